From an optimization exercise on the open Yosys and OpenROAD flow, aimed at small area and a short achievable clock period; shortcuts taken in it are not production practice. The RTL was checked by simulation tests, not by an equivalence proof against the original design. Runs are listed by start time; runs that overlapped did not see each other's results, and the first one shown may already differ from the original design. Not every run is shown, and edits may drop behaviour that the tests do not exercise. The clock port is modelled as an ideal driver; clocking choices that lean on that would not hold on a real chip. Power and IR drop assume default switching activity.

==> flow/design.v <==
module Timer_Cmp(DataA, DataB, AGB);
input  [21:0] DataA, DataB;
output AGB;
assign AGB = (DataA > DataB);
endmodule
module necount_cmp(DataA, DataB, ALEB);
input  [10:0] DataA, DataB;
output ALEB;
assign ALEB = (DataA <= DataB);
endmodule
module necount_inc(DataA, Sum);
input  [11:0] DataA;
output [11:0] Sum;
assign Sum = DataA + 12'd1;
endmodule
module timer( 
             rst_n,     
             clk_sys,   
             datain,    
             work_n,      
             state_start,
             state_over_n,
             time_up   
             );
input  rst_n;           
input  clk_sys;         
input  [21:0] datain;   
input  work_n;            
input  state_start;
input  state_over_n;
output time_up;          
reg    time_up;          
reg    [21:0] timedata; 
wire   cmp_result;
wire   [21:0] datain; 
wire   en;
wire   rst_n_w;
assign en      = state_start & state_over_n;
assign rst_n_w = rst_n       & !work_n;
always @ (posedge clk_sys)
    begin
         if (rst_n_w == 1'b0)
             begin
                  timedata <= 22'b1;
                  time_up <=  1'b0;
             end    
         else
             begin                
                  if (en == 1'b1)
                      begin
                           timedata <= timedata + 1'b1;
                           time_up <= cmp_result;
                      end
                  else
                      begin
                           timedata <= 22'b1;
                           time_up <=  1'b0;
                      end
             end              
    end
Timer_Cmp Timer_Cmp_0(timedata,datain,cmp_result);
endmodule  
module state_switch(
                   clk_sys,
                   rst_n,
                   time_up_in,
                   start,
                   state_over_in,
                   datain_scale,
                   datain_scan,
                   datain_noise,
                   datain_pluse,
                   datain_state_1ms,
                   dataout,
                   state_start,
                   state_over_n,
                   clk_en_scale,
                   clk_en_scan,
                   clk_en_noise,
                   clk_en_pluse,
                   clk_en_st1ms
                   );
input clk_sys;
input rst_n;
input time_up_in;
input[4:0] start;
input[3:0] state_over_in;
input[21:0] datain_scale;
input[19:0] datain_scan;
input[19:0] datain_noise;
input[19:0] datain_pluse;
input[19:0] datain_state_1ms;
output reg state_start;
output reg [21:0] dataout;
output reg state_over_n;
output reg clk_en_scale;
output reg clk_en_scan;
output reg clk_en_noise;
output reg clk_en_pluse;
output reg clk_en_st1ms;
always@(posedge clk_sys)
  begin
    if(!rst_n)
        begin
            state_over_n <= 1'b1;
            dataout <= 22'd0;
        end
    else
        begin
            case(start)
                5'b00001:
                    begin
                        state_over_n <= state_over_in[0];
                        dataout <= datain_scale;
                    end
                5'b00010:
                    begin
                        state_over_n <= state_over_in[1];
                        dataout <= datain_scan;
                    end
                5'b00100:
                    begin
                        state_over_n <= state_over_in[2];
                        dataout <= datain_noise;
                    end
                5'b01000:
                    begin
                        state_over_n <= state_over_in[3];
                        dataout <= datain_pluse;
                    end
                5'b10000:
                    begin
                        state_over_n <= 1'b1;
                        dataout <= datain_state_1ms;
                    end
                default:
                    begin
                        state_over_n <= 1'b1;
                        dataout <= 22'd0;               
                    end
             endcase       
        end
  end
always@(posedge clk_sys)
  begin
    if(!rst_n)
        state_start <= 1'b0;
    else
        if(start==5'd1|start==5'd2|start==5'd4|start==5'd8|start==5'd16)
            state_start <= 1'b1;
        else
            state_start <= 1'b0;
  end
always@(posedge clk_sys)
  begin
    if(!rst_n)
        begin
            clk_en_scale <= 1'b0;
            clk_en_scan  <= 1'b0;
            clk_en_noise <= 1'b0;
            clk_en_pluse <= 1'b0;
            clk_en_st1ms <= 1'b0;
        end
    else
        begin
            if(start[0])
                clk_en_scale <= time_up_in;
            else
                clk_en_scale <= 1'b0;
            if(start[1])
                clk_en_scan <= time_up_in;
            else
                clk_en_scan <= 1'b0;
            if(start[2])
                clk_en_noise <= time_up_in;
            else
                clk_en_noise <= 1'b0;
            if(start[3])
                clk_en_pluse <= time_up_in;
            else
                clk_en_pluse <= 1'b0;
            if(start[4])
                clk_en_st1ms <= time_up_in;
            else
                clk_en_st1ms <= 1'b0;
        end
  end
endmodule
module scalestate(
                  clk_sys,         
                  clken_p,
                  rst_n,         
                  soft_d,            
                  rt_sw,             
                  sw_acq1,           
                  sw_acq2,           
                  timecount,        
                  s_acq,            
                  dds_conf,           
                  datain,
                  load,
                  loadchoice,
                  pn_change,
                  inv_turn,
                  dump_start,
                  pluse_start,
                  pn_out,
                  bb_ch,
                  reset_out,
                  load_out,
                  s_acqnum,
                  intertodsp,
                  state_over_n,
                  strippluse,
                  dumpoff_ctr,
                  off_test,
                  tetw_pluse,
                  s_acq180,
                  long_opentime,
                  dump_sustain_ctrl,
                  ne_le             
                 );
parameter[20:0]   IDLE         = 21'b000000000000000000000,     
                  INI_RST1     = 21'b000000000000000000001,
                  INI_RST2     = 21'b000000000000000000010,
                  START        = 21'b000000000000000000100,
                  PLUSE90      = 21'b000000000000000001000,
                  DUMP90       = 21'b000000000000000010000,
                  SOFT_DUMP90  = 21'b000000000000000100000,
                  CUT_DEC90    = 21'b000000000000001000000,
                  RESET        = 21'b000000000000010000000,
                  DDSCONF      = 21'b000000000000100000000,
                  PLUSE180     = 21'b000000000001000000000,
                  DUMP180      = 21'b000000000010000000000,
                  SOFT_DUMP180 = 21'b000000000100000000000,
                  OPEN_DEC     = 21'b000000001000000000000,
                  OPEN_SWITCH  = 21'b000000010000000000000,
                  ECHO_ACQ     = 21'b000000100000000000000,
                  CUT_DEC180   = 21'b000001000000000000000,
                  JUMP         = 21'b000010000000000000000,
                  STOP         = 21'b000100000000000000000,         
                  START_TEST   = 21'b001000000000000000000,
                  DDSCONF_TEST = 21'b010000000000000000000, 
                  CUT_DECI90   = 21'b100000000000000000000;        
input  clk_sys;          
input  clken_p;
input  rst_n;            
input  [15:0] datain;
input  load;
input  [4:0] loadchoice;
input  pn_change;
input  inv_turn;
output soft_d;              
output rt_sw;               
output sw_acq1;             
output sw_acq2;             
output [21:0] timecount;   
output s_acq;              
output dds_conf;            
output dump_start;
output pluse_start;
output reset_out;
output load_out;
output [15:0] s_acqnum;
output intertodsp;
output state_over_n;
output pn_out;
output [11:0] strippluse;
output off_test;
output tetw_pluse;
output s_acq180;
output dumpoff_ctr;
output bb_ch;
output ne_le;
wire ne_le;
output reg long_opentime;
output reg dump_sustain_ctrl;
reg dumpoff_ctr;
reg    bb_ch;
reg    soft_d;              
reg    rt_sw;               
reg    sw_acq1;             
reg    sw_acq2;             
reg    [21:0] timecount;   
reg    s_acq;              
reg    dds_conf;            
reg    dump_start;
reg    pluse_start;
reg    reset_out;
reg    load_out;
reg    [15:0] s_acqnum;
reg    intertodsp;
reg    state_over_n;
reg    pn_out;
reg    [11:0] strippluse;
reg    off_test; 
reg    tetw_pluse;
reg    s_acq180;
reg    [15:0] PLUSETIME90;
reg    [15:0] PLUSETIME180;
reg    [15:0] DUMPTIME;
reg    [15:0] S_DUMPTIME;
reg    [21:0] CUTTIME90;
reg    [19:0] CUTTIME180;
reg    [19:0] OPENTIME;
reg    [15:0] ACQTIME;
reg    [10:0] NE_NUM;
reg    [11:0] ACQ90_NUM;
reg    [11:0] ACQ180_NUM;
reg    [11:0] ACQECHO_NUM;
reg    [11:0] STRIPNUM90_NUM;
reg    [11:0] STRIPNUM180_NUM;
reg    [10:0] M_NUM;
reg    [21:0] CUTTIME180_Tini;
reg    [21:0] CUTTIME180_TEL;
reg    [21:0] OPENTIME_TEL;
reg    [21:0] CUTTIMEI90;
reg    [20:0] CS;
reg    [20:0] NS;
reg    [10:0] necount;
wire   [10:0] necount1;
reg    necount_LE_M;
reg    necount_LE_NE;
wire   necount_LE_M_1;
wire   necount_LE_NE_1;
reg fst_lst_pulse;
reg M_pulse;
always @ (posedge clk_sys)
    begin
         if (load == 1'b1)
             begin
                  case(loadchoice)
                      0:
                          begin
                               PLUSETIME90 <= datain; 
                          end
                      1:
                          begin
                               PLUSETIME180 <= datain; 
                          end
                      2:
                          begin
                               DUMPTIME <= datain; 
                          end
                      3:
                          begin
                               S_DUMPTIME <= datain; 
                          end
                      4:
                          begin
                               CUTTIME90[15:0] <= datain; 
                          end
                      5:
                          begin
                               CUTTIME90[21:16] <= datain[5:0]; 
                          end
                      6:
                          begin
                               CUTTIME180[15:0] <= datain; 
                          end
                      7:
                          begin
                               CUTTIME180[19:16] <= datain[3:0]; 
                          end
                      8:
                          begin
                               OPENTIME[15:0] <= datain; 
                          end
                      9:
                          begin
                               OPENTIME[19:16] <= datain[3:0]; 
                          end
                      10:
                          begin
                               ACQTIME <= datain; 
                          end                  
                      11:
                          begin
                               NE_NUM <= datain[10:0]; 
                          end                  
                      12:
                          begin
                               ACQ90_NUM <= datain[11:0]; 
                          end                  
                      13:
                          begin
                               ACQ180_NUM <= datain[11:0]; 
                          end                  
                      14:
                          begin
                               ACQECHO_NUM <= datain[11:0]; 
                          end                  
                      15:
                          begin
                               STRIPNUM90_NUM <= datain[11:0]; 
                          end                  
                      16:
                          begin
                               STRIPNUM180_NUM <= datain[11:0]; 
                          end
                      17:
                          begin
                               M_NUM <= datain[10:0];
                          end
                      18:
                          begin
                               CUTTIME180_TEL[15:0] <= datain;
                          end
                      19:
                          begin
                               CUTTIME180_TEL[21:16] <= datain[5:0];
                          end
                      20:
                          begin
                               OPENTIME_TEL[15:0] <= datain;
                          end
                      21:
                          begin
                               OPENTIME_TEL[21:16] <= datain[5:0];
                          end 
                      22:
                          begin
                                CUTTIME180_Tini[15:0] <= datain;
                          end
                      23:
                          begin
                               CUTTIME180_Tini[21:16] <= datain[5:0];
                          end 
                      24:
                          begin
                               CUTTIMEI90[15:0] <= datain; 
                          end
                      25:
                          begin
                               CUTTIMEI90[21:16] <= datain[5:0]; 
                          end                     
                  endcase
             end
         else
             begin
                  PLUSETIME90       <= PLUSETIME90; 
                  PLUSETIME180      <= PLUSETIME180; 
                  DUMPTIME          <= DUMPTIME; 
                  S_DUMPTIME        <= S_DUMPTIME; 
                  CUTTIME90[15:0]   <= CUTTIME90[15:0]; 
                  CUTTIME90[21:16]  <= CUTTIME90[21:16]; 
                  CUTTIME180[15:0]  <= CUTTIME180[15:0]; 
                  CUTTIME180[19:16] <= CUTTIME180[19:16]; 
                  OPENTIME[15:0]    <= OPENTIME[15:0]; 
                  OPENTIME[19:16]   <=  OPENTIME[19:16]; 
                  ACQTIME           <= ACQTIME; 
                  NE_NUM            <= NE_NUM; 
                  ACQ90_NUM         <= ACQ90_NUM; 
                  ACQ180_NUM        <= ACQ180_NUM; 
                  ACQECHO_NUM       <= ACQECHO_NUM; 
                  STRIPNUM90_NUM    <= STRIPNUM90_NUM; 
                  STRIPNUM180_NUM   <= STRIPNUM180_NUM; 
                  M_NUM                 <= M_NUM;   
                  CUTTIME180_TEL[15:0]  <= CUTTIME180_TEL[15:0]; 
                  CUTTIME180_TEL[21:16] <= CUTTIME180_TEL[21:16]; 
                  OPENTIME_TEL[15:0]    <= OPENTIME_TEL[15:0];    
                  OPENTIME_TEL[21:16]   <= OPENTIME_TEL[21:16]; 
                  CUTTIME180_Tini[15:0] <= CUTTIME180_Tini[15:0];    
                  CUTTIME180_Tini[21:16]<= CUTTIME180_Tini[21:16];
                  CUTTIMEI90[15:0]   <= CUTTIMEI90[15:0]; 
                  CUTTIMEI90[21:16]  <= CUTTIMEI90[21:16];
             end
    end
always @ (posedge clk_sys)
   if(!rst_n) 
       CS <= IDLE;
   else 
       if(clken_p)      
           CS <= NS;
always @ (CS or necount_LE_NE or inv_turn)
    begin
        case(CS)
            IDLE:  
                NS = INI_RST1;
            CUT_DECI90:
                NS = INI_RST2;
            INI_RST1: 
                NS = INI_RST2;
            INI_RST2:
                NS = START;
            START:       
                NS = START_TEST;
            START_TEST:
                NS = PLUSE90;
            PLUSE90:
                NS = DUMP90;
            DUMP90:
                NS = SOFT_DUMP90;
            SOFT_DUMP90:
                NS = CUT_DEC90;
            CUT_DEC90:
                if(necount_LE_NE)
                    NS = RESET;
                else
                    NS = STOP;
            RESET:
                NS = DDSCONF;
            DDSCONF:
                NS = DDSCONF_TEST; 
            DDSCONF_TEST:
                NS = PLUSE180;
            PLUSE180:
                NS = DUMP180;
            DUMP180:
                NS = SOFT_DUMP180;
            SOFT_DUMP180:
                if (necount_LE_NE)
                    NS = OPEN_DEC;
                else
                    NS = CUT_DECI90;
            OPEN_DEC:
                NS = OPEN_SWITCH;
            OPEN_SWITCH:
                NS = ECHO_ACQ;
            ECHO_ACQ:
                NS = CUT_DEC180;   
            CUT_DEC180:
                NS = JUMP;
            JUMP:
                if(necount_LE_NE || inv_turn)
                    NS = RESET;
                else
                    NS = STOP;
            STOP:
                NS = STOP;
            default:
                NS = IDLE;
        endcase  
    end
always @ (posedge clk_sys)
    begin
        if(!rst_n)
            begin
                timecount     <= 50;    
                soft_d        <= 0;       
                rt_sw         <= 0;       
                sw_acq1       <= 1;      
                sw_acq2       <= 1;      
                s_acq         <= 0;     
                s_acq180      <= 0;
                bb_ch         <= 0;
                pluse_start   <= 0;
                reset_out     <= 0;
                load_out      <= 0;
                pn_out        <= 0;
                dds_conf      <= 0;      
                off_test      <= 0;
                dump_start    <= 0;
                dumpoff_ctr   <= 0;
                intertodsp    <= 0; 
                state_over_n  <= 1;   
                tetw_pluse    <= 1;
                long_opentime <= 0;
                dump_sustain_ctrl <= 0;
                necount <= 1;
                s_acqnum <= 0;
                strippluse <= 0;
                fst_lst_pulse <= 1;
                M_pulse <= 0;
            end        
        else 
            if(clken_p)
                case(NS)
                   IDLE:
                       ;
                   INI_RST1:
                       begin
                           reset_out <= 0;
                           timecount <= 90;
                       end
                   CUT_DECI90:
                       begin
                           soft_d  <= 0;      
                           rt_sw   <= 0;
                           sw_acq1 <= 1;      
                           sw_acq2 <= 1;
                           reset_out <= 0;              
                           timecount <= CUTTIMEI90;
                        end
                   INI_RST2:
                       begin
                           reset_out <= 1;
                           pn_out <= pn_change;
                           s_acqnum <= ACQ90_NUM;
                           strippluse <= STRIPNUM90_NUM;
                           timecount <= 200;
                       end
                   START:
                       begin
                           dump_start <= 1;          
                           soft_d  <= 1;      
                           rt_sw   <= 0;       
                           sw_acq1 <= 0;      
                           sw_acq2 <= 1;
                           dds_conf <= 1;      
                           load_out  <= 1;
                           bb_ch <= 0;
                           timecount <= 30; 
                       end
                   START_TEST:
                       begin
                           dump_start <= 1;          
                           soft_d  <= 1;      
                           rt_sw   <= 0;       
                           sw_acq1 <= 0;      
                           sw_acq2 <= 1;
                           pluse_start <= 1;
                           dds_conf <= 1;      
                           load_out  <= 1;
                           bb_ch <= 0;
                           s_acq <= 1;
                           timecount <= 570;
                       end
                   PLUSE90:
                       begin 
                           dds_conf <= 0;      
                           load_out  <= 0;
                           off_test <=1'b1;
                           timecount <= PLUSETIME90; 
                       end
                   DUMP90:
                       begin
                           pluse_start <= 1'b0;          
                           soft_d  <= 1;      
                           rt_sw   <= 0;       
                           sw_acq1 <= 1;      
                           sw_acq2 <= 1;
                           dump_start <= 1;
                           s_acq <= 0;            
                           intertodsp <= 1;
                           off_test <= 1'b0;
                           timecount <= DUMPTIME; 
                       end
                   SOFT_DUMP90:
                       begin
                           dump_start <= 0;
                           soft_d  <= 1;      
                           rt_sw   <= 1;       
                           sw_acq1 <= 1;      
                           sw_acq2 <= 1;
                           intertodsp <= 0;
                           timecount <= S_DUMPTIME;
                       end
                   CUT_DEC90:
                       begin
                           soft_d  <= 0;      
                           rt_sw   <= 0;       
                           sw_acq1 <= 1;      
                           sw_acq2 <= 1;
                           reset_out <= 0;              
                           timecount <= CUTTIME90;
                        end
                   RESET:
                       begin
                           reset_out <= 1;                
                           if(fst_lst_pulse)
                               begin
                                   s_acqnum <= ACQ180_NUM;
                                   strippluse <= STRIPNUM180_NUM; 
                               end
                           pn_out <= 1;
                           timecount <= 200;
                       end
                   DDSCONF:
                       begin 
                           dump_start <= 1;  
                           soft_d  <= 1;  
                           rt_sw   <= 0;       
                           if(fst_lst_pulse)
                               begin  
                                   sw_acq1 <= 0;      
                                   sw_acq2 <= 1;
                               end            
                           dds_conf <= 1;      
                           load_out  <= 1;
                           bb_ch <= 1;         
                           if(necount_LE_M)
                               long_opentime <= 1;
                           else  
                               long_opentime <= 0;
                           timecount <= 30;
                       end
                   DDSCONF_TEST:
                       begin 
                           dump_start <= 1;
                           soft_d  <= 1;      
                           rt_sw   <= 0;       
                           if(fst_lst_pulse)
                               begin  
                                   sw_acq1 <= 0;      
                                   sw_acq2 <= 1;
                                   s_acq180 <= 1;
                               end    
                           pluse_start <= 1;                        
                           dds_conf <= 1;      
                           load_out  <= 1;
                           bb_ch <= 1; 
                           s_acq <= 1;            
                           timecount <= 570;
                       end
                   PLUSE180:
                       begin
                           dds_conf <= 0;      
                           load_out  <= 0;
                           off_test<=1'b1;
                           timecount <= PLUSETIME180;
                       end
                   DUMP180:
                       begin
                           pluse_start <= 0;
                           soft_d  <= 1;      
                           rt_sw   <= 0;          
                           sw_acq1 <= 1;      
                           sw_acq2 <= 1;          
                           dump_start <= 1;
                           off_test<= 0;
                           s_acq180 <= 0;
                           if(fst_lst_pulse)
                               begin
                                   intertodsp <= 1;
                               end                 
                           timecount <= DUMPTIME;
                       end
                   SOFT_DUMP180:
                       begin 
                           dump_start <= 0;
                           soft_d  <= 1;      
                           rt_sw   <= 1;       
                           sw_acq1 <= 1;      
                           sw_acq2 <= 1;
                           intertodsp <= 0;
                           reset_out <= 0;
                           s_acqnum <= ACQECHO_NUM;
                           strippluse <= 0; 
                           dump_sustain_ctrl <= 1;
                            if (necount_LE_NE)
                                timecount <= S_DUMPTIME;
                            else
                                timecount <= 4000;
                       end
                  OPEN_DEC:
                       begin
                           soft_d  <= 0;      
                           rt_sw   <= 1;       
                           sw_acq1 <= 1;      
                           sw_acq2 <= 0;
                           reset_out <= 1;
                           load_out  <= 1;
                           if(necount_LE_M)
                               timecount <= OPENTIME_TEL;
                           else  
                               timecount <= OPENTIME;
                       end 
                   OPEN_SWITCH:
                       begin  
                           soft_d  <= 0;      
                           rt_sw   <= 1;       
                           sw_acq1 <= 1;      
                           sw_acq2 <= 0;
                           reset_out <= 1;
                           load_out  <= 1;
                           necount <= necount1;
                           dump_sustain_ctrl <= 0; 
                           timecount <= 200;
                       end
                   ECHO_ACQ:
                       begin
                           load_out  <= 0;
                           timecount <= ACQTIME;
                       end
                   CUT_DEC180:
                       begin 
                           soft_d  <= 0;      
                           rt_sw   <= 0;       
                           sw_acq1 <= 1;      
                           sw_acq2 <= 1;
                           s_acq <= 0; 
                           intertodsp <= 1;
                           if(necount_LE_M)
                               timecount <= CUTTIME180_TEL;
                           else 
                               if(M_pulse)  
                                   timecount <= CUTTIME180_Tini;
                               else          
                                   timecount <= CUTTIME180;
                       end
                   JUMP:
                       begin
                           intertodsp <= 0;
                           reset_out <= 0;  
                           if(necount == NE_NUM)
                               fst_lst_pulse <= 1;
                           else
                               fst_lst_pulse <= 0; 
                           if(necount == M_NUM)
                               M_pulse <= 1;
                           else
                               M_pulse <= 0;                            
                           timecount <= 100;
                       end
                   STOP:
                       begin    
                           reset_out <= 1;               
                           dumpoff_ctr <= 1;            
                           state_over_n <= 0;    
                           tetw_pluse <=0;          
                       end
                   default:
                           ;
               endcase
    end
necount_inc necount_inc_0(necount,necount1);
necount_cmp necount_cmp_0(necount,M_NUM,necount_LE_M_1);
necount_cmp necount_cmp_1(necount,NE_NUM,necount_LE_NE_1);
always @(posedge clk_sys) 
    begin
        if(!rst_n)
            begin
                necount_LE_M <= 0;
                necount_LE_NE <=0;
            end
        else
            begin
                necount_LE_M <= necount_LE_M_1;    
                necount_LE_NE <= necount_LE_NE_1;
            end
    end
assign ne_le=necount_LE_NE;
endmodule
module scanstate(
                 clk_sys,          
                 clken_p,
                 rst_n,          
                 dumpon_ctr,
                 dumpoff_ctr,
                 soft_d,            
                 rt_sw,             
                 sw_acq1,           
                 sw_acq2,           
                 timecount,        
                 s_acq,            
                 dds_conf,          
                 calctrl,           
                 state_over_n,         
                 scanload,
                 datain,
                 scanchoice,
                 resetout
                 );
parameter [7:0] IDLE        = 8'b00000001,
                INIT        = 8'b00000010,
                S_SOFTDUMP  = 8'b00000100,
                S_DECOPEN   = 8'b00001000,
                S_SWICHOPEN = 8'b00010000,
                S_ACQUITION = 8'b00100000,
                CUT_DECO    = 8'b01000000,
                STOP        = 8'b10000000;
input  clk_sys;            
input  clken_p;
input  rst_n;            
input  [15:0] datain;
input  scanload;
input  scanchoice;
output dumpon_ctr;
output dumpoff_ctr;
output soft_d;              
output rt_sw;               
output sw_acq1;             
output sw_acq2;             
output [19:0] timecount;   
output s_acq;              
output dds_conf;            
output calctrl;             
output state_over_n;          
output resetout;
reg dumpon_ctr;
reg dumpoff_ctr;
reg    soft_d;              
reg    rt_sw;               
reg    sw_acq1;             
reg    sw_acq2;             
reg    [19:0] timecount;   
reg    s_acq;              
reg    dds_conf;            
reg    calctrl;             
reg    state_over_n;          
reg    [15:0] acqtime;
reg    [15:0] dectime;
reg    resetout;
always @ (posedge clk_sys)
    begin
         if(scanload == 1'b1)
             begin
                  if(scanchoice)
                      begin
                           dectime <= datain;    
                      end
                  else
                      begin
                           acqtime <= datain;
                      end
            end
        else
            begin
                 dectime <= dectime;
                 acqtime <= acqtime;
            end
    end
reg[7:0] CS;
reg[7:0] NS;
always @ (posedge clk_sys)
   if(rst_n == 1'b0) 
       CS <= IDLE;
   else       
       if(clken_p)
           CS <= NS;
always @ (CS)
    begin
        case(CS)
            IDLE: 
                NS = INIT; 
            INIT:           
                NS = S_SOFTDUMP;
            S_SOFTDUMP:
                NS = S_DECOPEN;
            S_DECOPEN:
                NS = S_SWICHOPEN;
            S_SWICHOPEN:
                NS = S_ACQUITION;
            S_ACQUITION:
                NS = CUT_DECO;
            CUT_DECO:
                NS = STOP;
            STOP:
                NS = STOP;
            default:
                NS = IDLE;
        endcase 
    end
always @ (posedge clk_sys)
    begin
        if(rst_n == 1'b0)
            begin
                timecount <= 1;           
                dumpon_ctr <= 1'b0;
                dumpoff_ctr <= 1'b0;
                soft_d  <= 0;          
                rt_sw   <= 0;       
                sw_acq1 <= 1;         
                sw_acq2 <= 1;      
                s_acq    <= 0;        
                dds_conf <= 0;         
                calctrl  <= 0;         
                state_over_n <= 1;    
                resetout <= 0;
            end        
        else
            begin
                case(NS)
                    IDLE:  
                        ; 
                    INIT:            
                        timecount <= 100;
                    S_SOFTDUMP:                      
                         begin                             
                             dumpon_ctr <= 1'b1;
                             soft_d  <= 1;      
                             rt_sw   <= 1;       
                             sw_acq1 <= 1;      
                             sw_acq2 <= 1;
                             dds_conf <= 1;      
                             timecount <= 3000;            
                          end
                    S_DECOPEN:                       
                          begin
                             dumpon_ctr <= 1'b0;
                             soft_d  <= 0;       
                             rt_sw   <= 1;       
                             sw_acq2 <= 1;
                             dds_conf <= 0;      
                             calctrl  <= 1;      
                             resetout <= 0;
                             timecount <= dectime;            
                          end
                    S_SWICHOPEN:                    
                          begin
                             soft_d  <= 0;       
                             rt_sw   <= 1;       
                             sw_acq2 <= 0;
                             resetout <= 1;
                             timecount <= 500;               
                          end
                    S_ACQUITION:                    
                          begin
                             soft_d  <= 0;       
                             rt_sw   <= 1;       
                             sw_acq2 <= 0;
                             s_acq   <= 1;     
                             timecount <= acqtime;
                          end         
                    CUT_DECO:                        
                          begin
                             dumpoff_ctr <= 1'b1;
                             soft_d  <= 0;       
                             rt_sw   <= 0;       
                             sw_acq2 <= 1;
                             calctrl <= 0;      
                             timecount <= 100;      
                          end  
                    STOP:                           
                          begin
                             dumpoff_ctr <= 1'b0;
                             state_over_n <= 0;    
                          end  
                   default:
                        ;
               endcase
           end
    end
endmodule
module noisestate(
                  clk_sys,          
                  clken_p,
                  rst_n,          
                  dumpon_ctr,
                  dumpoff_ctr,
                  soft_d,            
                  rt_sw,             
                  sw_acq1,           
                  sw_acq2,           
                  timecount,        
                  n_acq,            
                  state_over_n,         
                  nload,
                  nchoice,
                  ndatain
                  );
parameter [7:0] IDLE        = 8'b00000001,
                INIT        = 8'b00000010,
                N_SOFTDUMP  = 8'b00000100,
                N_DECOPEN   = 8'b00001000,
                N_SWICHOPEN = 8'b00010000,
                N_ACQUITION = 8'b00100000,
                CUT_DECO    = 8'b01000000,
                STOP        = 8'b10000000;
input  clk_sys;            
input  clken_p;
input  rst_n;            
input  nload;
input  nchoice;
input  [15:0] ndatain;
output dumpon_ctr;
output dumpoff_ctr;
output soft_d;              
output rt_sw;               
output sw_acq1;             
output sw_acq2;             
output [19:0] timecount;   
output n_acq;              
output state_over_n;          
reg dumpon_ctr;
reg dumpoff_ctr;
reg    soft_d;              
reg    rt_sw;               
reg    sw_acq1;             
reg    sw_acq2;             
reg    [19:0] timecount;   
reg    n_acq;              
reg    state_over_n;          
reg    [15:0] acqtime;
reg    [15:0] dectime;
always @ (posedge clk_sys)
    begin
         if(nload == 1'b1)
             begin
                  if(nchoice)
                      begin
                           dectime <= ndatain;
                      end
                  else
                      begin
                           acqtime <= ndatain;
                      end
            end
        else
            begin
                 dectime <= dectime;
                 acqtime <= acqtime;
            end
    end
reg[7:0] CS;
reg[7:0] NS;
always @ (posedge clk_sys)
   if(rst_n == 1'b0) 
       CS <= IDLE;
   else       
       if(clken_p)
           CS <= NS;
always @ (CS)
    begin
        case(CS)
            IDLE: 
                NS = INIT; 
            INIT:           
                NS = N_SOFTDUMP;
             N_SOFTDUMP:                 
                NS = N_DECOPEN;       
             N_DECOPEN:                  
                NS = N_SWICHOPEN;       
             N_SWICHOPEN:               
                NS = N_ACQUITION;       
             N_ACQUITION:               
                NS = CUT_DECO;          
             CUT_DECO:                   
                NS = STOP;          
             STOP:                      
                NS = STOP; 
            default:
                NS = IDLE;
        endcase 
    end
always @ (posedge clk_sys)
    begin
        if(rst_n == 1'b0)
            begin
                timecount <= 1;      
                dumpon_ctr <= 1'b0;
                dumpoff_ctr <= 1'b0;
                soft_d  <= 0;         
                rt_sw   <= 0;       
                sw_acq1 <= 1;        
                sw_acq2 <= 1;      
                n_acq    <= 0;       
                state_over_n <= 1;    
            end        
        else
            begin
                case(NS)
                    IDLE:  
                        ; 
                    INIT:            
                        timecount <= 100;
                    N_SOFTDUMP:                    
                        begin
                            dumpon_ctr <= 1'b1;
                            soft_d  <= 1;        
                            rt_sw   <= 1;       
                            sw_acq1 <= 1;        
                            sw_acq2 <= 1;                 
                            timecount <= 3000;    
                        end  
                    N_DECOPEN:                       
                        begin
                            dumpon_ctr <= 1'b0;
                            soft_d  <= 0;         
                            rt_sw   <= 1;           
                            sw_acq1 <= 1;        
                            sw_acq2 <= 1;                        
                            timecount <= dectime;            
                        end           
                    N_SWICHOPEN:                    
                        begin
                            soft_d  <= 0;         
                            rt_sw   <= 1;           
                            sw_acq1 <= 1;        
                            sw_acq2 <= 0;
                            timecount <= 500;               
                        end 
                    N_ACQUITION:                    
                        begin
                            soft_d  <= 0;         
                            rt_sw   <= 1;           
                            sw_acq1 <= 1;        
                            sw_acq2 <= 0;           
                            n_acq   <= 1;        
                            timecount <= acqtime;              
                        end 
                    CUT_DECO:                        
                        begin
                            dumpoff_ctr <= 1'b1;
                            soft_d  <= 0;          
                            rt_sw   <= 0;           
                            sw_acq1 <= 1;         
                            sw_acq2 <= 1;           
                            n_acq   <= 0;         
                            timecount <= 100;      
                        end  
                    STOP:                          
                        begin
                            dumpoff_ctr <= 1'b0;
                            state_over_n <= 0;    
                        end  
                    default:
                        ;
               endcase
           end
    end
endmodule
module plusestate(
                  clk_sys,
                  clken_p,        
                  rst_n,        
                  soft_d,            
                  rt_sw,             
                  sw_acq1,           
                  sw_acq2,           
                  timecount,
                  pluse_acq,            
                  pluse_start,
                  off_test,
                  datain,
                  load,
                  loadchoice,
                  dump_start,
                  state_over_n,
                  dds_config,
                  dumpoff_ctr,
                  tetw_pluse
                 );
parameter [9:0] IDLE     = 10'b0000000001,
                INIT     = 10'b0000000010,
                INIT2    = 10'b0000000100,
                CONFIG   = 10'b0000001000,
                START    = 10'b0000010000,
                PLUSE    = 10'b0000100000,
                DUMP     = 10'b0001000000,
                STOP     = 10'b0010000000,
                INI_TEST = 10'b0100000000,
                START_test=10'b1000000000;
input  clk_sys;            
input  clken_p;
input  rst_n;            
input  [15:0] datain;
input  load;
input  loadchoice;
output soft_d;              
output rt_sw;               
output sw_acq1;             
output sw_acq2;             
output [19:0] timecount;   
output pluse_acq;              
output pluse_start;
output dump_start;
output state_over_n;
output  dds_config;
output dumpoff_ctr;
output off_test;
output tetw_pluse;
reg    soft_d;              
reg    rt_sw;               
reg    sw_acq1;             
reg    sw_acq2;             
reg    [19:0] timecount;   
reg    pluse_acq;              
reg    pluse_start;
reg    dump_start;
reg    state_over_n;
reg    dds_config;
reg    off_test;
reg    tetw_pluse;
reg    [15:0] PLUSETIME;
reg    [15:0] DUMPTIME;
reg    dumpoff_ctr;
always @ (posedge clk_sys)
    begin
         if(load == 1'b1) 
             begin
                  case(loadchoice)
                      0:
                          begin
                               PLUSETIME <= datain; 
                          end
                      1:
                          begin
                               DUMPTIME  <= datain; 
                          end
                  endcase
             end
         else
             begin
                  PLUSETIME <= PLUSETIME;
                  DUMPTIME  <= DUMPTIME;
             end
    end
reg[9:0] CS;
reg[9:0] NS;
always @ (posedge clk_sys)
   if(rst_n == 1'b0) 
       CS <= IDLE;
   else       
       if(clken_p)
           CS <= NS;
always @ (CS)
    begin
        case(CS)
            IDLE: 
               NS = INIT; 
            INIT:           
               NS = INIT2;
            INIT2:                 
               NS = INI_TEST;       
            INI_TEST:                  
               NS = CONFIG;       
            CONFIG:               
               NS = START;       
            START:               
               NS = START_test;          
            START_test:                   
               NS = PLUSE;        
            PLUSE:
               NS = DUMP;
            DUMP:
               NS = STOP;     
            STOP:                      
               NS = STOP; 
            default:
               NS = IDLE;
        endcase 
    end
always @ (posedge clk_sys)
    begin
        if(rst_n == 1'b0)
            begin
                timecount <= 1;
                soft_d  <= 0;       
                rt_sw   <= 0;       
                sw_acq1 <= 1;      
                sw_acq2 <= 1;      
                pluse_acq  <= 0;     
                pluse_start <= 0;
                dump_start <= 0;
                dds_config <= 0;
                state_over_n <= 1;   
                dumpoff_ctr <= 0; 
                off_test <= 0; 
                tetw_pluse <= 0;   
            end        
        else
            begin
                case(NS)
                    IDLE:  
                        ; 
                    INIT:            
                        timecount <= 10;
                    INIT2:                 
                        begin              
                            timecount <= 100;  
                        end  
                    INI_TEST:                    
                        begin
                            timecount <= 100;           
                        end           
                    CONFIG:                  
                        begin
                            sw_acq1 <= 0;     
                            sw_acq2 <= 1;         
                            timecount <= 400;   
                        end 
                    START:                
                        begin
                            soft_d  <= 1;     
                            rt_sw   <= 0;  
                            sw_acq1 <= 0;     
                            sw_acq2 <= 1;
                            dump_start <= 1;                
                            dds_config <= 1;
                            pluse_acq <= 1;            
                            timecount <= 30;  
                        end 
                    START_test:                     
                        begin
                            soft_d  <= 1;     
                            rt_sw   <= 0;  
                            sw_acq1 <= 0;     
                            sw_acq2 <= 1;
                            dump_start <= 1;                
                            dds_config <= 1;
                            pluse_start <= 1;
                            off_test <= 1;
                            pluse_acq <= 1;            
                            timecount <= 168;                          
                        end  
                    PLUSE:
                        begin
                            pluse_acq <= 1;            
                            dds_config <= 0;
                            timecount <= PLUSETIME;
                        end 
                    DUMP:
                        begin
                            pluse_start <= 0; 
                            off_test <= 0;                
                            soft_d  <= 1;      
                            rt_sw   <= 0;       
                            dump_start <= 1;
                            timecount <= DUMPTIME;
                        end 
                    STOP:                        
                        begin
                            dump_start <= 0;
                            dumpoff_ctr <= 1;
                            soft_d  <= 0;       
                            rt_sw   <= 0;       
                            sw_acq1 <= 1;      
                            sw_acq2 <= 1;   
                            pluse_acq <= 0;            
                            dump_start <= 0;
                            state_over_n <= 0;   
                            tetw_pluse <= 1;
                        end  
                    default:
                        ;
               endcase
           end
    end
endmodule
module state_1ms(
                  clk_sys,
                  clken_p,        
                  rst_n,
                  load,
                  loadchoice,  
                  datain,
                  reset_out,
                  dump_start,
                  pluse_start,
                  bri_cycle,
                  rt_sw,
                  soft_dump,
                  timecount      
                 );
input  clk_sys;            
input  clken_p;
input  rst_n;            
input  load;
input  [3:0] loadchoice;
input  [15:0] datain;
output reset_out;
output dump_start;
output pluse_start;
output bri_cycle;
output soft_dump;              
output rt_sw;               
output [19:0] timecount;   
reg reset_out;
reg dump_start;
reg pluse_start;
reg bri_cycle;
reg soft_dump;              
reg rt_sw;               
reg [19:0] timecount;   
parameter [9:0] IDLE   = 10'b0000000001,
                INIT   = 10'b0000000010,
                INIT2  = 10'b0000000100,
                RESET  = 10'b0000001000,
                S1     = 10'b0000010000,
                S2     = 10'b0000100000,
                S3     = 10'b0001000000,
                S4     = 10'b0010000000,
                S5     = 10'b0100000000,
                S6     = 10'b1000000000;
reg [19:0] PLUSECYCLE;
reg [19:0] PLUSETIME;
reg [19:0] M_DUMPTIME;
reg [19:0] S_DUMPTIME;
reg [19:0] CUTTIME;
always @ (posedge clk_sys)
    begin
         if(load == 1'b1) 
             begin
                  case(loadchoice)
                      0:
                          begin
                               PLUSECYCLE <= datain; 
                          end
                      1:
                          begin
                               PLUSETIME  <= datain; 
                          end
                      2:
                          begin
                               M_DUMPTIME <= datain; 
                          end
                      3:
                          begin
                               S_DUMPTIME  <= datain; 
                          end
                      4:
                          begin
                               CUTTIME[15:0] <= datain; 
                          end
                      5:
                          begin
                               CUTTIME[19:16] <= datain[3:0]; 
                          end
                 endcase
             end
         else
             begin
                  PLUSECYCLE <= PLUSECYCLE;
                  PLUSETIME  <= PLUSETIME;
                  M_DUMPTIME <= M_DUMPTIME;
                  S_DUMPTIME <= S_DUMPTIME;
                  CUTTIME    <= CUTTIME;
             end
    end
reg[9:0] CS;
reg[9:0] NS;
always @ (posedge clk_sys)
   if(rst_n == 1'b0) 
       CS <= IDLE;
   else       
       if(clken_p)
           CS <= NS;
always @ (CS)
    begin
        case(CS)
            IDLE: 
                NS = INIT; 
            INIT:           
                NS = INIT2;
            INIT2:
                NS = RESET;
            RESET:
                NS = S1;
            S1:
                NS = S2;
            S2:
                NS = S3;
            S3:
                NS = S4;
            S4:
                NS = S5;
            S5:
                NS = S6;
            S6:
                NS = IDLE;
            default:
                NS = IDLE;
        endcase 
    end
always @ (posedge clk_sys)
    begin
        if(rst_n == 1'b0)
            begin
                reset_out   <= 0;
                dump_start  <= 0;
                pluse_start <= 0;
                bri_cycle   <= 0;  
                soft_dump   <= 0;      
                rt_sw       <= 0;  
                timecount   <= 1;    
            end        
        else
            begin
                case(NS)
                    IDLE:  
                        ; 
                    INIT:            
                        timecount <= 10;
                    INIT2:
                        begin                     
                            reset_out   <= 0;
                            dump_start  <= 0;
                            pluse_start <= 0;
                            bri_cycle   <= 0;  
                            soft_dump   <= 0;      
                            rt_sw       <= 0;  
                            timecount   <= 100;    
                        end
                    RESET:
                        begin
                            reset_out   <= 1;
                            dump_start  <= 0;
                            pluse_start <= 0;
                            bri_cycle   <= 0;  
                            soft_dump   <= 0;      
                            rt_sw       <= 0;  
                            timecount   <= 100; 
                        end
                    S1:
                        begin
                            reset_out   <= 1;
                            dump_start  <= 1; 
                            pluse_start <= 0;
                            bri_cycle   <= 0;  
                            soft_dump   <= 1;      
                            rt_sw       <= 0;  
                            timecount   <= 100;
                        end
                    S2:
                        begin 
                            reset_out   <= 1;
                            dump_start  <= 1;
                            pluse_start <= 1; 
                            bri_cycle   <= 0;  
                            soft_dump   <= 1;      
                            rt_sw       <= 0;  
                            timecount   <= PLUSECYCLE;
                        end
                    S3:
                        begin 
                            reset_out   <= 1;
                            dump_start  <= 1;
                            pluse_start <= 1;
                            bri_cycle   <= 1; 
                            soft_dump   <= 1;      
                            rt_sw       <= 0;  
                            timecount   <= PLUSETIME;
                        end
                    S4:
                        begin 
                            reset_out   <= 1;
                            dump_start  <= 1;
                            pluse_start <= 0;
                            bri_cycle   <= 0;  
                            soft_dump   <= 1;      
                            rt_sw       <= 0;  
                            timecount   <= M_DUMPTIME;
                        end
                    S5:
                        begin 
                            reset_out   <= 1;
                            dump_start  <= 0;
                            pluse_start <= 0;
                            bri_cycle   <= 0;  
                            soft_dump   <= 1;
                            rt_sw       <= 1;  
                            timecount   <= S_DUMPTIME;
                        end
                    S6:
                        begin 
                            reset_out   <= 1;
                            dump_start  <= 0;
                            pluse_start <= 0;
                            bri_cycle   <= 0;  
                            soft_dump   <= 0;      
                            rt_sw       <= 0;  
                            timecount   <= CUTTIME;
                        end
                    default:
                        ;
               endcase
           end
    end
endmodule
module nmr_seq(
    input         clk_sys,
    input         rst_n,           
    input  [4:0]  start,           
    input  [15:0] datain,          
    input         scale_rst_n,
    input         scale_load,
    input  [4:0]  scale_choice,
    input         pn_change,
    input         inv_turn,
    output        scale_soft_d,
    output        scale_rt_sw,
    output        scale_sw_acq1,
    output        scale_sw_acq2,
    output        scale_s_acq,
    output        scale_dds_conf,
    output        scale_dump_start,
    output        scale_pluse_start,
    output        scale_pn_out,
    output        scale_bb_ch,
    output        scale_reset_out,
    output        scale_load_out,
    output [15:0] scale_s_acqnum,
    output        scale_intertodsp,
    output        scale_state_over_n,
    output [11:0] scale_strippluse,
    output        scale_dumpoff_ctr,
    output        scale_off_test,
    output        scale_tetw_pluse,
    output        scale_s_acq180,
    output        scale_long_opentime,
    output        scale_dump_sustain_ctrl,
    output        scale_ne_le,
    input         scan_rst_n,
    input         scan_load,
    input         scan_choice,
    output        scan_dumpon_ctr,
    output        scan_dumpoff_ctr,
    output        scan_soft_d,
    output        scan_rt_sw,
    output        scan_sw_acq1,
    output        scan_sw_acq2,
    output        scan_s_acq,
    output        scan_dds_conf,
    output        scan_calctrl,
    output        scan_state_over_n,
    output        scan_resetout,
    input         noise_rst_n,
    input         noise_load,
    input         noise_choice,
    output        noise_dumpon_ctr,
    output        noise_dumpoff_ctr,
    output        noise_soft_d,
    output        noise_rt_sw,
    output        noise_sw_acq1,
    output        noise_sw_acq2,
    output        noise_n_acq,
    output        noise_state_over_n,
    input         pluse_rst_n,
    input         pluse_load,
    input         pluse_choice,
    output        pluse_soft_d,
    output        pluse_rt_sw,
    output        pluse_sw_acq1,
    output        pluse_sw_acq2,
    output        pluse_acq,
    output        pluse_pluse_start,
    output        pluse_off_test,
    output        pluse_dump_start,
    output        pluse_state_over_n,
    output        pluse_dds_config,
    output        pluse_dumpoff_ctr,
    output        pluse_tetw_pluse,
    input         st1ms_rst_n,
    input         st1ms_load,
    input  [3:0]  st1ms_choice,
    output        st1ms_reset_out,
    output        st1ms_dump_start,
    output        st1ms_pluse_start,
    output        st1ms_bri_cycle,
    output        st1ms_rt_sw,
    output        st1ms_soft_dump,
    output        clk_en_scale,
    output        clk_en_scan,
    output        clk_en_noise,
    output        clk_en_pluse,
    output        clk_en_st1ms
);
wire [21:0] tc_scale;
wire [19:0] tc_scan, tc_noise, tc_pluse, tc_st1ms;
wire [21:0] sw_dataout;
wire        sw_state_start, sw_state_over_n, time_up;
timer timer_0 (
    .rst_n(rst_n), .clk_sys(clk_sys), .work_n(time_up),
    .state_start(sw_state_start), .state_over_n(sw_state_over_n),
    .time_up(time_up), .datain(sw_dataout));
state_switch state_switch_0 (
    .clk_sys(clk_sys), .rst_n(rst_n), .time_up_in(time_up),
    .state_start(sw_state_start), .state_over_n(sw_state_over_n),
    .dataout(sw_dataout),
    .clk_en_scale(clk_en_scale), .clk_en_scan(clk_en_scan),
    .clk_en_noise(clk_en_noise), .clk_en_pluse(clk_en_pluse),
    .clk_en_st1ms(clk_en_st1ms),
    .start(start),
    .state_over_in({pluse_state_over_n, noise_state_over_n,
                    scan_state_over_n, scale_state_over_n}),
    .datain_scale(tc_scale), .datain_scan(tc_scan),
    .datain_noise(tc_noise), .datain_pluse(tc_pluse),
    .datain_state_1ms(tc_st1ms));
scalestate scalestate_0 (
    .clk_sys(clk_sys), .clken_p(clk_en_scale), .rst_n(scale_rst_n),
    .soft_d(scale_soft_d), .rt_sw(scale_rt_sw),
    .sw_acq1(scale_sw_acq1), .sw_acq2(scale_sw_acq2),
    .s_acq(scale_s_acq), .dds_conf(scale_dds_conf),
    .load(scale_load), .pn_change(pn_change), .inv_turn(inv_turn),
    .dump_start(scale_dump_start), .pluse_start(scale_pluse_start),
    .pn_out(scale_pn_out), .bb_ch(scale_bb_ch),
    .reset_out(scale_reset_out), .load_out(scale_load_out),
    .intertodsp(scale_intertodsp), .state_over_n(scale_state_over_n),
    .dumpoff_ctr(scale_dumpoff_ctr), .off_test(scale_off_test),
    .tetw_pluse(scale_tetw_pluse), .s_acq180(scale_s_acq180),
    .long_opentime(scale_long_opentime),
    .dump_sustain_ctrl(scale_dump_sustain_ctrl), .ne_le(scale_ne_le),
    .timecount(tc_scale), .datain(datain), .loadchoice(scale_choice),
    .s_acqnum(scale_s_acqnum), .strippluse(scale_strippluse));
scanstate scanstate_0 (
    .clk_sys(clk_sys), .clken_p(clk_en_scan), .rst_n(scan_rst_n),
    .dumpon_ctr(scan_dumpon_ctr), .dumpoff_ctr(scan_dumpoff_ctr),
    .soft_d(scan_soft_d), .rt_sw(scan_rt_sw),
    .sw_acq1(scan_sw_acq1), .sw_acq2(scan_sw_acq2),
    .s_acq(scan_s_acq), .dds_conf(scan_dds_conf),
    .calctrl(scan_calctrl), .state_over_n(scan_state_over_n),
    .scanload(scan_load), .scanchoice(scan_choice),
    .resetout(scan_resetout), .timecount(tc_scan), .datain(datain));
noisestate noisestate_0 (
    .clk_sys(clk_sys), .clken_p(clk_en_noise), .rst_n(noise_rst_n),
    .dumpon_ctr(noise_dumpon_ctr), .dumpoff_ctr(noise_dumpoff_ctr),
    .soft_d(noise_soft_d), .rt_sw(noise_rt_sw),
    .sw_acq1(noise_sw_acq1), .sw_acq2(noise_sw_acq2),
    .n_acq(noise_n_acq), .state_over_n(noise_state_over_n),
    .nload(noise_load), .nchoice(noise_choice),
    .timecount(tc_noise), .ndatain(datain));
plusestate plusestate_0 (
    .clk_sys(clk_sys), .clken_p(clk_en_pluse), .rst_n(pluse_rst_n),
    .soft_d(pluse_soft_d), .rt_sw(pluse_rt_sw),
    .sw_acq1(pluse_sw_acq1), .sw_acq2(pluse_sw_acq2),
    .pluse_acq(pluse_acq), .pluse_start(pluse_pluse_start),
    .off_test(pluse_off_test), .load(pluse_load),
    .loadchoice(pluse_choice), .dump_start(pluse_dump_start),
    .state_over_n(pluse_state_over_n), .dds_config(pluse_dds_config),
    .dumpoff_ctr(pluse_dumpoff_ctr), .tetw_pluse(pluse_tetw_pluse),
    .timecount(tc_pluse), .datain(datain));
state_1ms state_1ms_0 (
    .clk_sys(clk_sys), .clken_p(clk_en_st1ms), .rst_n(st1ms_rst_n),
    .load(st1ms_load), .loadchoice(st1ms_choice),
    .reset_out(st1ms_reset_out), .dump_start(st1ms_dump_start),
    .pluse_start(st1ms_pluse_start), .bri_cycle(st1ms_bri_cycle),
    .rt_sw(st1ms_rt_sw), .soft_dump(st1ms_soft_dump),
    .timecount(tc_st1ms), .datain(datain));
endmodule
==> flow/run.sh <==
#!/bin/bash
# synth_recipe.tcl (not shown) runs the flow's synth.tcl, then flattens the netlist and writes it again
# the make line also repeats each setting of config.mk as NAME=value (left out here)
make -C /OpenROAD-flow-scripts/flow DESIGN_CONFIG=/design/flow/config.mk WORK_HOME=/design/flow/orfs CLKGATE_MAP_FILE= SYNTH_SCRIPT=/design/flow/synth_recipe.tcl finish
==> flow/config.mk <==
export PLATFORM = sky130hd
export DESIGN_NAME = nmr_seq
export DESIGN_NICKNAME = nmr_seq
export VERILOG_FILES = /design/flow/design.v
export SDC_FILE = /design/flow/constraint.sdc
export NUM_CORES = 4
export LEC_CHECK = 0
export CAP_MARGIN = 20
export CORE_MARGIN = 2
export CORE_UTILIZATION = 40
export PLACE_DENSITY = 0.6
export SLEW_MARGIN = 20
==> flow/constraint.sdc <==
create_clock -name core_clock -period 10.0 [get_ports {clk_sys}]
set_input_delay 2.0000 -clock core_clock [delete_from_list [all_inputs] [get_ports {clk_sys}]]
set_output_delay 2.0000 -clock core_clock [all_outputs]
set_load 0.01 [all_outputs]
==> key figures, run 1 <==
Cells and area
  – Area Overhead vs Synth: 17.0%
  – FF+latch area: 20500 um^2
  – Fill count: 6748
  – Commonest non-fill, non-tap cell in the layout: edfxtp_1
  – Most frequent cells in the layout: edfxtp_1 (492), dfxtp_1 (285), nor2_1 (230)
  – Area of the multi-input gates: between 9000 and 10000 um^2
  – Layout Cells excl Fill: 3738
  – ANT cells: 0
  – Layout net count: 2732
  – Share of post-route cells with drive strength above 1: 0.0945

Drt
  – Routed WL: 83800 um
  – Via density per instance: 5.66
  – First DRT Iteration DRCs: 2276
  – DR vias: 21200
  – Antenna Nets Post-Route: 0
  – Drt first pass iters: 10
  – # DRC: 0
  – WL per Instance: between 20 and 25 um

Critical path
  – Crit-path max FO: 13
  – Startpoint Class: input pin
  – CP max stage cell: o31ai_4
  – Ordered list of cells on the worst path: clkdlybuf4s50_1, o2111ai_1, a21oi_2, or3_1, or4_4, o31ai_4, buf_6, mux2i_1
  – Buf/Inv on CP: 2
  – CP Capture Type: register
  – Crit Path Class: input pin to register
  – CP delay by family, top: simple AND/OR/NAND/NOR gates
  – Max incr delay on CP: 0.68 ns
  – Critical Path AT: about 5.0 ns
  – Required time worst endpoint: 10.54 ns

CTS
  – Root buffer cell: clkbuf_16
  – CTS sink cnt: 778
  – Hold buffer count at cts: 0
  – CTS tree: done
  – Clk buf depth: 3
  – Worst skew pair latency: 0.63 ns
  – Reg clk slew, reported paths: about 0.060 ns
  – Post-CTS Resized: 0
  – H-tree depth: 3
  – Postcts setup bufs: 0
  – CTS buffer count: 83

STA
  – Final max-slew violation count: 0
  – Fin. Hold Viols: 0
  – Worst-Margin Slew: 1.12 ns
  – Final setup skew: about 0.033 ns
  – Relative slew slack: 0.244
  – RSZ-0062 raised after global routing: false
  – Crit share post-route: 0.444
  – Setup ws final: 5.56 ns
  – Tmin final: roughly 4.4 ns
  – Final setup fails: 0
  – Setup_tns: 0 ns
  – Fmax: 225 MHz

Logic synthesis
  – Part of the Yosys area used for sequential elements: 0.663
  – #FFs+latches synth: just under 800
  – Post-synth EDFFs: 492
  – Yosys warns: 9
  – Ys flop type: edfxtp_1
  – Mapped Area: 30900 um^2
  – Ys async rst share: 0
  – Post-Synthesis Cells: 2500
  – Syn_area_per_cell: 12.4 um^2
  – Netlist cell types: 78

Place
  – Detail Placement HPWL: ~53000 um
  – Placed cells: 3581
  – Setup Slack @ Placement: 4.69 ns
  – Port bufs: between 100 and 150
  – Placer Congestion: 0.879

Pwr
  – Static Leak: 12.3 nW
  – Worst VDD drop: 0.130 mV
  – Clock share of power: 0.457
  – Int Pwr: ~5.3 mW
  – Combinational Power Share: 0.025
  – Sw Share: 0.208
  – Power density over the cells: 186 nW/um^2
  – Reg power frac: 0.518
  – Net Switching: 1.40 mW

Global routing
  – GRT overflow: 0
  – First-pass GRT wire length: 127000 um
  – Number of global-route vias before repair: 20700
  – Largest net degree at the start of global routing: 86
  – GRT Overall Usage: 0.210
  – Antenna violations before repair: 2

Die
  – Die X: 282 um
  – Starting Density: 0.406
  – Row Count: ~100
  – Die extent in y: 282 um
  – I/O pin count: around 140
  – Core area: roughly 76000 um^2
  – Die Area: 79500 um^2

Flow run
  – Max Cap Viol: 0

Hold path
  – Worst Hold Class: register to register

Outcome
  – Status: timing/DRC/antenna clean
==> power by group through the flow <==
stage	clock, mW	sequential (mW)	combinational, mW
floorplan	0	3.55	0.0719
global placement	0	3.55	0.169
detailed placement	0	3.56	0.173
CTS	3.13	3.49	0.174
global route	3.27	3.49	0.186
finish	3.07	3.49	0.171
==> metal layers <==
layer,part of all wire,vias up,global-route usage
li1,-,9729,-
met1,0.43,10500,0.285
met2,0.48,805,0.348
met3,0.068,149,0.0322
met4,0.027,0,0.0633
met5,0,-,0
==> flip-flops by register name, summed over array words and instances (netlist names), 20 cells and up <==
signal and count:
scalestate_0.timecount 22, scalestate_0.CUTTIMEI90 22, scalestate_0.CUTTIME90 22, state_1ms_0.timecount 20, scalestate_0.CUTTIME180 20, scalestate_0.CUTTIME180_TEL 22, scalestate_0.CUTTIME180_Tini 22, scalestate_0.OPENTIME 20
state_1ms_0.CUTTIME 20, timer_0.timedata 22, state_switch_0.dataout 22, scalestate_0.OPENTIME_TEL 22, scalestate_0.CS 21
==> per-stage QoR <==
step	total power [mW]	hold WS, ns	utilization	cell area (um^2)
final	6.73	0.444	0.475	36200
after global routing	6.95	0.471	0.475	36200
after CTS	6.79	0.448	0.474	36200
after detailed placement	3.73	0.439	0.438	33400
after global placement	3.72	0.435	0.438	33400
after floorplan	3.62	0.422	-	30900
==> cell families after synthesis <==
family,after synthesis,share of synthesized area
simple gates,807,0.131
flops,778,0.663
compound gates,530,0.120
buf+inv,218,0.0296
mux,90,0.0295
fa+ha+maj,46,0.0186
xor+xnor,29,0.00822
other cells,2,0.000243
==> worst paths after layout <==
path / from / endpoint / slack, ns / depth (start not counted)
max reg2reg: scalestate_0.CS[20]$_SDFFE_PN0P_ / scalestate_0.timecount[14]$_SDFFE_PN0P_ / 6.04 / 9
min reg2reg: scalestate_0.dumpoff_ctr$_SDFFE_PN0P_ / scalestate_0.dumpoff_ctr$_SDFFE_PN0P_ / 0.44 / 2
max: inv_turn / scalestate_0.timecount[14]$_SDFFE_PN0P_ / 5.56 / 8
min: scalestate_0.dumpoff_ctr$_SDFFE_PN0P_ / scalestate_0.dumpoff_ctr$_SDFFE_PN0P_ / 0.44 / 2
==> synthesized netlist by cell type, types with 28 or more instances <==
library cell,instances,share of area
edfxtp_1,492,0.48
nor2b_1,39,0.0079
o21ai_0,91,0.015
clkbuf_1,103,0.013
a21oi_1,135,0.022
a22oi_1,87,0.021
nand2b_1,35,0.0071
nand3_1,41,0.0066
inv_1,71,0.0086
nand4_1,38,0.0077
dfxtp_1,286,0.19
nor3_1,46,0.0074
mux2i_1,88,0.029
ha_1,46,0.019
a222oi_1,59,0.019
nor2_1,232,0.028
nand2_1,207,0.025
a221oi_1,28,0.0079
nor4_1,28,0.0057
==> worst reg2reg max path: stages, from the launching register on <==
cell and delay, ns:
dfxtp_1 0.47, nor3_1 0.09, buf_4 0.19, and3_1 0.28, nand4_1 0.68, nand4_1 0.48
or4_4 0.57, o31ai_4 0.68, buf_6 0.25, mux2i_1 0.20
==> final cells by class <==
| type | instances | share of cell area |
|---|---|---|
| Clock buffer | 121 | 0.0662 |
| Clock inverter | 33 | 0.00986 |
| Inverter | 73 | 0.00757 |
| Multi-Input combinational cell | 1510 | 0.266 |
| Sequential cell | 778 | 0.567 |
| Tap cell | 1030 | 0.0356 |
| Timing Repair Buffer | 193 | 0.0477 |
==> run 2, diff against run 1 <==
==> flow/design.v (replaced) <==
module Timer_Cmp(DataA, DataB, AGB);
input  [21:0] DataA, DataB;
output AGB;
assign AGB = (DataA > DataB);
endmodule
module necount_cmp(DataA, DataB, ALEB);
input  [10:0] DataA, DataB;
output ALEB;
assign ALEB = (DataA <= DataB);
endmodule
module necount_inc(DataA, Sum);
input  [11:0] DataA;
output [11:0] Sum;
assign Sum = DataA + 12'd1;
endmodule
module timer(
    input         clk_sys,
    input         rst_n,
    input         en,           
    input  [21:0] datain,       
    output reg    time_up
);
reg [21:0] timedata;
always @(posedge clk_sys) begin
    if (!rst_n || time_up || !en) begin
        timedata <= 22'd1;
        time_up  <= 1'b0;
    end else begin
        timedata <= timedata + 22'd1;
        time_up  <= (timedata > datain);
    end
end
endmodule
module state_switch(
    input             clk_sys,
    input             rst_n,
    input             time_up_in,
    input      [4:0]  start,
    input      [3:0]  state_over_in,    
    input      [21:0] datain_scale,
    input      [19:0] datain_scan,
    input      [19:0] datain_noise,
    input      [19:0] datain_pluse,
    input      [19:0] datain_state_1ms,
    output reg [21:0] dataout,
    output reg        en,
    output reg        clk_en_scale,
    output reg        clk_en_scan,
    output reg        clk_en_noise,
    output reg        clk_en_pluse,
    output reg        clk_en_st1ms
);
wire onehot = (start == 5'd1) | (start == 5'd2) | (start == 5'd4) |
              (start == 5'd8) | (start == 5'd16);
wire over_sel = (start[0] & state_over_in[0]) | (start[1] & state_over_in[1]) |
                (start[2] & state_over_in[2]) | (start[3] & state_over_in[3]) |
                start[4];
always @(posedge clk_sys) begin
    dataout <= ({22{start[0]}} & datain_scale) |
               ({22{start[1]}} & {2'b00, datain_scan}) |
               ({22{start[2]}} & {2'b00, datain_noise}) |
               ({22{start[3]}} & {2'b00, datain_pluse}) |
               ({22{start[4]}} & {2'b00, datain_state_1ms});
    en           <= rst_n & onehot & over_sel;
    clk_en_scale <= rst_n & start[0] & time_up_in;
    clk_en_scan  <= rst_n & start[1] & time_up_in;
    clk_en_noise <= rst_n & start[2] & time_up_in;
    clk_en_pluse <= rst_n & start[3] & time_up_in;
    clk_en_st1ms <= rst_n & start[4] & time_up_in;
end
endmodule
module scalestate(
    input             clk_sys,
    input             clken_p,
    input             rst_n,
    input      [15:0] datain,
    input             load,
    input      [4:0]  loadchoice,
    input             pn_change,
    input             inv_turn,
    output reg        soft_d,
    output reg        rt_sw,
    output reg        sw_acq1,
    output reg        sw_acq2,
    output reg [21:0] timecount,
    output reg        s_acq,
    output reg        dds_conf,
    output reg        dump_start,
    output reg        pluse_start,
    output reg        pn_out,
    output reg        bb_ch,
    output reg        reset_out,
    output reg        load_out,
    output     [15:0] s_acqnum,
    output reg        intertodsp,
    output            state_over_n,
    output reg [11:0] strippluse,
    output reg        dumpoff_ctr,
    output reg        off_test,
    output            tetw_pluse,
    output reg        s_acq180,
    output reg        long_opentime,
    output reg        dump_sustain_ctrl,
    output            ne_le
);
reg [15:0] PLUSETIME90;
reg [15:0] PLUSETIME180;
reg [15:0] DUMPTIME;
reg [15:0] S_DUMPTIME;
reg [21:0] CUTTIME90;
reg [19:0] CUTTIME180;
reg [19:0] OPENTIME;
reg [15:0] ACQTIME;
reg [10:0] NE_NUM;
reg [11:0] ACQ90_NUM;
reg [11:0] ACQ180_NUM;
reg [11:0] ACQECHO_NUM;
reg [11:0] STRIPNUM90_NUM;
reg [11:0] STRIPNUM180_NUM;
reg [10:0] M_NUM;
reg [21:0] CUTTIME180_Tini;
reg [21:0] CUTTIME180_TEL;
reg [21:0] OPENTIME_TEL;
reg [21:0] CUTTIMEI90;
always @(posedge clk_sys)
    if (load)
        case (loadchoice)
            5'd0:  PLUSETIME90            <= datain;
            5'd1:  PLUSETIME180           <= datain;
            5'd2:  DUMPTIME               <= datain;
            5'd3:  S_DUMPTIME             <= datain;
            5'd4:  CUTTIME90[15:0]        <= datain;
            5'd5:  CUTTIME90[21:16]       <= datain[5:0];
            5'd6:  CUTTIME180[15:0]       <= datain;
            5'd7:  CUTTIME180[19:16]      <= datain[3:0];
            5'd8:  OPENTIME[15:0]         <= datain;
            5'd9:  OPENTIME[19:16]        <= datain[3:0];
            5'd10: ACQTIME                <= datain;
            5'd11: NE_NUM                 <= datain[10:0];
            5'd12: ACQ90_NUM              <= datain[11:0];
            5'd13: ACQ180_NUM             <= datain[11:0];
            5'd14: ACQECHO_NUM            <= datain[11:0];
            5'd15: STRIPNUM90_NUM         <= datain[11:0];
            5'd16: STRIPNUM180_NUM        <= datain[11:0];
            5'd17: M_NUM                  <= datain[10:0];
            5'd18: CUTTIME180_TEL[15:0]   <= datain;
            5'd19: CUTTIME180_TEL[21:16]  <= datain[5:0];
            5'd20: OPENTIME_TEL[15:0]     <= datain;
            5'd21: OPENTIME_TEL[21:16]    <= datain[5:0];
            5'd22: CUTTIME180_Tini[15:0]  <= datain;
            5'd23: CUTTIME180_Tini[21:16] <= datain[5:0];
            5'd24: CUTTIMEI90[15:0]       <= datain;
            5'd25: CUTTIMEI90[21:16]      <= datain[5:0];
            default: ;
        endcase
localparam IDLE = 0, R1 = 1, R2 = 2, ST = 3, STT = 4, P90 = 5, D90 = 6,
           SD90 = 7, CD90 = 8, RES = 9, DC = 10, DCT = 11, P180 = 12,
           D180 = 13, SD180 = 14, OD = 15, OS = 16, EA = 17, CD180 = 18,
           J = 19, STOP = 20, CDI90 = 21;
reg  [21:0] cs;
reg  [21:0] ns;
reg  [10:0] necount;
reg         le_m, le_ne;
reg         fst_lst_pulse, M_pulse;
reg  [11:0] acqnum;
reg         not_stop;
wire go_on = le_ne | inv_turn;
always @(*) begin
    ns        = 22'd0;
    ns[R1]    = cs[IDLE];
    ns[R2]    = cs[R1] | cs[CDI90];
    ns[ST]    = cs[R2];
    ns[STT]   = cs[ST];
    ns[P90]   = cs[STT];
    ns[D90]   = cs[P90];
    ns[SD90]  = cs[D90];
    ns[CD90]  = cs[SD90];
    ns[RES]   = (cs[CD90] & le_ne) | (cs[J] & go_on);
    ns[STOP]  = (cs[CD90] & !le_ne) | (cs[J] & !go_on) | cs[STOP];
    ns[DC]    = cs[RES];
    ns[DCT]   = cs[DC];
    ns[P180]  = cs[DCT];
    ns[D180]  = cs[P180];
    ns[SD180] = cs[D180];
    ns[OD]    = cs[SD180] & le_ne;
    ns[CDI90] = cs[SD180] & !le_ne;
    ns[OS]    = cs[OD];
    ns[EA]    = cs[OS];
    ns[CD180] = cs[EA];
    ns[J]     = cs[CD180];
end
always @(posedge clk_sys)
    if (!rst_n)       cs <= 22'd1;      
    else if (clken_p) cs <= ns;
wire [21:0] tc_next =
      ({22{cs[IDLE]}}                        & 22'd90)
    | ({22{cs[R1] | cs[CDI90] | cs[CD90] | cs[J] | cs[OD]}} & 22'd200)
    | ({22{cs[R2] | cs[RES]}}                & 22'd30)
    | ({22{cs[ST] | cs[DC]}}                 & 22'd570)
    | ({22{cs[STT]}}                         & {6'd0, PLUSETIME90})
    | ({22{cs[P90] | cs[P180]}}              & {6'd0, DUMPTIME})
    | ({22{cs[D90] | (cs[D180] & le_ne)}}    & {6'd0, S_DUMPTIME})
    | ({22{cs[D180] & !le_ne}}               & 22'd4000)
    | ({22{cs[SD90]}}                        & CUTTIME90)
    | ({22{cs[DCT]}}                         & {6'd0, PLUSETIME180})
    | ({22{cs[SD180] & !le_ne}}              & CUTTIMEI90)
    | ({22{cs[SD180] & le_ne & le_m}}        & OPENTIME_TEL)
    | ({22{cs[SD180] & le_ne & !le_m}}       & {2'd0, OPENTIME})
    | ({22{cs[OS]}}                          & {6'd0, ACQTIME})
    | ({22{cs[EA] & le_m}}                   & CUTTIME180_TEL)
    | ({22{cs[EA] & !le_m & M_pulse}}        & CUTTIME180_Tini)
    | ({22{cs[EA] & !le_m & !M_pulse}}       & {2'd0, CUTTIME180})
    | ({22{cs[CD180]}}                       & 22'd100);
always @(posedge clk_sys) begin
    if (!rst_n) begin
        timecount         <= 22'd50;
        soft_d            <= 1'b0;
        rt_sw             <= 1'b0;
        sw_acq1           <= 1'b1;
        sw_acq2           <= 1'b1;
        s_acq             <= 1'b0;
        s_acq180          <= 1'b0;
        bb_ch             <= 1'b0;
        pluse_start       <= 1'b0;
        reset_out         <= 1'b0;
        load_out          <= 1'b0;
        pn_out            <= 1'b0;
        dds_conf          <= 1'b0;
        off_test          <= 1'b0;
        dump_start        <= 1'b0;
        dumpoff_ctr       <= 1'b0;
        intertodsp        <= 1'b0;
        not_stop          <= 1'b1;
        long_opentime     <= 1'b0;
        dump_sustain_ctrl <= 1'b0;
        necount           <= 11'd1;
        acqnum            <= 12'd0;
        strippluse        <= 12'd0;
        fst_lst_pulse     <= 1'b1;
        M_pulse           <= 1'b0;
    end else if (clken_p) begin
        timecount <= tc_next;
        dump_start <= ns[ST] | ns[STT] | ns[P90] | ns[D90] |
                      ns[DC] | ns[DCT] | ns[P180] | ns[D180];
        soft_d     <= ns[ST] | ns[STT] | ns[P90] | ns[D90] | ns[SD90] |
                      ns[DC] | ns[DCT] | ns[P180] | ns[D180] | ns[SD180];
        rt_sw      <= ns[SD90] | ns[SD180] | ns[OD] | ns[OS] | ns[EA];
        sw_acq1    <= !(ns[ST] | ns[STT] | ns[P90] |
                        ((ns[DC] | ns[DCT] | ns[P180]) & fst_lst_pulse));
        sw_acq2    <= !(ns[OD] | ns[OS] | ns[EA]);
        dds_conf   <= ns[ST] | ns[STT] | ns[DC] | ns[DCT];
        load_out   <= ns[ST] | ns[STT] | ns[DC] | ns[DCT] | ns[OD] | ns[OS];
        pluse_start <= ns[STT] | ns[P90] | ns[DCT] | ns[P180];
        off_test   <= ns[P90] | ns[P180];
        s_acq180   <= (ns[DCT] | ns[P180]) & fst_lst_pulse;
        if (ns[STT] | ns[DCT])       s_acq <= 1'b1;
        else if (ns[D90] | ns[CD180]) s_acq <= 1'b0;
        if (ns[ST] | ns[STT])        bb_ch <= 1'b0;
        else if (ns[DC] | ns[DCT])   bb_ch <= 1'b1;
        if (ns[R1] | ns[CDI90] | ns[CD90] | ns[SD180] | ns[J])
            reset_out <= 1'b0;
        else if (ns[R2] | ns[OD] | ns[OS] | cs[CD90] | cs[J] | cs[STOP])
            reset_out <= 1'b1;
        if (ns[R2])                          pn_out <= pn_change;
        else if ((cs[CD90] & le_ne) | cs[J]) pn_out <= 1'b1;
        if (ns[D90] | (ns[D180] & fst_lst_pulse) | ns[CD180]) intertodsp <= 1'b1;
        else if (ns[SD90] | ns[SD180] | ns[J])                 intertodsp <= 1'b0;
        if (ns[STOP]) begin
            dumpoff_ctr <= 1'b1;
            not_stop    <= 1'b0;
        end
        if (ns[DC]) long_opentime <= le_m;
        if (ns[SD180])   dump_sustain_ctrl <= 1'b1;
        else if (ns[OS]) dump_sustain_ctrl <= 1'b0;
        if (ns[OS]) necount <= necount + 11'd1;
        if (ns[R2]) begin
            acqnum     <= ACQ90_NUM;
            strippluse <= STRIPNUM90_NUM;
        end else if (ns[RES] & fst_lst_pulse) begin
            acqnum     <= ACQ180_NUM;
            strippluse <= STRIPNUM180_NUM;
        end else if (ns[SD180]) begin
            acqnum     <= ACQECHO_NUM;
            strippluse <= 12'd0;
        end
        if (ns[J]) begin
            fst_lst_pulse <= (necount == NE_NUM);
            M_pulse       <= (necount == M_NUM);
        end
    end
end
always @(posedge clk_sys)
    if (!rst_n) begin
        le_m  <= 1'b0;
        le_ne <= 1'b0;
    end else begin
        le_m  <= (necount <= M_NUM);
        le_ne <= (necount <= NE_NUM);
    end
assign s_acqnum     = {4'd0, acqnum};
assign state_over_n = not_stop;
assign tetw_pluse   = not_stop;
assign ne_le        = le_ne;
endmodule
module scanstate(
    input             clk_sys,
    input             clken_p,
    input             rst_n,
    input      [15:0] datain,
    input             scanload,
    input             scanchoice,
    output reg        dumpon_ctr,
    output reg        dumpoff_ctr,
    output            soft_d,
    output reg        rt_sw,
    output            sw_acq1,
    output reg        sw_acq2,
    output reg [19:0] timecount,
    output reg        s_acq,
    output            dds_conf,
    output reg        calctrl,
    output reg        state_over_n,
    output reg        resetout
);
reg [15:0] acqtime;
reg [15:0] dectime;
always @(posedge clk_sys)
    if (scanload) begin
        if (scanchoice) dectime <= datain;
        else            acqtime <= datain;
    end
reg  [2:0] cs;
wire [2:0] q = (cs == 3'd7) ? 3'd7 : cs + 3'd1;
always @(posedge clk_sys)
    if (!rst_n)       cs <= 3'd0;
    else if (clken_p) cs <= q;
always @(posedge clk_sys) begin
    if (!rst_n) begin
        timecount    <= 20'd1;
        dumpon_ctr   <= 1'b0;
        dumpoff_ctr  <= 1'b0;
        rt_sw        <= 1'b0;
        sw_acq2      <= 1'b1;
        s_acq        <= 1'b0;
        calctrl      <= 1'b0;
        state_over_n <= 1'b1;
        resetout     <= 1'b0;
    end else begin
        case (q)
            3'd2:    timecount <= 20'd3000;
            3'd3:    timecount <= {4'd0, dectime};
            3'd4:    timecount <= 20'd500;
            3'd5:    timecount <= {4'd0, acqtime};
            default: timecount <= 20'd100;
        endcase
        dumpon_ctr   <= (q == 3'd2);
        dumpoff_ctr  <= (q == 3'd6);
        rt_sw        <= (q >= 3'd2) && (q <= 3'd5);
        sw_acq2      <= !((q == 3'd4) || (q == 3'd5));
        s_acq        <= (q >= 3'd5);
        calctrl      <= (q >= 3'd3) && (q <= 3'd5);
        state_over_n <= (q != 3'd7);
        resetout     <= (q >= 3'd4);
    end
end
assign soft_d   = dumpon_ctr;
assign dds_conf = dumpon_ctr;
assign sw_acq1  = 1'b1;
endmodule
module noisestate(
    input             clk_sys,
    input             clken_p,
    input             rst_n,
    input             nload,
    input             nchoice,
    input      [15:0] ndatain,
    output reg        dumpon_ctr,
    output reg        dumpoff_ctr,
    output            soft_d,
    output reg        rt_sw,
    output            sw_acq1,
    output reg        sw_acq2,
    output reg [19:0] timecount,
    output reg        n_acq,
    output reg        state_over_n
);
reg [15:0] acqtime;
reg [15:0] dectime;
always @(posedge clk_sys)
    if (nload) begin
        if (nchoice) dectime <= ndatain;
        else         acqtime <= ndatain;
    end
reg  [2:0] cs;
wire [2:0] q = (cs == 3'd7) ? 3'd7 : cs + 3'd1;
always @(posedge clk_sys)
    if (!rst_n)       cs <= 3'd0;
    else if (clken_p) cs <= q;
always @(posedge clk_sys) begin
    if (!rst_n) begin
        timecount    <= 20'd1;
        dumpon_ctr   <= 1'b0;
        dumpoff_ctr  <= 1'b0;
        rt_sw        <= 1'b0;
        sw_acq2      <= 1'b1;
        n_acq        <= 1'b0;
        state_over_n <= 1'b1;
    end else begin
        case (q)
            3'd2:    timecount <= 20'd3000;
            3'd3:    timecount <= {4'd0, dectime};
            3'd4:    timecount <= 20'd500;
            3'd5:    timecount <= {4'd0, acqtime};
            default: timecount <= 20'd100;
        endcase
        dumpon_ctr   <= (q == 3'd2);
        dumpoff_ctr  <= (q == 3'd6);
        rt_sw        <= (q >= 3'd2) && (q <= 3'd5);
        sw_acq2      <= !((q == 3'd4) || (q == 3'd5));
        n_acq        <= (q == 3'd5);
        state_over_n <= (q != 3'd7);
    end
end
assign soft_d  = dumpon_ctr;
assign sw_acq1 = 1'b1;
endmodule
module plusestate(
    input             clk_sys,
    input             clken_p,
    input             rst_n,
    input      [15:0] datain,
    input             load,
    input             loadchoice,
    output            soft_d,
    output            rt_sw,
    output reg        sw_acq1,
    output            sw_acq2,
    output reg [19:0] timecount,
    output            pluse_acq,
    output reg        pluse_start,
    output            off_test,
    output reg        dump_start,
    output reg        state_over_n,
    output reg        dds_config,
    output reg        dumpoff_ctr,
    output            tetw_pluse
);
reg [15:0] PLUSETIME;
reg [15:0] DUMPTIME;
always @(posedge clk_sys)
    if (load) begin
        if (loadchoice) DUMPTIME  <= datain;
        else            PLUSETIME <= datain;
    end
reg  [3:0] cs;
wire [3:0] q = (cs == 4'd9) ? 4'd9 : cs + 4'd1;
always @(posedge clk_sys)
    if (!rst_n)       cs <= 4'd0;
    else if (clken_p) cs <= q;
always @(posedge clk_sys) begin
    if (!rst_n) begin
        timecount    <= 20'd1;
        sw_acq1      <= 1'b1;
        pluse_start  <= 1'b0;
        dump_start   <= 1'b0;
        state_over_n <= 1'b1;
        dds_config   <= 1'b0;
        dumpoff_ctr  <= 1'b0;
    end else begin
        case (q)
            4'd1:    timecount <= 20'd10;
            4'd4:    timecount <= 20'd400;
            4'd5:    timecount <= 20'd30;
            4'd6:    timecount <= 20'd168;
            4'd7:    timecount <= {4'd0, PLUSETIME};
            4'd8:    timecount <= {4'd0, DUMPTIME};
            default: timecount <= 20'd100;
        endcase
        sw_acq1      <= !((q >= 4'd4) && (q <= 4'd8));
        pluse_start  <= (q == 4'd6) || (q == 4'd7);
        dump_start   <= (q >= 4'd5) && (q <= 4'd8);
        state_over_n <= (q != 4'd9);
        dds_config   <= (q == 4'd5) || (q == 4'd6);
        dumpoff_ctr  <= (q == 4'd9);
    end
end
assign soft_d     = dump_start;
assign pluse_acq  = dump_start;
assign off_test   = pluse_start;
assign tetw_pluse = dumpoff_ctr;
assign rt_sw      = 1'b0;
assign sw_acq2    = 1'b1;
endmodule
module state_1ms(
    input             clk_sys,
    input             clken_p,
    input             rst_n,
    input             load,
    input      [3:0]  loadchoice,
    input      [15:0] datain,
    output reg        reset_out,
    output reg        dump_start,
    output reg        pluse_start,
    output reg        bri_cycle,
    output reg        rt_sw,
    output reg        soft_dump,
    output reg [19:0] timecount
);
reg [15:0] PLUSECYCLE;
reg [15:0] PLUSETIME;
reg [15:0] M_DUMPTIME;
reg [15:0] S_DUMPTIME;
reg [19:0] CUTTIME;
always @(posedge clk_sys)
    if (load)
        case (loadchoice)
            4'd0: PLUSECYCLE    <= datain;
            4'd1: PLUSETIME     <= datain;
            4'd2: M_DUMPTIME    <= datain;
            4'd3: S_DUMPTIME    <= datain;
            4'd4: CUTTIME[15:0]  <= datain;
            4'd5: CUTTIME[19:16] <= datain[3:0];
            default: ;
        endcase
reg  [3:0] cs;
wire [3:0] q = (cs == 4'd9) ? 4'd0 : cs + 4'd1;
always @(posedge clk_sys)
    if (!rst_n)       cs <= 4'd0;
    else if (clken_p) cs <= q;
always @(posedge clk_sys) begin
    if (!rst_n) begin
        reset_out   <= 1'b0;
        dump_start  <= 1'b0;
        pluse_start <= 1'b0;
        bri_cycle   <= 1'b0;
        soft_dump   <= 1'b0;
        rt_sw       <= 1'b0;
        timecount   <= 20'd1;
    end else begin
        dump_start  <= (q >= 4'd4) && (q <= 4'd7);
        pluse_start <= (q == 4'd5) || (q == 4'd6);
        bri_cycle   <= (q == 4'd6);
        soft_dump   <= (q >= 4'd4) && (q <= 4'd8);
        rt_sw       <= (q == 4'd8);
        if (q == 4'd2)
            reset_out <= 1'b0;
        else if (q >= 4'd3)
            reset_out <= 1'b1;
        case (q)
            4'd0:    ;
            4'd1:    timecount <= 20'd10;
            4'd5:    timecount <= {4'd0, PLUSECYCLE};
            4'd6:    timecount <= {4'd0, PLUSETIME};
            4'd7:    timecount <= {4'd0, M_DUMPTIME};
            4'd8:    timecount <= {4'd0, S_DUMPTIME};
            4'd9:    timecount <= CUTTIME;
            default: timecount <= 20'd100;
        endcase
    end
end
endmodule
module nmr_seq(
    input         clk_sys,
    input         rst_n,           
    input  [4:0]  start,           
    input  [15:0] datain,          
    input         scale_rst_n,
    input         scale_load,
    input  [4:0]  scale_choice,
    input         pn_change,
    input         inv_turn,
    output        scale_soft_d,
    output        scale_rt_sw,
    output        scale_sw_acq1,
    output        scale_sw_acq2,
    output        scale_s_acq,
    output        scale_dds_conf,
    output        scale_dump_start,
    output        scale_pluse_start,
    output        scale_pn_out,
    output        scale_bb_ch,
    output        scale_reset_out,
    output        scale_load_out,
    output [15:0] scale_s_acqnum,
    output        scale_intertodsp,
    output        scale_state_over_n,
    output [11:0] scale_strippluse,
    output        scale_dumpoff_ctr,
    output        scale_off_test,
    output        scale_tetw_pluse,
    output        scale_s_acq180,
    output        scale_long_opentime,
    output        scale_dump_sustain_ctrl,
    output        scale_ne_le,
    input         scan_rst_n,
    input         scan_load,
    input         scan_choice,
    output        scan_dumpon_ctr,
    output        scan_dumpoff_ctr,
    output        scan_soft_d,
    output        scan_rt_sw,
    output        scan_sw_acq1,
    output        scan_sw_acq2,
    output        scan_s_acq,
    output        scan_dds_conf,
    output        scan_calctrl,
    output        scan_state_over_n,
    output        scan_resetout,
    input         noise_rst_n,
    input         noise_load,
    input         noise_choice,
    output        noise_dumpon_ctr,
    output        noise_dumpoff_ctr,
    output        noise_soft_d,
    output        noise_rt_sw,
    output        noise_sw_acq1,
    output        noise_sw_acq2,
    output        noise_n_acq,
    output        noise_state_over_n,
    input         pluse_rst_n,
    input         pluse_load,
    input         pluse_choice,
    output        pluse_soft_d,
    output        pluse_rt_sw,
    output        pluse_sw_acq1,
    output        pluse_sw_acq2,
    output        pluse_acq,
    output        pluse_pluse_start,
    output        pluse_off_test,
    output        pluse_dump_start,
    output        pluse_state_over_n,
    output        pluse_dds_config,
    output        pluse_dumpoff_ctr,
    output        pluse_tetw_pluse,
    input         st1ms_rst_n,
    input         st1ms_load,
    input  [3:0]  st1ms_choice,
    output        st1ms_reset_out,
    output        st1ms_dump_start,
    output        st1ms_pluse_start,
    output        st1ms_bri_cycle,
    output        st1ms_rt_sw,
    output        st1ms_soft_dump,
    output        clk_en_scale,
    output        clk_en_scan,
    output        clk_en_noise,
    output        clk_en_pluse,
    output        clk_en_st1ms
);
wire [21:0] tc_scale;
wire [19:0] tc_scan, tc_noise, tc_pluse, tc_st1ms;
wire [21:0] sw_dataout;
wire        sw_en, time_up;
timer timer_0 (
    .clk_sys(clk_sys), .rst_n(rst_n), .en(sw_en),
    .datain(sw_dataout), .time_up(time_up));
state_switch state_switch_0 (
    .clk_sys(clk_sys), .rst_n(rst_n), .time_up_in(time_up),
    .start(start),
    .state_over_in({pluse_state_over_n, noise_state_over_n,
                    scan_state_over_n, scale_state_over_n}),
    .datain_scale(tc_scale), .datain_scan(tc_scan),
    .datain_noise(tc_noise), .datain_pluse(tc_pluse),
    .datain_state_1ms(tc_st1ms),
    .dataout(sw_dataout), .en(sw_en),
    .clk_en_scale(clk_en_scale), .clk_en_scan(clk_en_scan),
    .clk_en_noise(clk_en_noise), .clk_en_pluse(clk_en_pluse),
    .clk_en_st1ms(clk_en_st1ms));
scalestate scalestate_0 (
    .clk_sys(clk_sys), .clken_p(clk_en_scale), .rst_n(scale_rst_n),
    .soft_d(scale_soft_d), .rt_sw(scale_rt_sw),
    .sw_acq1(scale_sw_acq1), .sw_acq2(scale_sw_acq2),
    .s_acq(scale_s_acq), .dds_conf(scale_dds_conf),
    .load(scale_load), .pn_change(pn_change), .inv_turn(inv_turn),
    .dump_start(scale_dump_start), .pluse_start(scale_pluse_start),
    .pn_out(scale_pn_out), .bb_ch(scale_bb_ch),
    .reset_out(scale_reset_out), .load_out(scale_load_out),
    .intertodsp(scale_intertodsp), .state_over_n(scale_state_over_n),
    .dumpoff_ctr(scale_dumpoff_ctr), .off_test(scale_off_test),
    .tetw_pluse(scale_tetw_pluse), .s_acq180(scale_s_acq180),
    .long_opentime(scale_long_opentime),
    .dump_sustain_ctrl(scale_dump_sustain_ctrl), .ne_le(scale_ne_le),
    .timecount(tc_scale), .datain(datain), .loadchoice(scale_choice),
    .s_acqnum(scale_s_acqnum), .strippluse(scale_strippluse));
scanstate scanstate_0 (
    .clk_sys(clk_sys), .clken_p(clk_en_scan), .rst_n(scan_rst_n),
    .dumpon_ctr(scan_dumpon_ctr), .dumpoff_ctr(scan_dumpoff_ctr),
    .soft_d(scan_soft_d), .rt_sw(scan_rt_sw),
    .sw_acq1(scan_sw_acq1), .sw_acq2(scan_sw_acq2),
    .s_acq(scan_s_acq), .dds_conf(scan_dds_conf),
    .calctrl(scan_calctrl), .state_over_n(scan_state_over_n),
    .scanload(scan_load), .scanchoice(scan_choice),
    .resetout(scan_resetout), .timecount(tc_scan), .datain(datain));
noisestate noisestate_0 (
    .clk_sys(clk_sys), .clken_p(clk_en_noise), .rst_n(noise_rst_n),
    .dumpon_ctr(noise_dumpon_ctr), .dumpoff_ctr(noise_dumpoff_ctr),
    .soft_d(noise_soft_d), .rt_sw(noise_rt_sw),
    .sw_acq1(noise_sw_acq1), .sw_acq2(noise_sw_acq2),
    .n_acq(noise_n_acq), .state_over_n(noise_state_over_n),
    .nload(noise_load), .nchoice(noise_choice),
    .timecount(tc_noise), .ndatain(datain));
plusestate plusestate_0 (
    .clk_sys(clk_sys), .clken_p(clk_en_pluse), .rst_n(pluse_rst_n),
    .soft_d(pluse_soft_d), .rt_sw(pluse_rt_sw),
    .sw_acq1(pluse_sw_acq1), .sw_acq2(pluse_sw_acq2),
    .pluse_acq(pluse_acq), .pluse_start(pluse_pluse_start),
    .off_test(pluse_off_test), .load(pluse_load),
    .loadchoice(pluse_choice), .dump_start(pluse_dump_start),
    .state_over_n(pluse_state_over_n), .dds_config(pluse_dds_config),
    .dumpoff_ctr(pluse_dumpoff_ctr), .tetw_pluse(pluse_tetw_pluse),
    .timecount(tc_pluse), .datain(datain));
state_1ms state_1ms_0 (
    .clk_sys(clk_sys), .clken_p(clk_en_st1ms), .rst_n(st1ms_rst_n),
    .load(st1ms_load), .loadchoice(st1ms_choice),
    .reset_out(st1ms_reset_out), .dump_start(st1ms_dump_start),
    .pluse_start(st1ms_pluse_start), .bri_cycle(st1ms_bri_cycle),
    .rt_sw(st1ms_rt_sw), .soft_dump(st1ms_soft_dump),
    .timecount(tc_st1ms), .datain(datain));
endmodule
==> key figures, run 2 <==
CTS
  – Postcts setup bufs: 0 (unchanged)
  – Root buffer cell: clkbuf_16
  – Hold buffer count at cts: 0 (unchanged)
  – CTS buffer count: 81 (-2.4%)
  – CTS sink cnt: 753 (-3.2%)
  – Reg clk slew, reported paths: 0.06 ns (about the same)
  – Post-CTS Resized: 0 (unchanged)
  – Clk buf depth: 3 (unchanged)
  – H-tree depth: 3 (unchanged)
  – Worst skew pair latency: 0.62 ns (about the same)
  – CTS tree: done

Drt
  – WL per Instance: 22.4 um (about the same)
  – Routed WL: 73400 um (-12%)
  – Antenna Nets Post-Route: 0 (unchanged)
  – First DRT Iteration DRCs: 1536 (-33%)
  – # DRC: 0 (unchanged)
  – Via density per instance: 5.48 (-3.2%)
  – Drt first pass iters: 6 (-4)
  – DR vias: 18000 (-15%)

Global routing
  – GRT Overall Usage: 0.197 (-0.0129)
  – GRT overflow: 0 (unchanged)
  – Largest net degree at the start of global routing: 60 (-30%)
  – First-pass GRT wire length: 110000 um (-13%)
  – Number of global-route vias before repair: 17600 (-15%)
  – Antenna violations before repair: 3 (+1)

Cells and area
  – Fin util: 0.470 (-0.00465)
  – Share of post-route cells with drive strength above 1: 0.0984 (+0.00388)
  – Layout Cells excl Fill: 3277 (-12%)
  – Final Cell Area: 33400 um^2 (-7.6%)
  – Commonest non-fill, non-tap cell in the layout: edfxtp_1
  – Layout net count: 2367 (-13%)
  – Area Overhead vs Synth: 16.8%
  – ANT cells: 0 (unchanged)
  – Most frequent cells in the layout: edfxtp_1 (492), dfxtp_1 (260), nor2_1 (176)

Die
  – Die X: 271 um (-3.7%)
  – Starting Density: 0.402 (-0.00324)
  – Die extent in y: 271 um (-3.7%)
  – Row Count: 98 (-3.0%)
  – I/O pin count: 138 (unchanged)
  – Die Area: 73700 um^2 (-7.3%)
  – Core area: 71100 um^2 (-6.7%)

Logic synthesis
  – Yosys top cell area share: 0.516 (+0.0383)
  – Part of the Yosys area used for sequential elements: 0.699 (+0.0356)
  – Ys async rst share: 0 (unchanged)
  – Synth area leader: edfxtp_1
  – Post-Synthesis Cells: 2137 (-15%)
  – Most frequent cells after synthesis: edfxtp_1 (492), dfxtp_1 (261), nor2_1 (180)
  – Ys flop type: edfxtp_1
  – #FFs+latches synth: 753 (-3.2%)
  – Post-synth EDFFs: 492 (unchanged)
  – Syn_area_per_cell: 13.4 um^2 (+8.3%)
  – Mapped Area: 28600 um^2 (-7.4%)
  – Yosys warns: 7 (-2)
  – Main area contributors after synthesis: edfxtp_1 (52%), dfxtp_1 (18%), a22oi_1 (2.5%), ha_1 (2.4%), nor2_1 (2.4%)
  – Netlist cell types: 84 (+7.7%)
  – Most common cell in the netlist: edfxtp_1

Pwr
  – Net Switching: 1.32 mW (-5.6%)
  – Int Pwr: 5.17 mW (-3.1%)
  – Power density over the cells: 194 nW/um^2 (+4.3%)
  – Static Leak: 11.3 nW (-8.4%)
  – Worst VDD drop: 0.141 mV (+8.2%)
  – Sw Share: 0.203 (-0.00421)
  – Combinational Power Share: 0.022 (-0.003)
  – Clock share of power: 0.456 (about the same)
  – Reg power frac: 0.522 (+0.004)

Critical path
  – CP Capture Type: output port
  – Crit Path Class: register to output port
  – Max incr delay on CP: 0.75 ns (+0.07 ns)
  – CP max stage cell: dfxtp_1
  – CP delay by family, top: flip-flops
  – Crit-path max FO: 12 (-1)
  – Required time worst endpoint: 8.00 ns (-2.54 ns)
  – Startpoint Class: register
  – Ordered list of cells on the worst path: clkdlybuf4s50_1
  – Reg2Reg Setup Slack: 7.29 ns (+1.25 ns)
  – Critical Path AT: 2.03 ns (-2.95 ns)
  – Buf/Inv on CP: 1 (-1)

STA
  – Fmax: 248 MHz (+10%)
  – Final setup skew: 0.0278 ns (-0.00488 ns)
  – Fin. Hold Viols: 0 (unchanged)
  – Tmin final: 4.03 ns (-0.411 ns)
  – Worst-Margin Slew: 1.12 ns (-0.00177 ns)
  – Relative slew slack: 0.250 (+0.00588)
  – Final max-slew violation count: 0 (unchanged)
  – RSZ-0062 raised after global routing: false
  – Final setup fails: 0 (unchanged)
  – Setup ws final: 5.97 ns (+0.411 ns)
  – Crit share post-route: 0.403 (-0.0411)
  – Setup_tns: 0 ns (unchanged)

Place
  – Placed cells: 3130 (-13%)
  – Port bufs: 129 (unchanged)
  – Detail Placement HPWL: 46100 um (-14%)
  – Placer Congestion: 0.823 (-6.4%)
  – Area post-placement: 30800 um^2 (-7.9%)
  – Setup Slack @ Placement: 5.70 ns (+1.01 ns)

Hold path
  – Worst Hold Class: register to register

Outcome
  – Status: timing/DRC/antenna clean

Flow run
  – Max Cap Viol: 0 (unchanged)
## run 2: cell types whose count changed after synthesis, sizes merged, moves of 19 or more
| cell | before | now |
|---|---|---|
| nor3 | 49 | 17 |
| buf | 42 | 68 |
| dfxtp | 286 | 261 |
| a21oi | 135 | 90 |
| nand2b | 35 | 9 |
| mux2i | 88 | 62 |
| clkbuf | 103 | 68 |
| nand4 | 38 | 12 |
| nor2 | 233 | 181 |
| a222oi | 59 | 28 |
| nand2 | 207 | 143 |
| nor4 | 33 | 5 |
| or3 | 21 | 2 |
## run 2: worst paths after layout
kind / startpoint / end / depth (start not counted)
worst max-delay path: scalestate_0.le_ne$_SDFF_PN0_ / scale_ne_le / 1
worst min-delay path: timer_0.timedata[0]$_SDFF_PP1_ / timer_0.timedata[0]$_SDFF_PP1_ / 1
worst max register to register: scalestate_0.le_m$_SDFF_PN0_ / scalestate_0.timecount[8]$_SDFFE_PN0P_ / 5
worst min register to register: timer_0.timedata[0]$_SDFF_PP1_ / timer_0.timedata[0]$_SDFF_PP1_ / 1
## run 2: stage by stage
step / hold slack, ns / power (mW)
after floorplan: 0.396 / 3.50
after global placement: 0.416 / 3.59
after detailed placement: 0.418 / 3.60
after CTS: 0.430 / 6.54
after global routing: 0.466 / 6.68
final: 0.426 / 6.49
## run 2: layer usage
layer	global-route usage	routed length, um	vias to the layer above
li1	-	-	8258
met1	0.264	31200	8981
met2	0.329	35700	610
met3	0.0352	4650	114
met4	0.0575	1900	0
met5	0	0	-
## run 2: area by class of cell
| class | instances | area (um^2) |
|---|---|---|
| well taps | 950 | 1190 |
| clock inverters | 37 | 372 |
| clock buffers | 109 | 2280 |
| repair buffers | 174 | 1590 |
| inverters | 69 | 259 |
| fillers | 6239 | 37700 |
| flip-flops and latches | 753 | 20000 |
| multi-input cells | 1185 | 7730 |
## run 2: logic make-up after synthesis
logic type	count (synthesis)	share of synthesized area
multiplexers	74	0.0264
XOR/XNOR	37	0.0113
adder cells (fa/ha/maj)	57	0.0248
other	2	0.000262
buffers and inverters	205	0.0332
AO/OA/AOI/OAI	486	0.118
flip-flops	753	0.699
AND/OR/NAND/NOR	523	0.0866
## run 2: power groups by stage
stage / logic, mW / registers (mW) / clock network (mW)
after floorplan: 0.0552 / 3.45 / 0
after global placement: 0.145 / 3.45 / 0
after detailed placement: 0.149 / 3.45 / 0
after CTS: 0.149 / 3.39 / 3.01
after global routing: 0.158 / 3.39 / 3.13
final: 0.146 / 3.39 / 2.96
==> run 3, diff against run 2 <==
--- a/flow/design.v
+++ b/flow/design.v
@@ -331,12 +331,17 @@
     end
 reg  [2:0] cs;
 wire [2:0] q = (cs == 3'd7) ? 3'd7 : cs + 3'd1;
+reg  [2:0] qr;     
 always @(posedge clk_sys)
-    if (!rst_n)       cs <= 3'd0;
-    else if (clken_p) cs <= q;
+    if (!rst_n) begin
+        cs <= 3'd0;
+        qr <= 3'd0;
+    end else begin
+        if (clken_p) cs <= q;
+        qr <= q;
+    end
 always @(posedge clk_sys) begin
     if (!rst_n) begin
-        timecount    <= 20'd1;
         dumpon_ctr   <= 1'b0;
         dumpoff_ctr  <= 1'b0;
         rt_sw        <= 1'b0;
@@ -346,13 +351,6 @@
         state_over_n <= 1'b1;
         resetout     <= 1'b0;
     end else begin
-        case (q)
-            3'd2:    timecount <= 20'd3000;
-            3'd3:    timecount <= {4'd0, dectime};
-            3'd4:    timecount <= 20'd500;
-            3'd5:    timecount <= {4'd0, acqtime};
-            default: timecount <= 20'd100;
-        endcase
         dumpon_ctr   <= (q == 3'd2);
         dumpoff_ctr  <= (q == 3'd6);
         rt_sw        <= (q >= 3'd2) && (q <= 3'd5);
@@ -366,6 +364,15 @@
 assign soft_d   = dumpon_ctr;
 assign dds_conf = dumpon_ctr;
 assign sw_acq1  = 1'b1;
+always @(*)
+    case (qr)
+        3'd0:    timecount = 20'd1;
+        3'd2:    timecount = 20'd3000;
+        3'd3:    timecount = {4'd0, dectime};
+        3'd4:    timecount = 20'd500;
+        3'd5:    timecount = {4'd0, acqtime};
+        default: timecount = 20'd100;
+    endcase
 endmodule
 module noisestate(
     input             clk_sys,
@@ -393,12 +400,17 @@
     end
 reg  [2:0] cs;
 wire [2:0] q = (cs == 3'd7) ? 3'd7 : cs + 3'd1;
+reg  [2:0] qr;     
 always @(posedge clk_sys)
-    if (!rst_n)       cs <= 3'd0;
-    else if (clken_p) cs <= q;
+    if (!rst_n) begin
+        cs <= 3'd0;
+        qr <= 3'd0;
+    end else begin
+        if (clken_p) cs <= q;
+        qr <= q;
+    end
 always @(posedge clk_sys) begin
     if (!rst_n) begin
-        timecount    <= 20'd1;
         dumpon_ctr   <= 1'b0;
         dumpoff_ctr  <= 1'b0;
         rt_sw        <= 1'b0;
@@ -406,13 +418,6 @@
         n_acq        <= 1'b0;
         state_over_n <= 1'b1;
     end else begin
-        case (q)
-            3'd2:    timecount <= 20'd3000;
-            3'd3:    timecount <= {4'd0, dectime};
-            3'd4:    timecount <= 20'd500;
-            3'd5:    timecount <= {4'd0, acqtime};
-            default: timecount <= 20'd100;
-        endcase
         dumpon_ctr   <= (q == 3'd2);
         dumpoff_ctr  <= (q == 3'd6);
         rt_sw        <= (q >= 3'd2) && (q <= 3'd5);
@@ -423,6 +428,15 @@
 end
 assign soft_d  = dumpon_ctr;
 assign sw_acq1 = 1'b1;
+always @(*)
+    case (qr)
+        3'd0:    timecount = 20'd1;
+        3'd2:    timecount = 20'd3000;
+        3'd3:    timecount = {4'd0, dectime};
+        3'd4:    timecount = 20'd500;
+        3'd5:    timecount = {4'd0, acqtime};
+        default: timecount = 20'd100;
+    endcase
 endmodule
 module plusestate(
     input             clk_sys,
@@ -454,12 +468,17 @@
     end
 reg  [3:0] cs;
 wire [3:0] q = (cs == 4'd9) ? 4'd9 : cs + 4'd1;
+reg  [3:0] qr;     
 always @(posedge clk_sys)
-    if (!rst_n)       cs <= 4'd0;
-    else if (clken_p) cs <= q;
+    if (!rst_n) begin
+        cs <= 4'd0;
+        qr <= 4'd0;
+    end else begin
+        if (clken_p) cs <= q;
+        qr <= q;
+    end
 always @(posedge clk_sys) begin
     if (!rst_n) begin
-        timecount    <= 20'd1;
         sw_acq1      <= 1'b1;
         pluse_start  <= 1'b0;
         dump_start   <= 1'b0;
@@ -467,15 +486,6 @@
         dds_config   <= 1'b0;
         dumpoff_ctr  <= 1'b0;
     end else begin
-        case (q)
-            4'd1:    timecount <= 20'd10;
-            4'd4:    timecount <= 20'd400;
-            4'd5:    timecount <= 20'd30;
-            4'd6:    timecount <= 20'd168;
-            4'd7:    timecount <= {4'd0, PLUSETIME};
-            4'd8:    timecount <= {4'd0, DUMPTIME};
-            default: timecount <= 20'd100;
-        endcase
         sw_acq1      <= !((q >= 4'd4) && (q <= 4'd8));
         pluse_start  <= (q == 4'd6) || (q == 4'd7);
         dump_start   <= (q >= 4'd5) && (q <= 4'd8);
@@ -490,6 +500,17 @@
 assign tetw_pluse = dumpoff_ctr;
 assign rt_sw      = 1'b0;
 assign sw_acq2    = 1'b1;
+always @(*)
+    case (qr)
+        4'd0:    timecount = 20'd1;
+        4'd1:    timecount = 20'd10;
+        4'd4:    timecount = 20'd400;
+        4'd5:    timecount = 20'd30;
+        4'd6:    timecount = 20'd168;
+        4'd7:    timecount = {4'd0, PLUSETIME};
+        4'd8:    timecount = {4'd0, DUMPTIME};
+        default: timecount = 20'd100;
+    endcase
 endmodule
 module state_1ms(
     input             clk_sys,
@@ -647,6 +668,18 @@
     output        clk_en_pluse,
     output        clk_en_st1ms
 );
+reg  [15:0] datain_d;
+reg         scan_load_d, scan_choice_d, noise_load_d, noise_choice_d;
+reg         pluse_load_d, pluse_choice_d;
+always @(posedge clk_sys) begin
+    datain_d       <= datain;
+    scan_load_d    <= scan_load;
+    scan_choice_d  <= scan_choice;
+    noise_load_d   <= noise_load;
+    noise_choice_d <= noise_choice;
+    pluse_load_d   <= pluse_load;
+    pluse_choice_d <= pluse_choice;
+end
 wire [21:0] tc_scale;
 wire [19:0] tc_scan, tc_noise, tc_pluse, tc_st1ms;
 wire [21:0] sw_dataout;
@@ -689,26 +722,26 @@
     .sw_acq1(scan_sw_acq1), .sw_acq2(scan_sw_acq2),
     .s_acq(scan_s_acq), .dds_conf(scan_dds_conf),
     .calctrl(scan_calctrl), .state_over_n(scan_state_over_n),
-    .scanload(scan_load), .scanchoice(scan_choice),
-    .resetout(scan_resetout), .timecount(tc_scan), .datain(datain));
+    .scanload(scan_load_d), .scanchoice(scan_choice_d),
+    .resetout(scan_resetout), .timecount(tc_scan), .datain(datain_d));
 noisestate noisestate_0 (
     .clk_sys(clk_sys), .clken_p(clk_en_noise), .rst_n(noise_rst_n),
     .dumpon_ctr(noise_dumpon_ctr), .dumpoff_ctr(noise_dumpoff_ctr),
     .soft_d(noise_soft_d), .rt_sw(noise_rt_sw),
     .sw_acq1(noise_sw_acq1), .sw_acq2(noise_sw_acq2),
     .n_acq(noise_n_acq), .state_over_n(noise_state_over_n),
-    .nload(noise_load), .nchoice(noise_choice),
-    .timecount(tc_noise), .ndatain(datain));
+    .nload(noise_load_d), .nchoice(noise_choice_d),
+    .timecount(tc_noise), .ndatain(datain_d));
 plusestate plusestate_0 (
     .clk_sys(clk_sys), .clken_p(clk_en_pluse), .rst_n(pluse_rst_n),
     .soft_d(pluse_soft_d), .rt_sw(pluse_rt_sw),
     .sw_acq1(pluse_sw_acq1), .sw_acq2(pluse_sw_acq2),
     .pluse_acq(pluse_acq), .pluse_start(pluse_pluse_start),
-    .off_test(pluse_off_test), .load(pluse_load),
-    .loadchoice(pluse_choice), .dump_start(pluse_dump_start),
+    .off_test(pluse_off_test), .load(pluse_load_d),
+    .loadchoice(pluse_choice_d), .dump_start(pluse_dump_start),
     .state_over_n(pluse_state_over_n), .dds_config(pluse_dds_config),
     .dumpoff_ctr(pluse_dumpoff_ctr), .tetw_pluse(pluse_tetw_pluse),
-    .timecount(tc_pluse), .datain(datain));
+    .timecount(tc_pluse), .datain(datain_d));
 state_1ms state_1ms_0 (
     .clk_sys(clk_sys), .clken_p(clk_en_st1ms), .rst_n(st1ms_rst_n),
     .load(st1ms_load), .loadchoice(st1ms_choice),
==> flow/flow/run.sh (new file) <==
#!/bin/bash
# Layout flow: the standard ORFS flow (standard.sh, synthesis unchanged)
# with two changes: the port buffers are buf_2 cells, and setup repair aims
# for a tighter slack than the 10 ns clock needs. The clock period and the
# constraints are the design's. ORFS writes each step's full log under
# orfs/logs; make's own output goes to standard_flow.log.
set -uo pipefail
bash standard.sh \
    "BUFFER_PORTS_ARGS=-buffer_cell sky130_fd_sc_hd__buf_2" \
    SETUP_SLACK_MARGIN=6.8 \
    finish > standard_flow.log 2>&1
==> flow/standard.sh (new file) <==
#!/bin/bash
# synth_recipe.tcl (not shown) runs the flow's synth.tcl, then flattens the netlist and writes it again
# the make line also repeats each setting of config.mk as NAME=value (left out here)
make -C /OpenROAD-flow-scripts/flow DESIGN_CONFIG=/design/flow/config.mk WORK_HOME=/design/flow/orfs CLKGATE_MAP_FILE= SYNTH_SCRIPT=/design/flow/synth_recipe.tcl "${@:-finish}"
--- a/flow/config.mk
+++ b/flow/config.mk
@@ -7,6 +7,9 @@
 export LEC_CHECK = 0
 export CAP_MARGIN = 20
 export CORE_MARGIN = 2
-export CORE_UTILIZATION = 40
-export PLACE_DENSITY = 0.6
+export CORE_UTILIZATION = 65
+export CTS_BUF_LIST = sky130_fd_sc_hd__clkbuf_8 sky130_fd_sc_hd__clkbuf_16
+export CTS_CLUSTER_DIAMETER = 100
+export CTS_CLUSTER_SIZE = 30
+export PLACE_DENSITY = 0.75
 export SLEW_MARGIN = 20
removed: flow/run.sh
==> key figures, run 3 <==
Drt
  – Antenna Nets Post-Route: 0 (unchanged)
  – Drt first pass iters: 9 (+3)
  – DR vias: 17500 (-2.7%)
  – Routed WL: 65500 um (-11%)
  – WL per Instance: 24.1 um (+7.7%)
  – First DRT Iteration DRCs: 2292 (+49%)
  – # DRC: 0 (unchanged)
  – Via density per instance: 6.44 (+17%)

Critical path
  – CP Capture Type: output port
  – FF-to-FF Start: scalestate_0.le_m$_SDFF_PN0_
  – Startpoint Class: register
  – Required time worst endpoint: 8.00 ns (about the same)
  – Crit Path Class: register to output port
  – Critical Path AT: 1.18 ns (-0.85 ns)
  – CP delay by family, top: flip-flops
  – Worst R2R End: scalestate_0.timecount[12]$_SDFFE_PN0P_
  – Buf/Inv on CP: 1 (unchanged)
  – Ordered list of cells on the worst path: buf_2
  – Reg2Reg Setup Slack: 7.44 ns (+0.15 ns)
  – Worst Reg2Reg Path Length in Cells: 5 (unchanged)
  – CP max stage cell: dfxtp_1
  – Crit-path max FO: 2 (-10)
  – Max incr delay on CP: 0.41 ns (-0.34 ns)

Place
  – Setup Slack @ Placement: 5.77 ns (+0.0647 ns)
  – Detail Placement HPWL: 41500 um (-10%)
  – Placed cells: 2657 (-15%)
  – Placer Congestion: 0.860 (+4.5%)
  – Port bufs: 129 (unchanged)

STA
  – Setup_tns: 0 ns (unchanged)
  – Fin. Hold Viols: 0 (unchanged)
  – Worst-Margin Slew: 1.09 ns (-0.0277 ns)
  – Final setup skew: 0.0181 ns (-0.00967 ns)
  – Setup ws final: 6.82 ns (+0.855 ns)
  – Final setup fails: 0 (unchanged)
  – Tmin final: 3.18 ns (-0.855 ns)
  – Crit share post-route: 0.318 (-0.0855)
  – Relative slew slack: 0.251 (+0.00110)
  – RSZ-0062 raised after global routing: true
  – Fmax: 315 MHz (+27%)
  – Final max-slew violation count: 0 (unchanged)

Outcome
  – Status: timing/DRC/antenna clean

Cells and area
  – Area of the multi-input gates: 7580 um^2 (-1.9%)
  – FF+latch area: 19700 um^2 (-1.5%)
  – Area Overhead vs Synth: 6.97%
  – Layout net count: 2254 (-4.8%)
  – Share of post-route cells with drive strength above 1: 0.117 (+0.0183)
  – Layout Cells excl Fill: 2716 (-17%)
  – Fill count: 2881 (-54%)
  – Commonest non-fill, non-tap cell in the layout: edfxtp_1
  – Most frequent cells in the layout: edfxtp_1 (492), dfxtp_1 (235), nand2_1 (139)
  – Fin util: 0.708 (+0.238)
  – ANT cells: 0 (unchanged)

Pwr
  – Power density over the cells: 162 nW/um^2 (-16%)
  – Static Leak: 10.3 nW (-8.1%)
  – Int Pwr: 3.87 mW (-25%)
  – Reg power frac: 0.685 (+0.163)
  – Worst VDD drop: 0.167 mV (+19%)
  – Sw Share: 0.205 (+0.00125)
  – Net Switching: 0.994 mW (-25%)
  – Clock share of power: 0.290 (-0.166)
  – Combinational Power Share: 0.025 (+0.003)

Die
  – Die extent in y: 211 um (-22%)
  – Die Area: 44700 um^2 (-39%)
  – Starting Density: 0.662 (+0.260)
  – Die X: 211 um (-22%)
  – Row Count: 75 (-23%)
  – Core area: 42200 um^2 (-41%)
  – I/O pin count: 138 (unchanged)

Logic synthesis
  – Syn_area_per_cell: 13.4 um^2 (about the same)
  – Ys async rst share: 0 (unchanged)
  – Part of the Yosys area used for sequential elements: 0.704 (+0.00487)
  – Yosys warns: 8 (+1)
  – Yosys top cell area share: 0.528 (+0.0121)
  – Most common cell in the netlist: edfxtp_1
  – Post-synth EDFFs: 492 (unchanged)
  – Netlist cell types: 75 (-11%)
  – Ys flop type: edfxtp_1
  – Post-Synthesis Cells: 2090 (-2.2%)
  – Main area contributors after synthesis: edfxtp_1 (53%), dfxtp_1 (18%), ha_1 (2.3%), nor2_1 (2.0%), a22oi_1 (1.9%)
  – #FFs+latches synth: 737 (-2.1%)
  – Synth area leader: edfxtp_1
  – Most frequent cells after synthesis: edfxtp_1 (492), dfxtp_1 (245), nor2_1 (152)
  – Mapped Area: 28000 um^2 (-2.3%)

Global routing
  – GRT overflow: 0 (unchanged)
  – First-pass GRT wire length: 99200 um (-9.7%)
  – Antenna violations before repair: 0 (-3)
  – GRT Overall Usage: 0.294 (+0.0965)
  – Largest net degree at the start of global routing: 63 (+5.0%)
  – Number of global-route vias before repair: 16800 (-4.9%)

CTS
  – Clk buf depth: 3 (unchanged)
  – Worst skew pair latency: 0.61 ns (about the same)
  – Root buffer cell: clkbuf_16
  – CTS sink cnt: 737 (-2.1%)
  – H-tree depth: 1 (-2)
  – CTS tree: done
  – Reg clk slew, reported paths: 0.11 ns (+0.05 ns)
  – CTS buffer count: 28 (-65%)

Hold path
  – Worst Hold Depth: 2 (+1)
  – Hold endpoint: scalestate_0.acqnum[0]$_SDFFE_PN0P_
  – Worst Hold Class: register to register
  – HP Start: scalestate_0.acqnum[0]$_SDFFE_PN0P_

Flow run
  – Max Cap Viol: 0 (unchanged)
run 3: cell count changes in the layout (fill, tap and decap cells not counted), sizes merged, moves of 13 or more:
cell,previous run,this run
clkdlybuf4s50,122,0
buf,51,156
clkbuf,110,29
mux2i,62,24
nor2,181,152
a22oi,96,70
clkinv,24,0
nand2b,9,28
dfxtp,261,245
inv,72,88
a311oi,14,0
nor3,17,30
run 3: what timing repair did:
item	in CTS	in global routing
hold buffers	0	0
gates resized for setup	15	6
hold endpoints to repair	0	0
buffers inserted	6	0
setup endpoints to repair	28	43
pin swaps	1	0
run 3: stage by stage:
step,power (mW),hold slack [ns],area (um^2)
floorplan,3.44,0.412,28100
global placement,3.51,0.444,29000
detailed placement,3.52,0.446,29000
CTS,4.87,0.463,29900
global route,4.98,0.493,29900
finish,4.86,0.466,29900
run 3: area by class of cell:
cell class | count | area share
inverter | 65 | 0.00824
tap | 539 | 0.0225
multi-input combinational | 1167 | 0.254
sequential | 737 | 0.659
timing repair buffer | 156 | 0.0292
clock inverter | 23 | 0.00331
clock buffer | 29 | 0.0243
run 3: kinds of logic after synthesis:
kind of cell	count (synthesis)	share of synthesized area
compound gates	496	0.126
xor+xnor	34	0.0107
fa+ha+maj	53	0.0236
buf+inv	192	0.0298
flops	737	0.704
mux	24	0.00859
other cells	2	0.000269
simple gates	552	0.0976
run 3: power by group through the flow:
stage | combinational, mW | sequential [mW] | clock (mW)
2_1_floorplan | 0.0544 | 3.39 | 0
3_3_place_gp | 0.116 | 3.40 | 0
3_5_place_dp | 0.119 | 3.40 | 0
4_1_cts | 0.120 | 3.33 | 1.42
5_1_grt | 0.130 | 3.33 | 1.52
6_report | 0.122 | 3.33 | 1.41
run 3: worst max-delay path by stage:
stage	from	end	slack (ns)	depth (start not counted)
after detailed placement	inv_turn	scalestate_0.strippluse[8]$_SDFFE_PN0P_	5.77	6
after floorplan	scale_load	scalestate_0.DUMPTIME[0]$_DFFE_PP_	6.55	3
final	scalestate_0.reset_out$_SDFFE_PN0P_	scale_reset_out	6.82	1
after global placement	scale_rst_n	scalestate_0.le_ne$_SDFF_PN0_	5.90	6
after global routing	scale_load	scalestate_0.OPENTIME[5]$_DFFE_PP_	6.79	4
after CTS	scalestate_0.pluse_start$_SDFFE_PN0P_	scale_pluse_start	6.80	1
run 3: worst min-delay path, cell delays in order, from the launching register on:
cell and delay [ns]:
dfxtp_1 0.33, nand2_1 0.05, a21oi_1 0.05
run 3: per-layer routing:
metal	vias to the layer above	wire length [um]	global-route usage
met5	-	0	0
met3	95	4810	0.0303
met4	0	1660	0.0789
met2	765	32500	0.498
li1	7960	-	-
met1	8665	26500	0.411
==> run 4, diff against run 3 <==
==> flow/flow/run.sh (replaced) <==
#!/bin/bash
# Layout flow: the standard ORFS flow (standard.sh, synthesis unchanged)
# with these changes, all at the design's clock period and constraints:
#  - port buffers are buf_2 cells;
#  - setup repair aims for a tighter slack than the 10 ns clock needs;
#  - after CTS, post_cts.tcl replaces the upper levels of the clock tree by
#    root buffers fed from the clock port (see there).
# ORFS writes each step's full log under orfs/logs; make's output goes to
# standard_flow.log.
set -uo pipefail
here=$(cd "$(dirname "$0")" && pwd)
bash standard.sh \
    "BUFFER_PORTS_ARGS=-buffer_cell sky130_fd_sc_hd__buf_2" \
    SETUP_SLACK_MARGIN=${SETUP_MARGIN:-7.0} \
    POST_CTS_TCL="$here/post_cts.tcl" \
    ${EXTRA_MAKE_ARGS:-} \
    finish > standard_flow.log 2>&1
==> flow/flow/clock_roots.tcl (new file) <==
# Rebuild the top of the clock tree: keep CTS's leaf buffers (and any sink
# wired to the upper levels), remove the upper-level buffers and the dummy
# loads CTS added to balance them, and drive the sinks from NROOTS root
# buffers, each fed straight from the clock port and placed at the centre of
# the sinks it drives. Every register still gets its clock through buffers.
proc rebuild_clock_roots { nroots root_master } {
  set db [ord::get_db]
  set block [ord::get_db_block]
  set port_net [$block findNet $::env(CLOCK_PORT_NET)]
  set master [$db findMaster $root_master]
  # upper-level buffers: reachable from the port through clock buffers that
  # are not leaf buffers
  set upper {}
  set loads {}
  set dummies {}
  set frontier [list $port_net]
  while {[llength $frontier] > 0} {
    set net [lindex $frontier 0]
    set frontier [lrange $frontier 1 end]
    foreach it [$net getITerms] {
      if {![$it isInputSignal] && [$it getIoType] ne "INPUT"} { continue }
      set inst [$it getInst]
      set name [$inst getName]
      set mname [[$inst getMaster] getName]
      if {[string match "clkload*" $name]} { lappend dummies $inst; continue }
      if {[string match "clkbuf_*" $name] && ![string match "clkbuf_leaf_*" $name] \
            && [string match "*clkbuf*" $mname]} {
        lappend upper $inst
        set onet [[$inst findITerm X] getNet]
        if {$onet ne "NULL"} { lappend frontier $onet }
        continue
      }
      if {$net ne $port_net} { lappend loads $it }
    }
  }
  puts "clock_roots: [llength $upper] upper buffers, [llength $dummies] dummy loads, [llength $loads] sinks to re-drive"
  if {[llength $upper] == 0} { return }
  # remove upper buffers, their nets and the dummies
  set kill_nets {}
  foreach inst $upper {
    set onet [[$inst findITerm X] getNet]
    if {$onet ne "NULL"} { lappend kill_nets $onet }
  }
  foreach it $loads { $it disconnect }
  foreach inst [concat $upper $dummies] { odb::dbInst_destroy $inst }
  foreach net $kill_nets { odb::dbNet_destroy $net }
  # split the sinks into nroots groups by position: sort by x, then by y in halves
  set pts {}
  foreach it $loads {
    set b [[$it getInst] getBBox]
    lappend pts [list $it [expr {([$b xMin] + [$b xMax]) / 2}] [expr {([$b yMin] + [$b yMax]) / 2}]]
  }
  set groups [list $pts]
  while {[llength $groups] < $nroots} {
    # split the largest group along its longer side
    set gi 0; set best -1
    for {set i 0} {$i < [llength $groups]} {incr i} {
      set n [llength [lindex $groups $i]]
      if {$n > $best} { set best $n; set gi $i }
    }
    set g [lindex $groups $gi]
    set xs [lmap p $g {lindex $p 1}]; set ys [lmap p $g {lindex $p 2}]
    set dx [expr {[tcl::mathfunc::max {*}$xs] - [tcl::mathfunc::min {*}$xs]}]
    set dy [expr {[tcl::mathfunc::max {*}$ys] - [tcl::mathfunc::min {*}$ys]}]
    set key [expr {$dx >= $dy ? 1 : 2}]
    set s [lsort -integer -index $key $g]
    set h [expr {[llength $s] / 2}]
    set groups [lreplace $groups $gi $gi [lrange $s 0 [expr {$h - 1}]] [lrange $s $h end]]
  }
  set k 0
  foreach g $groups {
    set sx 0; set sy 0
    foreach p $g { incr sx [lindex $p 1]; incr sy [lindex $p 2] }
    set cx [expr {$sx / [llength $g]}]; set cy [expr {$sy / [llength $g]}]
    set inst [odb::dbInst_create $block $master "clkroot_$k"]
    set net [odb::dbNet_create $block "clknet_root_$k"]
    $net setSigType CLOCK
    [$inst findITerm A] connect $port_net
    [$inst findITerm X] connect $net
    foreach p $g { [lindex $p 0] connect $net }
    $inst setLocation $cx $cy
    $inst setPlacementStatus PLACED
    puts "clock_roots: clkroot_$k drives [llength $g] sinks at ($cx, $cy)"
    incr k
  }
}
==> flow/flow/post_cts.tcl (new file) <==
# Runs at the end of ORFS's CTS step (POST_CTS_TCL). CTS builds a root
# buffer, a level of branch buffers and the leaf buffers; the branch level
# adds about 0.2 ns to every register's clock. Replace the root and branch
# level by a few root buffers fed from the clock port (all registers keep a
# balanced, buffered clock), then legalise and repair timing again.
source [file join [file dirname [info script]] clock_roots.tcl]
set ::env(CLOCK_PORT_NET) clk_sys
rebuild_clock_roots 4 sky130_fd_sc_hd__clkbuf_16
detailed_placement
estimate_parasitics -placement
report_clock_skew
repair_timing_helper
detailed_placement
check_placement -verbose
estimate_parasitics -placement
report_clock_skew
report_worst_slack -max
report_worst_slack -min
==> key figures, run 4 <==
STA
  – Final setup fails: 0 (unchanged)
  – Worst-Margin Slew: 1.26 ns (+0.170 ns)
  – Relative slew slack: 0.135 (-0.116)
  – Fin. Hold Viols: 0 (unchanged)
  – Fmax: 323 MHz (+2.6%)
  – Final setup skew: 0.0367 ns (+0.0186 ns)
  – Final max-slew violation count: 0 (unchanged)
  – Setup_tns: 0 ns (unchanged)
  – Tmin final: 3.10 ns (-0.0806 ns)
  – Crit share post-route: 0.310 (-0.00806)
  – RSZ-0062 raised after global routing: true

Logic synthesis
  – Ys async rst share: 0 (unchanged)
  – Mapped Area: 28000 um^2 (unchanged)
  – Yosys warns: 8 (unchanged)
  – Post-synth EDFFs: 492 (unchanged)
  – Most frequent cells after synthesis: edfxtp_1 (492), dfxtp_1 (245), nor2_1 (152)
  – Part of the Yosys area used for sequential elements: 0.704 (unchanged)
  – Synth area leader: edfxtp_1
  – Yosys top cell area share: 0.528 (unchanged)
  – Ys flop type: edfxtp_1
  – Netlist cell types: 75 (unchanged)
  – Post-Synthesis Cells: 2090 (unchanged)
  – #FFs+latches synth: 737 (unchanged)
  – Syn_area_per_cell: 13.4 um^2 (unchanged)
  – Main area contributors after synthesis: edfxtp_1 (53%), dfxtp_1 (18%), ha_1 (2.3%), nor2_1 (2.0%), a22oi_1 (1.9%)
  – Most common cell in the netlist: edfxtp_1

Cells and area
  – Area Overhead vs Synth: 13.4%
  – Commonest non-fill, non-tap cell in the layout: edfxtp_1
  – Layout Cells excl Fill: 2777 (+2.2%)
  – Most frequent cells in the layout: edfxtp_1 (492), dfxtp_1 (184), nand2_1 (129)
  – Fin util: 0.751 (+0.0424)
  – Share of post-route cells with drive strength above 1: 0.187 (+0.0702)
  – Layout net count: 2315 (+2.7%)

CTS
  – CTS tree: done
  – Reg clk slew, reported paths: 0.12 ns (about the same)
  – Worst skew pair latency: 0.39 ns (-0.22 ns)
  – CTS sink cnt: 737 (unchanged)

Critical path
  – FF-to-FF Start: scalestate_0.cs[4]$_SDFFE_PN0P_
  – Crit-path max FO: 5 (+3)
  – CP Capture Type: register
  – Required time worst endpoint: 10.27 ns (+2.27 ns)
  – Crit Path Class: input pin to register
  – Worst R2R End: scalestate_0.timecount[12]$_SDFFE_PN0P_
  – Reg2Reg Setup Slack: 7.25 ns (-0.19 ns)
  – Startpoint Class: input pin
  – Crit path launch: inv_turn
  – Worst Reg2Reg Path Length in Cells: 5 (unchanged)
  – Critical Path AT: 3.37 ns (+2.19 ns)

Pwr
  – Total power: 4.88 mW (+0.42%)
  – Power density over the cells: 154 nW/um^2 (-5.3%)
  – Sw Share: 0.205 (+0.000533)
  – Combinational Power Share: 0.028 (+0.003)
  – Int Pwr: 3.88 mW (+0.35%)
  – Worst VDD drop: 0.189 mV (+13%)
  – Net Switching: 1.00 mW (+0.68%)
  – Static Leak: 11.0 nW (+6.2%)
  – Reg power frac: 0.682 (-0.003)
  – Clock share of power: 0.290 (about the same)

Drt
  – DR vias: 18300 (+4.4%)
  – Antenna Nets Post-Route: 0 (unchanged)
  – WL per Instance: 25.6 um (+6.1%)
  – First DRT Iteration DRCs: 2579 (+13%)
  – Via density per instance: 6.57 (+2.1%)
  – Routed WL: 71100 um (+8.5%)
  – Drt first pass iters: 6 (-3)
  – # DRC: 0 (unchanged)

Die
  – I/O pin count: 138 (unchanged)
  – Die Area: 44700 um^2 (unchanged)
  – Core area: 42200 um^2 (unchanged)
  – Die extent in y: 211 um (unchanged)
  – Starting Density: 0.662 (unchanged)
  – Row Count: 75 (unchanged)
  – Die X: 211 um (unchanged)

Hold path
  – Worst Hold Depth: 2 (unchanged)
  – Hold endpoint: scalestate_0.dumpoff_ctr$_SDFFE_PN0P_
  – Worst Hold Class: register to register
  – HP Start: scalestate_0.dumpoff_ctr$_SDFFE_PN0P_

Place
  – Placed cells: 2655 (-0.075%)
  – Placer Congestion: 0.829 (-3.6%)
  – Detail Placement HPWL: 42400 um (+2.1%)
  – Port bufs: 129 (unchanged)

Flow run
  – Max Cap Viol: 0 (unchanged)

Global routing
  – Antenna violations before repair: 4 (+4)
  – GRT Overall Usage: 0.316 (+0.0224)
  – First-pass GRT wire length: 105000 um (+5.6%)
  – Number of global-route vias before repair: 17600 (+4.9%)
  – GRT overflow: 0 (unchanged)
  – Largest net degree at the start of global routing: 70 (+11%)

Outcome
  – Status: timing/DRC/antenna clean
[run 4: worst max-delay path by stage]
stage	endpoint	slack, ns
2_1_floorplan	scalestate_0.acqnum[6]$_SDFFE_PN0P_	6.79
3_3_place_gp	scalestate_0.strippluse[10]$_SDFFE_PN0P_	5.86
3_5_place_dp	scalestate_0.strippluse[9]$_SDFFE_PN0P_	5.81
5_1_grt	scalestate_0.acqnum[11]$_SDFFE_PN0P_	6.88
6_report	scalestate_0.acqnum[11]$_SDFFE_PN0P_	6.90
[run 4: final cells by class, clock buffers not listed]
cell class,instances,area (um^2)
Tap cell,539,674
Timing Repair Buffer,214,2190
Buffer,4,100
Inverter,65,249
Sequential cell,737,19800
Antenna cell,1,2.50
Clock inverter,23,98.8
Multi-Input combinational cell,1169,7980
Fill cell,2598,10500
[run 4: layer usage]
metal	part of all wire	up-vias	GRT usage
li1	-	8105	-
met1	0.38	8993	0.414
met2	0.49	987	0.531
met3	0.089	162	0.0564
met4	0.037	6	0.123
met5	0.00059	-	0
[run 4: power groups by stage]
stage                     combinational (mW)  clock (mW)  sequential (mW)
after floorplan                       0.0601           0             3.39
after global placement                 0.124           0             3.39
after detailed placement               0.126           0             3.40
after global routing                   0.144        1.52             3.33
final                                  0.136        1.42             3.33
[run 4: per-stage QoR]
stage / instance area, um^2 / hold WS, ns / setup WS (ns)
6_report: 31700 / 0.467 / 6.90
5_1_grt: 31700 / 0.487 / 6.88
3_5_place_dp: 29100 / 0.440 / 5.81
3_3_place_gp: 29100 / 0.433 / 5.86
2_1_floorplan: 28300 / 0.412 / 6.79
[run 4: logic make-up after synthesis]
family	share of synthesized area
other cells	0.000269
mux	0.00859
simple gates	0.0976
xor+xnor	0.0107
fa+ha+maj	0.0236
compound gates	0.126
buf+inv	0.0298
flops	0.704
[run 4: critical path: stages]
cell	delay (ns)
buf_8	0.10
o21a_4	0.19
o21a_4	0.21
o31ai_4	0.21
buf_6	0.14
buf_6	0.12
buf_12	0.10
buf_16	0.11
a311o_1	0.11
a21oi_1	0.06
==> run 5, diff against run 4 <==
==> flow/flow/run.sh (replaced) <==
#!/bin/bash
# Layout flow: the standard ORFS flow (standard.sh, synthesis unchanged)
# with these changes, all at the design's clock period and constraints:
#  - port buffers are buf_2 cells;
#  - setup repair aims for a tighter slack than the 10 ns clock needs, and
#    may change a cell's drive strength across footprints;
#  - after CTS, post_cts.tcl replaces the upper levels of the clock tree by
#    root buffers fed from the clock port (see there).
# ORFS writes each step's full log under orfs/logs; make's output goes to
# standard_flow.log.
set -uo pipefail
here=$(cd "$(dirname "$0")" && pwd)
bash standard.sh \
    "BUFFER_PORTS_ARGS=-buffer_cell sky130_fd_sc_hd__buf_2" \
    SETUP_SLACK_MARGIN=7.0 MATCH_CELL_FOOTPRINT=0 \
    POST_CTS_TCL="$here/post_cts.tcl" \
    ${EXTRA_MAKE_ARGS:-} \
    finish > standard_flow.log 2>&1
==> key figures, run 5 <==
Outcome
  – Status: timing/DRC/antenna clean

Die
  – Die extent in y: 211 um (unchanged)
  – Starting Density: 0.662 (unchanged)
  – I/O pin count: 138 (unchanged)
  – Die Area: 44700 um^2 (unchanged)
  – Row Count: 75 (unchanged)
  – Die X: 211 um (unchanged)
  – Core area: 42200 um^2 (unchanged)

Drt
  – WL per Instance: 24.9 um (-2.7%)
  – # DRC: 0 (unchanged)
  – Via density per instance: 6.49 (-1.3%)
  – DR vias: 17900 (-2.0%)
  – Drt first pass iters: 8 (+2)
  – Antenna Nets Post-Route: 0 (unchanged)
  – First DRT Iteration DRCs: 2300 (-11%)
  – Routed WL: 68700 um (-3.4%)

STA
  – RSZ-0062 raised after global routing: true
  – Fin. Hold Viols: 0 (unchanged)
  – Fmax: 330 MHz (+2.1%)
  – Final max-slew violation count: 0 (unchanged)
  – Setup_tns: 0 ns (unchanged)
  – Final setup fails: 0 (unchanged)
  – Tmin final: 3.03 ns (-0.0622 ns)
  – Hold slack: 0.467 ns (+0.000558 ns)
  – Crit share post-route: 0.303 (-0.00622)
  – Relative slew slack: 0.295 (+0.160)
  – Worst-Margin Slew: 1.06 ns (-0.209 ns)
  – Final setup skew: 0.0317 ns (-0.00491 ns)

Critical path
  – Reg2Reg Setup Slack: 7.32 ns (+0.07 ns)
  – Crit-path max FO: 6 (+1)
  – Max incr delay on CP: 0.48 ns (+0.27 ns)
  – CP Capture Type: register
  – FF-to-FF Start: scalestate_0.le_m$_SDFF_PN0_
  – CP max stage cell: nor2_1
  – Required time worst endpoint: 10.04 ns (-0.23 ns)
  – Critical Path AT: 3.07 ns (-0.30 ns)
  – Ordered list of cells on the worst path: buf_2, nand2_1, nor2_1
  – Startpoint Class: input pin
  – Worst Reg2Reg Path Length in Cells: 6 (+1)
  – Worst R2R End: scalestate_0.timecount[4]$_SDFFE_PN1P_
  – Crit Path Class: input pin to register

Global routing
  – GRT Overall Usage: 0.310 (-0.00596)
  – First-pass GRT wire length: 103000 um (-2.1%)
  – Antenna violations before repair: 5 (+1)
  – Number of global-route vias before repair: 17200 (-2.1%)
  – Largest net degree at the start of global routing: 63 (-10%)
  – GRT overflow: 0 (unchanged)

Logic synthesis
  – #FFs+latches synth: 737 (unchanged)
  – Most common cell in the netlist: edfxtp_1
  – Netlist cell types: 75 (unchanged)
  – Synth area leader: edfxtp_1
  – Main area contributors after synthesis: edfxtp_1 (53%), dfxtp_1 (18%), ha_1 (2.3%), nor2_1 (2.0%), a22oi_1 (1.9%)
  – Post-synth EDFFs: 492 (unchanged)
  – Part of the Yosys area used for sequential elements: 0.704 (unchanged)
  – Yosys warns: 8 (unchanged)
  – Mapped Area: 28000 um^2 (unchanged)
  – Most frequent cells after synthesis: edfxtp_1 (492), dfxtp_1 (245), nor2_1 (152)
  – Yosys top cell area share: 0.528 (unchanged)
  – Ys async rst share: 0 (unchanged)
  – Post-Synthesis Cells: 2090 (unchanged)
  – Ys flop type: edfxtp_1
  – Syn_area_per_cell: 13.4 um^2 (unchanged)

CTS
  – CTS sink cnt: 737 (unchanged)
  – Reg clk slew, reported paths: 0.12 ns (about the same)
  – Worst skew pair latency: 0.39 ns (about the same)
  – CTS tree: done

Cells and area
  – Final Cell Area: 31300 um^2 (-1.3%)
  – Layout net count: 2297 (-0.78%)
  – FF+latch area: 19800 um^2 (about the same)
  – Area Overhead vs Synth: 11.9%
  – Area of the multi-input gates: 7830 um^2 (-1.9%)
  – Fin util: 0.741 (-0.00996)
  – Share of post-route cells with drive strength above 1: 0.169 (-0.0179)
  – ANT cells: 0 (-1)
  – Commonest non-fill, non-tap cell in the layout: edfxtp_1
  – Fill count: 2674 (+2.9%)
  – Most frequent cells in the layout: edfxtp_1 (492), dfxtp_1 (186), nand2_1 (136)

Hold path
  – Worst Hold Class: register to register
  – HP Start: scalestate_0.acqnum[5]$_SDFFE_PN0P_
  – Worst Hold Depth: 2 (unchanged)
  – Hold endpoint: scalestate_0.acqnum[5]$_SDFFE_PN0P_

Place
  – Port bufs: 129 (unchanged)
  – Detail Placement HPWL: 42300 um (about the same)
  – Placer Congestion: 0.848 (+2.3%)
  – Area post-placement: 29100 um^2 (about the same)

Flow run
  – Max Cap Viol: 0 (unchanged)

Pwr
  – Power density over the cells: 155 nW/um^2 (+0.97%)
  – Total power: 4.86 mW (-0.37%)
  – Worst VDD drop: 0.229 mV (+21%)
  – Static Leak: 10.8 nW (-2.0%)
## run 5: worst max path at each step
stage | start | end | slack, ns
after floorplan | inv_turn | scalestate_0.acqnum[6]$_SDFFE_PN0P_ | 6.79
after global placement | inv_turn | scalestate_0.strippluse[6]$_SDFFE_PN0P_ | 5.85
after detailed placement | inv_turn | scalestate_0.strippluse[1]$_SDFFE_PN0P_ | 5.73
after global routing | inv_turn | scalestate_0.acqnum[4]$_SDFFE_PN0P_ | 6.94
final | scale_choice[0] | scalestate_0.CUTTIME180[16]$_DFFE_PP_ | 6.97
## run 5: critical path, delay by kind of cell
kind / cells / cell delay [ns]
and+or+nand+nor: 2 / 0.93
buffers and inverters: 1 / 0.13
## run 5: cell type report, clock buffers not listed
class | count | share of cell area
Buffer | 4 | 0.00320
Clock inverter | 23 | 0.00316
Inverter | 65 | 0.00780
Multi-Input combinational cell | 1168 | 0.250
Sequential cell | 737 | 0.632
Tap cell | 539 | 0.0216
Timing Repair Buffer | 197 | 0.0616
## run 5: logic make-up (layout without fill, tap and decap cells)
kind of cell / count (synthesis) / after routing / synth area share
AND/OR/NAND/NOR: 552 / 553 / 0.0976
other: 2 / 8 / 0.000269
multiplexers: 24 / 24 / 0.00859
flip-flops: 737 / 737 / 0.704
XOR/XNOR: 34 / 34 / 0.0107
adder cells (fa/ha/maj): 53 / 53 / 0.0236
buffers and inverters: 192 / 314 / 0.0298
AO/OA/AOI/OAI: 496 / 496 / 0.126
## run 5: per-stage QoR
stage          setup WS, ns  instances
2_1_floorplan          6.79       2096
3_3_place_gp           5.85       2651
3_5_place_dp           5.73       2651
5_1_grt                6.94       2758
6_report               6.97       2758
## run 5: layer usage
layer / vias up / global-route usage / share of wire / wire [um]
met4: 4 / 0.113 / 0.036 / 2490
li1: 8054 / - / - / -
met2: 857 / 0.514 / 0.49 / 33600
met1: 8835 / 0.423 / 0.39 / 26700
met5: - / 0 / 0.00035 / 24
met3: 146 / 0.0449 / 0.085 / 5860
## run 5: power breakdown
part	leakage (nW)	switching (mW)	total, mW	internal [mW]
Sequential	6.48	0.0248	3.33	3.30
Combinational	3.81	0.104	0.135	0.0307
Clock	0.482	0.854	1.40	0.546
Total	10.8	0.983	4.86	3.88

## re-timing with driven ports
In the flow no input, the clock included, has a driving cell. The finished layouts below were timed again as built, in two steps.
Step 1, drivers: a clkbuf_16 drives clk_sys and a buf_2 each remaining input, both assumed.
Step 2 also shifts input and output timing later by t, the mid clock arrival at the registers, as if the neighbouring blocks saw the same clock.
Three values: ideal, step 1, step 2; two values: the first two.
run	t, ns	setup WS [ns]	pins driven straight from the clock port
run 1	0.670	5.556 / 5.591 / 4.921	1
run 2	0.664	5.967 / 5.909 / 5.699	1
run 3	0.662	6.823 / 6.764 / 6.261	1
run 4	0.489	6.903 / 6.964 / 6.487	4
run 5	0.490	6.965 / 6.961 / 6.550	4
After both steps setup and hold are still met in every run listed. The setup slack of run 1, which loses most, moves by +0.035 ns with the drivers and by -0.635 ns with both steps.
